Source: an optimization exercise on an open RTL-to-GDS flow (aim: small area and a short achievable clock period). Production flows keep margins and buffers that such runs may drop. Only simulation tests tie the RTL to the original design; equivalence was not proved. The runs stand in the order in which they began. Some may have run side by side, so a run need not build on the results above it, and the first need not be the original design. Not every run is shown, and edits may drop behaviour that the tests do not exercise.

### flow/config.mk
export PLATFORM = sky130hd
export DESIGN_NAME = mult64_top
export DESIGN_NICKNAME = mult64_top
export VERILOG_FILES = /design/flow/design.v
export SDC_FILE = /design/flow/constraint.sdc
export NUM_CORES = 4
export LEC_CHECK = 0
export CAP_MARGIN = 20
export CORE_MARGIN = 2
export CORE_UTILIZATION = 40
export SLEW_MARGIN = 20
### flow/constraint.sdc
create_clock -name core_clock -period 16.0 [get_ports {clk}]
set_input_delay 3.2000 -clock core_clock [delete_from_list [all_inputs] [get_ports {clk}]]
set_output_delay 3.2000 -clock core_clock [all_outputs]
set_load 0.01 [all_outputs]
### flow/design.v
`timescale 1ns / 1ps
module multiplier64x64(input [63:0]a,b, output [127:0]sum);
	reg[63:0] p1;
	reg[64:0] p2;
	reg[65:0] p3;
	reg[66:0] p4;
	reg[67:0] p5;
	reg[68:0] p6;
	reg[69:0] p7;
	reg[70:0] p8;
	reg[71:0] p9;
	reg[72:0] p10;
	reg[73:0] p11;
	reg[74:0] p12;
	reg[75:0] p13;
	reg[76:0] p14;
	reg[77:0] p15;
	reg[78:0] p16;
	reg[79:0] p17;
	reg[80:0] p18;
	reg[81:0] p19;
	reg[82:0] p20;
	reg[83:0] p21;
	reg[84:0] p22;
	reg[85:0] p23;
	reg[86:0] p24;
	reg[87:0] p25;
	reg[88:0] p26;
	reg[89:0] p27;
	reg[90:0] p28;
	reg[91:0] p29;
	reg[92:0] p30;
	reg[93:0] p31;
	reg[94:0] p32;
	reg[95:0] p33;
	reg[96:0] p34;
	reg[97:0] p35;
	reg[98:0] p36;
	reg[99:0] p37;
	reg[100:0] p38;
	reg[101:0] p39;
	reg[102:0] p40;
	reg[103:0] p41;
	reg[104:0] p42;
	reg[105:0] p43;
	reg[106:0] p44;
	reg[107:0] p45;
	reg[108:0] p46;
	reg[109:0] p47;
	reg[110:0] p48;
	reg[111:0] p49;
	reg[112:0] p50;
	reg[113:0] p51;
	reg[114:0] p52;
	reg[115:0] p53;
	reg[116:0] p54;
	reg[117:0] p55;
	reg[118:0] p56;
	reg[119:0] p57;
	reg[120:0] p58;
	reg[121:0] p59;
	reg[122:0] p60;
	reg[123:0] p61;
	reg[124:0] p62;
	reg[125:0] p63;
	reg[126:0] p64;
always @(a or b) begin
	if(b[0]==1'b0)
		p1[63:0] <= 0;
	else 
		p1[63:0] <= a;
	if(b[1]==1'b0)
		p2[64:0] <= 0;
	else begin
		p2[0] <= 0;
		p2[64:1] <= a;
	end
	if(b[2]==1'b0)
		p3[65:0] <= 0;
	else begin
		p3[1:0] <= 0;
		p3[65:2] <= a;
	end	
	if(b[3]==1'b0)
		p4[66:0] <= 0;
	else begin
		p4[2:0] <= 0;
		p4[66:3] <= a;
	end	
	if(b[4]==1'b0)
		p5[67:0] <= 0;
	else begin
		p5[3:0] <= 0;
		p5[67:4] <= a;
	end
	if(b[5]==1'b0)
		p6[68:0] <= 0;
	else begin
		p6[4:0] <= 0;
		p6[68:5] <= a;
	end
	if(b[6]==1'b0)
		p7[69:0] <= 0;
	else begin
		p7[5:0] <= 0;
		p7[69:6] <= a;
	end
	if(b[7]==1'b0)
		p8[70:0] <= 0;
	else begin
		p8[6:0] <= 0;
		p8[70:7] <= a;
	end
	if(b[8]==1'b0)
		p9[71:0] <= 0;
	else begin
		p9[7:0] <= 0;
		p9[71:8] <= a;
	end
	if(b[9]==1'b0)
		p10[72:0] <= 0;
	else begin
		p10[8:0] <= 0;
		p10[72:9] <= a;
	end
	if(b[10]==1'b0)
		p11[73:0] <= 0;
	else begin
		p11[9:0] <= 0;
		p11[73:10] <= a;
	end
	if(b[11]==1'b0)
		p12[74:0] <= 0;
	else begin
		p12[10:0] <= 0;
		p12[74:11] <= a;
	end
	if(b[12]==1'b0)
		p13[75:0] <= 0;
	else begin
		p13[11:0] <= 0;
		p13[75:12] <= a;
	end
	if(b[13]==1'b0)
		p14[76:0] <= 0;
	else begin
		p14[12:0] <= 0;
		p14[76:13] <= a;
	end
	if(b[14]==1'b0)
		p15[77:0] <= 0;
	else begin
		p15[13:0] <= 0;
		p15[77:14] <= a;
	end
	if(b[15]==1'b0)
		p16[78:0] <= 0;
	else begin
		p16[14:0] <= 0;
		p16[78:15] <= a;
	end
	if(b[16]==1'b0)
		p17[79:0] <= 0;
	else begin
		p17[15:0] <= 0;
		p17[79:16] <= a;
	end
	if(b[17]==1'b0)
		p18[80:0] <= 0;
	else begin
		p18[16:0] <= 0;
		p18[80:17] <= a;
	end
	if(b[18]==1'b0)
		p19[81:0] <= 0;
	else begin
		p19[17:0] <= 0;
		p19[81:18] <= a;
	end
	if(b[19]==1'b0)
		p20[82:0] <= 0;
	else begin
		p20[18:0] <= 0;
		p20[82:19] <= a;
	end	
	if(b[20]==1'b0)
		p21[83:0] <= 0;
	else begin
		p21[19:0] <= 0;
		p21[83:20] <= a;
	end	
	if(b[21]==1'b0)
		p22[84:0] <= 0;
	else begin
		p22[20:0] <= 0;
		p22[84:21] <= a;
	end	
	if(b[22]==1'b0)
		p23[85:0] <= 0;
	else begin
		p23[21:0] <= 0;
		p23[85:22] <= a;
	end
	if(b[23]==1'b0)
		p24[86:0] <= 0;
	else begin
		p24[22:0] <= 0;
		p24[86:23] <= a;
	end	
	if(b[24]==1'b0)
		p25[87:0] <= 0;
	else begin
		p25[23:0] <= 0;
		p25[87:24] <= a;
	end	
	if(b[25]==1'b0)
		p26[88:0] <= 0;
	else begin
		p26[24:0] <= 0;
		p26[88:25] <= a;
	end
	if(b[26]==1'b0)
		p27[89:0] <= 0;
	else begin
		p27[25:0] <= 0;
		p27[89:26] <= a;
	end
	if(b[27]==1'b0)
		p28[90:0] <= 0;
	else begin
		p28[26:0] <= 0;
		p28[90:27] <= a;
	end	
	if(b[28]==1'b0)
		p29[91:0] <= 0;
	else begin
		p29[27:0] <= 0;
		p29[91:28] <= a;
	end	
	if(b[29]==1'b0)
		p30[92:0] <= 0;
	else begin
		p30[28:0] <= 0;
		p30[92:29] <= a;
	end	
	if(b[30]==1'b0)
		p31[93:0] <= 0;
	else begin
		p31[29:0] <= 0;
		p31[93:30] <= a;
	end		
	if(b[31]==1'b0)
		p32[94:0] <= 0;
	else begin
		p32[30:0] <= 0;
		p32[94:31] <= a;
	end		
	if(b[32]==1'b0)
		p33[95:0] <= 0;
	else begin
		p33[31:0] <= 0;
		p33[95:32] <= a;
	end		
	if(b[33]==1'b0)
		p34[96:0] <= 0;
	else begin
		p34[32:0] <= 0;
		p34[96:33] <= a;
	end		
	if(b[34]==1'b0)
		p35[97:0] <= 0;
	else begin
		p35[33:0] <= 0;
		p35[97:34] <= a;
	end		
	if(b[35]==1'b0)
		p36[98:0] <= 0;
	else begin
		p36[34:0] <= 0;
		p36[98:35] <= a;
	end		
	if(b[36]==1'b0)
		p37[99:0] <= 0;
	else begin
		p37[35:0] <= 0;
		p37[99:36] <= a;
	end		
	if(b[37]==1'b0)
		p38[100:0] <= 0;
	else begin
		p38[36:0] <= 0;
		p38[100:37] <= a;
	end		
	if(b[38]==1'b0)
		p39[101:0] <= 0;
	else begin
		p39[37:0] <= 0;
		p39[101:38] <= a;
	end		
	if(b[39]==1'b0)
		p40[102:0] <= 0;
	else begin
		p40[38:0] <= 0;
		p40[102:39] <= a;
	end		
	if(b[40]==1'b0)
		p41[103:0] <= 0;
	else begin
		p41[39:0] <= 0;
		p41[103:40] <= a;
	end		
	if(b[41]==1'b0)
		p42[104:0] <= 0;
	else begin
		p42[40:0] <= 0;
		p42[104:41] <= a;
	end		
	if(b[42]==1'b0)
		p43[105:0] <= 0;
	else begin
		p43[41:0] <= 0;
		p43[105:42] <= a;
	end		
	if(b[43]==1'b0)
		p44[106:0] <= 0;
	else begin
		p44[42:0] <= 0;
		p44[106:43] <= a;
	end		
	if(b[44]==1'b0)
		p45[107:0] <= 0;
	else begin
		p45[43:0] <= 0;
		p45[107:44] <= a;
	end		
	if(b[45]==1'b0)
		p46[108:0] <= 0;
	else begin
		p46[44:0] <= 0;
		p46[108:45] <= a;
	end		
	if(b[46]==1'b0)
		p47[109:0] <= 0;
	else begin
		p47[45:0] <= 0;
		p47[109:46] <= a;
	end		
	if(b[47]==1'b0)
		p48[110:0] <= 0;
	else begin
		p48[46:0] <= 0;
		p48[110:47] <= a;
	end		
	if(b[48]==1'b0)
		p49[111:0] <= 0;
	else begin
		p49[47:0] <= 0;
		p49[111:48] <= a;
	end		
	if(b[49]==1'b0)
		p50[112:0] <= 0;
	else begin
		p50[48:0] <= 0;
		p50[112:49] <= a;
	end		
	if(b[50]==1'b0)
		p51[113:0] <= 0;
	else begin
		p51[49:0] <= 0;
		p51[113:50] <= a;
	end		
	if(b[51]==1'b0)
		p52[114:0] <= 0;
	else begin
		p52[50:0] <= 0;
		p52[114:51] <= a;
	end		
	if(b[52]==1'b0)
		p53[115:0] <= 0;
	else begin
		p53[51:0] <= 0;
		p53[115:52] <= a;
	end			
	if(b[53]==1'b0)
		p54[116:0] <= 0;
	else begin
		p54[52:0] <= 0;
		p54[116:53] <= a;
	end			
	if(b[54]==1'b0)
		p55[117:0] <= 0;
	else begin
		p55[53:0] <= 0;
		p55[117:54] <= a;
	end			
	if(b[55]==1'b0)
		p56[118:0] <= 0;
	else begin
		p56[54:0] <= 0;
		p56[118:55] <= a;
	end			
	if(b[56]==1'b0)
		p57[119:0] <= 0;
	else begin
		p57[55:0] <= 0;
		p57[119:56] <= a;
	end			
	if(b[57]==1'b0)
		p58[120:0] <= 0;
	else begin
		p58[56:0] <= 0;
		p58[120:57] <= a;
	end			
	if(b[58]==1'b0)
		p59[121:0] <= 0;
	else begin
		p59[57:0] <= 0;
		p59[121:58] <= a;
	end			
	if(b[59]==1'b0)
		p60[122:0] <= 0;
	else begin
		p60[58:0] <= 0;
		p60[122:59] <= a;
	end			
	if(b[60]==1'b0)
		p61[123:0] <= 0;
	else begin
		p61[59:0] <= 0;
		p61[123:60] <= a;
	end			
	if(b[61]==1'b0)
		p62[124:0] <= 0;
	else begin
		p62[60:0] <= 0;
		p62[124:61] <= a;
	end		
	if(b[62]==1'b0)
		p63[125:0] <= 0;
	else begin
		p63[61:0] <= 0;
		p63[125:62] <= a;
	end
	if(b[63]==1'b0)
		p64[126:0] <= 0;
	else begin
		p64[62:0] <= 0;
		p64[126:63] <= a;
	end
end
	assign sum=p1+p2+p3+p4+p5+p6+p7+p8+p9+p10+p11+p12+p13+p14+p15+p16+p17+p18+p19+p20+p21+p22+p23+p24+p25+p26+p27+p28+p29+p30+p31+p32+p33+p34+p35+p36+p37+p38+p39+p40+p41+p42+p43+p44+p45+p46+p47+p48+p49+p50+p51+p52+p53+p54+p55+p56+p57+p58+p59+p60+p61+p62+p63+p64;
endmodule
`timescale 1ns / 1ps
module mult64_top(
    input              clk,
    input      [63:0]  a,
    input      [63:0]  b,
    output reg [127:0] prod
    );
    wire [127:0] sum;
    multiplier64x64 u_mult(.a(a), .b(b), .sum(sum));
    always @(posedge clk) begin
        prod <= sum;
    end
endmodule
### flow/run.sh
#!/bin/bash
# synth_recipe.tcl (not shown) runs the flow's synth.tcl, then flattens the netlist and writes it again
# the make line also repeats each setting of config.mk as NAME=value (left out here)
make -C /OpenROAD-flow-scripts/flow DESIGN_CONFIG=/design/flow/config.mk WORK_HOME=/design/flow/orfs CLKGATE_MAP_FILE= SYNTH_SCRIPT=/design/flow/synth_recipe.tcl finish
==> results of run 1 <==
-- cell usage after synthesis, drive strengths merged (16+ instances only) --
library cell,n,area [µm²]
nor2b,23,143.9
ha,602,7532
o21ai,133,665.6
clkbuf,945,3547
a31oi,21,137.6
and2,961,6012
nand2b,16,100.1
o21a,26,196.4
a21oi,244,1236
buf,29,157.7
nor2,120,450.4
nor3,27,150.2
dfxtp,128,2562
a211oi,18,147.6
a21o,96,720.7
inv,3455,12970
nand2,3310,12430
o21bai,48,364.1
nand3,35,175.2
xor2,77,674.4
and3,22,137.6
fa,3786,75790
nand4,53,331.6
xnor2,97,849.6
-- per-stage QoR --
stage / std cells / hold WS [ps] / cell area [µm²] / util, %
2_1_floorplan: 14423 / 3504 / 128800 / -
3_3_place_gp: 18271 / 3817 / 134700 / 41.98
3_5_place_dp: 18271 / 3784 / 134700 / 41.98
4_1_cts: 18303 / 3194 / 135400 / 42.20
5_1_grt: 18309 / 3220 / 135400 / 42.21
6_report: 18340 / 3238 / 135500 / 42.23
-- final timing paths --
kind,depth (start not counted),start,to,slack (ps)
setup / recovery,37,b[0],prod[125]$_DFF_P_,1500
hold / removal,3,b[1],prod[1]$_DFF_P_,3240
-- worst max-delay path: cells and delay by family --
kind | cells | cell delay (ps)
adders and majority gates | 11 | 5230
and+or+nand+nor | 4 | 860
xor gates and xnor gates | 1 | 100
AOI/OAI and AO/OA | 16 | 4670
buffers and inverters | 5 | 860
-- cell usage in the layout, fill, tap and decap left out, types with 16 or more instances in the layout --
master,count
fa_1,3786
inv_1,3455
nand2_1,3308
and2_1,961
ha_1,602
buf_4,244
a21oi_1,240
clkdlybuf4s50_1,128
dfxtp_1,128
buf_2,122
nor2_1,120
o21ai_0,102
xnor2_1,97
a21o_1,96
xor2_1,77
nand4_1,53
o21bai_1,47
diode_2,37
nand3_1,35
o21ai_1,31
o21a_1,25
clkbuf_16,25
nor3_1,24
nor2b_1,23
buf_12,23
and3_1,22
a31oi_1,20
a211oi_1,17
nand2b_1,16
-- cell type report --
class,instances,area [µm²],area share (%)
diodes,37,92.59,0.06832
flip-flops and latches,128,2562,1.891
clock buffers,28,656.9,0.4847
inverters,3455,12970,9.570
multi-input cells,9866,109600,80.89
clock inverters,4,45.04,0.03324
well taps,4305,5386,3.975
repair buffers,517,4184,3.087
-- metal layers --
layer	global-route usage (%)	share of wire, %	routed length [µm]	vias to the layer above
li1	-	-	-	39859
met1	34.47	35	166400	52183
met2	49.94	48	227800	4568
met3	6.719	8.6	40610	1416
met4	20.15	8.4	39640	30
met5	0	0.043	206	-
-- logic make-up after synthesis --
family | share of synthesized area (%)
AOI/OAI and AO/OA | 3.385
xor gates and xnor gates | 1.183
adders and majority gates | 64.67
buffers and inverters | 12.94
DFF | 1.989
muxes | 0.02428
and+or+nand+nor | 15.81
==> metrics.md, run 1 <==
| Metric | Value |
|---|---|
| Status | no timing/DRC/antenna violations |
| Slowest-stage cell, CP | o31ai_1 |
| Crit end category | flop |
| Gr usage total | between 20 and 30% |
| Sink Count | ~130 |
| Crit path top cell by count | fa_1 |
| First-pass DRT Iterations | 6 |
| Fin. Hold Viols | 0 |
| Std cell rows | 208 |
| Initial DRC Count | between 7,000 and 8,000 |
| Slew HR | 16.52% |
| DR vias | 98,056 |
| Setup TNS | 0 ps |
| Overflow after GRT | 0 |
| Ys async rst share | 0% |
| Via density | 5.347 |
| Initial antenna violation count | 56 |
| Post-DP HPWL | 391.3 mm |
| WL/cell | 25.88 µm |
| CTS tree | built |
| Mean post-synth cell area | 8.933 µm² |
| Synth Register Bits | 128 |
| Max Cap Viol | 0 |
| Clock tree buffer depth | 3 |
| Fin worst setup slack | ~1500 ps |
| Fraction of layout cells with a size suffix above 1 | 3.250% |
| Setup Fix Bufs, Post-CTS | 0 |
| WS Path Type | input pin to flop |
| Fmax | approximately 0.07 GHz |
| Ys flop type | dfxtp_1 |
| Filler instances | around 32,000 |
| Hold Crit Class | input pin to flop |
| Num CTS Buffers | 25 |
| EDFF count, synth | 0 |
| Yosys Warn Count | 2 |
| Startpoint Class | input pin |
| Die area | 0.3267 mm² |
| CP max stage delay | roughly 800 ps |
| Number of port buffers | 256 |
| Die Y | 571.6 µm |
| Worst-margin pin slew | 1252 ps |
| Arr. time, crit path | 14,990 ps |
| CTS Root Cell | clkbuf_16 |
| Mapped cell area | 0.1288 mm² |
| First-pass GRT wire length | 706.7 mm |
| Die W | 571.6 µm |
| Synth Instances | roughly 14,000 |
| Synthesis-to-layout area growth | 5.180% |
| Reg with most FFs | prod |
| Placeable Area | 0.3209 mm² |
| GPL Wtd Cong | 1.005 |
| Pre-CTS setup slack | 1120 ps |
| Count of cell types in the netlist | between 80 and 90 |
| Clk slew on worst S/H paths | 60 ps |
| Post-layout min period | 14,500 ps |
| Period utilisation layout | between 90% and 100% |
| # nets final | 18,510 |
| Resized Gates After CTS | 0 |
| H-tree Lvls | 4 |
| Hold buffer count at CTS | 0 |
| RSZ-0062 raised after global routing | false |
| Vias in the first global route | 106,388 |
| Residual DRC count | 0 |
| Required time of the worst setup path | 16,490 ps |
| Post-synthesis sequential area ratio | 1.989% |
| Top flop regs | prod: 128 flops |
| Slew Limit Fails | 0 |
| Routed WL | between 400 and 500 mm |
| Setup-failing EPs final | 0 |
| Critical path peak fanout | 54 |
| Initial Utilization | 40.15% |
| Largest net degree at the start of global routing | 65 |
| Remaining antenna violation count after routing | 0 |
| Max reg flops | 128 |
| Ports | 257 |
Power of run 1 is not shown: default switching activity piles up to over one toggle a cycle in this logic, so the estimate is an artifact.
## Run 2: large edit since run 1, in outline
flow/design.v: 465 -> 6703 lines; modules unchanged: 1
  multiplier64x64: edited, 451 -> 6682 lines, shown in part
  fa_cell: new, 4 lines
  ha_cell: new, 4 lines
  code outside the modules changed too, not shown
==> module multiplier64x64 as of run 2, first 85 of 6682 lines <==
module multiplier64x64(input [63:0] a, input [63:0] b, output [127:0] sum);
wire one0, two0, neg0;
wire [64:0] pp0;
wire one1, two1, neg1;
wire [64:0] pp1;
wire one2, two2, neg2;
wire [64:0] pp2;
wire one3, two3, neg3;
wire [64:0] pp3;
wire one4, two4, neg4;
wire [64:0] pp4;
wire one5, two5, neg5;
wire [64:0] pp5;
wire one6, two6, neg6;
wire [64:0] pp6;
wire one7, two7, neg7;
wire [64:0] pp7;
wire one8, two8, neg8;
wire [64:0] pp8;
wire one9, two9, neg9;
wire [64:0] pp9;
wire one10, two10, neg10;
wire [64:0] pp10;
wire one11, two11, neg11;
wire [64:0] pp11;
wire one12, two12, neg12;
wire [64:0] pp12;
wire one13, two13, neg13;
wire [64:0] pp13;
wire one14, two14, neg14;
wire [64:0] pp14;
wire one15, two15, neg15;
wire [64:0] pp15;
wire one16, two16, neg16;
wire [64:0] pp16;
wire one17, two17, neg17;
wire [64:0] pp17;
wire one18, two18, neg18;
wire [64:0] pp18;
wire one19, two19, neg19;
wire [64:0] pp19;
wire one20, two20, neg20;
wire [64:0] pp20;
wire one21, two21, neg21;
wire [64:0] pp21;
wire one22, two22, neg22;
wire [64:0] pp22;
wire one23, two23, neg23;
wire [64:0] pp23;
wire one24, two24, neg24;
wire [64:0] pp24;
wire one25, two25, neg25;
wire [64:0] pp25;
wire one26, two26, neg26;
wire [64:0] pp26;
wire one27, two27, neg27;
wire [64:0] pp27;
wire one28, two28, neg28;
wire [64:0] pp28;
wire one29, two29, neg29;
wire [64:0] pp29;
wire one30, two30, neg30;
wire [64:0] pp30;
wire one31, two31, neg31;
wire [64:0] pp31;
wire h0_s, h0_c;
wire h1_s, h1_c;
wire f0_s, f0_c;
wire h2_s, h2_c;
wire f1_s, f1_c;
wire h3_s, h3_c;
wire f2_s, f2_c;
wire f3_s, f3_c;
wire h4_s, h4_c;
wire f4_s, f4_c;
wire f5_s, f5_c;
wire h5_s, h5_c;
wire f6_s, f6_c;
wire f7_s, f7_c;
wire f8_s, f8_c;
wire h6_s, h6_c;
wire f9_s, f9_c;
wire f10_s, f10_c;
wire f11_s, f11_c;
wire h7_s, h7_c;
==> module fa_cell as of run 2 <==
module fa_cell(input x, input y, input z, output s, output c);
assign s = x ^ y ^ z;
assign c = (x & y) | (x & z) | (y & z);
endmodule
==> module ha_cell as of run 2 <==
module ha_cell(input x, input y, output s, output c);
assign s = x ^ y;
assign c = x & y;
endmodule
--- a/flow/config.mk
+++ b/flow/config.mk
@@ -5,7 +5,9 @@
 export SDC_FILE = /design/flow/constraint.sdc
 export NUM_CORES = 4
 export LEC_CHECK = 0
+export ABC_AREA = 1
 export CAP_MARGIN = 20
 export CORE_MARGIN = 2
 export CORE_UTILIZATION = 40
 export SLEW_MARGIN = 20
+export SYNTH_HIERARCHICAL = 1
==> run 2 against run 1 <==
Against the previous run: sequential share of layout area rose by 0.74 points; setup slack improved by 1800 ps; non-clock buffer count rose by 26; fmax rose by 14%; still clean on timing, DRC and antenna; global-route usage rose by 16 points; die area fell by 29%; utilization rose by 0.58 points.
==> metrics.md, run 2 <==
| Metric | Value |
|---|---|
| Setup TNS | 0 ps (unchanged) |
| First-pass GRT wire length | 754.4 mm (+6.7%) |
| H-tree Lvls | 4 (unchanged) |
| Placeable Area | 0.2275 mm² (-29%) |
| Std cell rows | 175 (-16%) |
| Required time of the worst setup path | 16,300 ps (-190 ps) |
| Period utilisation layout | 79.30% (-11 points) |
| Initial Utilization | 40.28% (+0.12 points) |
| Share of the synthesized area in the top cell type | 42.84% (-16 points) |
| Post-synthesis sequential area ratio | 2.796% (+0.81 points) |
| CTS tree | built |
| List of most frequent post-synthesis cells | 2,111 x xor2_1, 2,015 x o22ai_1, 1,961 x fa_1 |
| WL/cell | 43.35 µm (+67%) |
| Clock tree buffer depth | 2 (-1) |
| Fin. Hold Viols | 0 (unchanged) |
| Mean post-synth cell area | 9.019 µm² (+0.96%) |
| Most frequent cells in the layout | 2,109 x xor2_1, 2,015 x o22ai_1, 1,961 x fa_1 |
| Post-layout min period | 12,690 ps (-1811 ps) |
| Count of cell types in the netlist | 42 (-52%) |
| Largest net degree at the start of global routing | 65 (unchanged) |
| Final hold slack | 3291 ps (+53.27 ps) |
| Routed WL | 552.3 mm (+16%) |
| Max reg flops | 128 (unchanged) |
| Fmax | 0.07882 GHz (+14%) |
| CP max stage delay | 790 ps (about the same) |
| Initial DRC Count | 16,957 (+130%) |
| Filler instances | 22,313 (-30%) |
| Post-DP HPWL | 370.4 mm (-5.3%) |
| Reg with most FFs | prod |
| Hold buffer count at CTS | 0 (unchanged) |
| Die area | 0.2329 mm² (-29%) |
| Hold Crit Class | input pin to flop |
| Worst-margin pin slew | 1325 ps (+72.44 ps) |
| Yosys top cell by area | fa_1 |
| First-pass DRT Iterations | 11 (+5) |
| Critical path peak fanout | 33 (-39%) |
| Arr. time, crit path | 12,980 ps (-2010 ps) |
| WS Path Type | input pin to flop |
| DR vias | 94,915 (-3.2%) |
| GPL Wtd Cong | 1.104 (+9.9%) |
| Status | no timing/DRC/antenna violations |
| Ys async rst share | 0% (unchanged) |
| # nets final | 12,013 (-35%) |
| Slew HR | 11.39% (-5.1 points) |
| Initial antenna violation count | 40 (-29%) |
| Resized Gates After CTS | 0 (unchanged) |
| Synthesis-to-layout area growth | 6.282% |
| Clk slew on worst S/H paths | 70 ps (about the same) |
| Sink Count | 128 (unchanged) |
| Most common cell in the netlist | xor2_1 |
| Vias in the first global route | 96,826 (-9.0%) |
| RSZ-0062 raised after global routing | false |
| Slowest-stage cell, CP | buf_4 |
| Residual DRC count | 0 (unchanged) |
| Setup Fix Bufs, Post-CTS | 0 (unchanged) |
| Ys flop type | dfxtp_1 |
| Top flop regs | prod: 128 flops |
| Startpoint Class | input pin |
| Critical-path cell list | buf_4 -> buf_4 -> nor2_1 -> a21oi_4 -> buf_4 -> o22ai_1 -> xor2_1 -> fa_1 -> fa_1 -> fa_1 -> fa_1 -> fa_1 -> fa_1 -> fa_1 -> fa_1 -> ha_1 -> a21oi_1 -> o21ai_0 -> a21oi_1 -> o21ai_0 -> a21oi_1 -> nand3_1 -> xor2_1 |
| Synth top area cells | fa_1 43%, xor2_1 20%, o22ai_1 14% |
| Die Y | 482.6 µm (-16%) |
| Fraction of layout cells with a size suffix above 1 | 7.629% (+4.4 points) |
| Via density | 7.450 (+39%) |
| EDFF count, synth | 0 (unchanged) |
| Ports | 257 (unchanged) |
| Die W | 482.6 µm (-16%) |
| Setup-failing EPs final | 0 (unchanged) |
| Number of port buffers | 256 (unchanged) |
| Fin worst setup slack | 3312 ps (+1811 ps) |
| Gr usage total | 46.16% (+16 points) |
| Overflow after GRT | 0 (unchanged) |
| Pre-CTS setup slack | 3378 ps (+2258 ps) |
| Remaining antenna violation count after routing | 0 (unchanged) |
| Max Cap Viol | 0 (unchanged) |
| CTS Root Cell | clkbuf_16 |
| Most common cell after layout, fill and taps aside | xor2_1 |
| Mapped cell area | 0.09163 mm² (-29%) |
| Num CTS Buffers | 17 (-32%) |
| Crit path top cell by count | fa_1 |
| Slew Limit Fails | 0 (unchanged) |
| Synth Instances | 10,160 (-30%) |
| Crit end category | flop |
| Synth Register Bits | 128 (unchanged) |
| Yosys Warn Count | 7 (+5) |
==> run 2: changes by cell type in the layout (fill, tap and decap cells not counted), sizes merged, moves of 79 or more <==
cell / delta
a21o: -83
ha: -367
nand3: +79
inv: -2792
and2: -960
clkdlybuf4s50: +95
nor2: +383
o21ai: +79
fa: -1825
xor2: +2034
o22ai: +2013
xnor2: -93
nand2: -2537
==> run 2: cell families (layout without fill, tap and decap cells) <==
group	Yosys count	count (layout)	synth area share, %
other	0	31	0
adder cells (fa/ha/maj)	2196	2196	46.05
flip-flops	128	128	2.796
buffers and inverters	1693	1233	7.055
AND/OR/NAND/NOR	1464	1464	6.868
XOR/XNOR	2115	2115	20.22
AO/OA/AOI/OAI	2564	2564	17.01
==> run 2: final timing paths <==
path / depth (start not counted) / end / slack [ps] / start
max: 23 / prod[78]$_DFF_P_ / 3310 / b[3]
min: 2 / prod[0]$_DFF_P_ / 3290 / b[1]
==> run 2: critical path: cells and delay by family <==
kind                     cells  cell delay [ps]
AO/OA/AOI/OAI                7             2260
buffers and inverters        3             1820
AND/OR/NAND/NOR              2              640
adder cells (fa/ha/maj)      9             4590
XOR/XNOR                     2              420
==> run 2: area by class of cell <==
class	instances	area (µm²)	share of cell area, %
Antenna cell	31	77.57	0.07965
Clock buffer	17	425.4	0.4368
Sequential cell	128	2562	2.631
Multi-Input combinational cell	8339	82900	85.13
Clock inverter	14	131.4	0.1349
Timing Repair Buffer	543	5049	5.184
Inverter	659	2475	2.541
Tap cell	3009	3765	3.866
==> run 2: routing by layer <==
metal  vias to the layer above  wire length [µm]  GRT usage, %  share of wire, %
met5                         -              1040         3.002              0.19
met1                     46743            187900         54.26                34
met4                        33             57310         35.43                10
met2                     11266            211100         62.19                38
met3                      3727             95020         24.80                17
li1                      33146                 -             -                 -
==> run 2: metrics by stage <==
step           instance area (µm²)  utilization, %  cells
3_3_place_gp                 96730           42.52  12677
6_report                     97390           42.81  12740
5_1_grt                      97340           42.79  12719
3_5_place_dp                 96750           42.53  12677
2_1_floorplan                91630               -  10160
4_1_cts                      97300           42.77  12708
==> run 2: per-module statistics from Yosys, one instance, submodules excluded <==
module,cell area [µm²],copies in the design
fa_cell,20.02,1961
ha_cell,12.51,85
mult64_top,2562,1
multiplier64x64,48750,1
Power of run 2 is left out for the same reason.
==> inputs of run 3 (changes only) <==
--- a/flow/config.mk
+++ b/flow/config.mk
@@ -9,5 +9,6 @@
 export CAP_MARGIN = 20
 export CORE_MARGIN = 2
 export CORE_UTILIZATION = 40
+export SETUP_SLACK_MARGIN = 4.5
 export SLEW_MARGIN = 20
 export SYNTH_HIERARCHICAL = 1
==> run 3 against run 2 <==
Against the previous run: still clean; flip-flop and latch count unchanged; cell count is essentially flat; count of clock-buffer cells in the layout stayed put; global-route usage is essentially flat; via count is essentially flat; utilization rose by 0.26 points; die area stayed put; routed wire length fell by 0.14%; non-clock buffer count increased by 9.
==> metrics.md, run 3 <==
| Metric | Value |
|---|---|
| Status | no timing/DRC/antenna violations |
| Pre-CTS setup slack | 3378 ps (unchanged) |
| Num CTS Buffers | 17 (unchanged) |
| Slew Limit Fails | 0 (unchanged) |
| Clk slew on worst S/H paths | 70 ps (about the same) |
| Synthesis-to-layout area growth | 6.920% |
| RSZ-0062 raised after global routing | true |
| WL/cell | 43.27 µm (-0.19%) |
| Mapped cell area | 0.09163 mm² (unchanged) |
| Die W | 482.6 µm (unchanged) |
| Worst-margin pin slew | 1405 ps (+80.11 ps) |
| Clock tree buffer depth | 2 (unchanged) |
| Hold buffer count at CTS | 0 (unchanged) |
| Post-DP HPWL | 370.4 mm (unchanged) |
| Fin. Hold Viols | 0 (unchanged) |
| Ports | 257 (unchanged) |
| Hold Crit Class | input pin to flop |
| DR vias | 94,922 (+0.0074%) |
| Period utilisation layout | 72.98% (-6.3 points) |
| Gr usage total | 46.16% (about the same) |
| Synth top area cells | fa_1 43%, xor2_1 20%, o22ai_1 14% |
| Max reg flops | 128 (unchanged) |
| Most frequent cells in the layout | 2,108 x xor2_1, 2,014 x o22ai_1, 1,961 x fa_1 |
| Setup TNS | 0 ps (unchanged) |
| GPL Wtd Cong | 1.104 (unchanged) |
| Yosys Warn Count | 7 (unchanged) |
| Synth Register Bits | 128 (unchanged) |
| EDFF count, synth | 0 (unchanged) |
| First-pass DRT Iterations | 12 (+1) |
| Filler instances | 22,261 (-0.23%) |
| Crit end category | flop |
| Reg with most FFs | prod |
| Post-synthesis sequential area ratio | 2.796% (unchanged) |
| Critical path peak fanout | 52 (+58%) |
| Number of port buffers | 256 (unchanged) |
| Xor/xnor cell area share of the yosys netlist | 20.22% (unchanged) |
| Initial DRC Count | 17,262 (+1.8%) |
| Fin worst setup slack | 4324 ps (+1012 ps) |
| Fraction of layout cells with a size suffix above 1 | 8.023% (+0.39 points) |
| CTS Root Cell | clkbuf_16 |
| Min-Delay Path Depth | 2 (unchanged) |
| Required time of the worst setup path | 16,310 ps (about the same) |
| Max Cap Viol | 0 (unchanged) |
| Simple-Gate Fraction of Synth Area | 6.868% (unchanged) |
| Largest net degree at the start of global routing | 65 (unchanged) |
| Initial antenna violation count | 27 (-33%) |
| First-pass GRT wire length | 754.3 mm (about the same) |
| Main combinational cell family by area after synthesis | adder cells |
| Placeable Area | 0.2275 mm² (unchanged) |
| Share of the synthesized area in the top cell type | 42.84% (unchanged) |
| Std cell rows | 175 (unchanged) |
| Startpoint Class | input pin |
| WS Path Type | input pin to flop |
| Most common cell in the netlist | xor2_1 |
| Fmax | 0.08564 GHz (+8.7%) |
| Synth Area in Adders | 46.05% (unchanged) |
| Overflow after GRT | 0 (unchanged) |
| Most common cell after layout, fill and taps aside | xor2_1 |
| Residual DRC count | 0 (unchanged) |
| Synth Instances | 10,160 (unchanged) |
| Final hold slack | 3292 ps (+0.6000 ps) |
| Top flop regs | prod: 128 flops |
| Mean post-synth cell area | 9.019 µm² (unchanged) |
| Remaining antenna violation count after routing | 0 (unchanged) |
| Sink Count | 128 (unchanged) |
| List of most frequent post-synthesis cells | 2,111 x xor2_1, 2,015 x o22ai_1, 1,961 x fa_1 |
| Vias in the first global route | 96,864 (+0.039%) |
| # nets final | 12,022 (+0.075%) |
| Die area | 0.2329 mm² (unchanged) |
| Post-layout min period | 11,680 ps (-1012 ps) |
| Ys flop type | dfxtp_1 |
| H-tree Lvls | 4 (unchanged) |
| Multiplexer share of the synthesized area | 0% (unchanged) |
| Arr. time, crit path | 11,990 ps (-990 ps) |
| Dpl cells | 12,677 (unchanged) |
| Yosys top cell by area | fa_1 |
| Ys async rst share | 0% (unchanged) |
| Setup-failing EPs final | 0 (unchanged) |
| Initial Utilization | 40.28% (unchanged) |
| Compound-cell area share of the yosys netlist | 17.01% (unchanged) |
| CTS tree | built |
| Die Y | 482.6 µm (unchanged) |
| Post-Layout Cell Count | 12,746 (+0.047%) |
| Via density | 7.447 (about the same) |
| Slew HR | 6.029% (-5.4 points) |
| Count of cell types in the netlist | 42 (unchanged) |
| Routed WL | 551.5 mm (-0.14%) |
## run 3: cell types whose count changed in the layout (fill, tap and decap cells not counted), moves of 4 or more
| cell | change |
|---|---|
| buf_4 | -58 |
| buf_6 | +51 |
| inv_2 | -20 |
| inv_4 | +20 |
| ha_1 | -13 |
| ha_2 | +13 |
| a21oi_1 | -12 |
| a21oi_2 | +12 |
| buf_8 | +7 |
| buf_12 | +6 |
| nand2_2 | -4 |
## run 3: kinds of logic after synthesis
group                      Yosys count
adders and majority gates         2196
DFF                                128
AOI/OAI and AO/OA                 2564
buffers and inverters             1693
and+or+nand+nor                   1464
xor gates and xnor gates          2115
## run 3: final timing paths
path | from | end | slack [ps]
max | b[36] | prod[99]$_DFF_P_ | 4320
min | b[1] | prod[0]$_DFF_P_ | 3290
## run 3: what timing repair did
item,4_1_cts,5_1_grt
resized for setup,44,116
buffers inserted,4,5
gates cloned,0,0
endpoints found under the setup margin,58,67
pin swaps,0,1
## run 3: area by class of cell
cell class                 count  area (µm²)  share of cell area, %
tap                         3009        3765                  3.843
clock buffer                  17       425.4                 0.4342
clock inverter                14       131.4                 0.1341
antenna                       28       70.07                0.07152
multi-input combinational   8339       83040                  84.76
timing repair buffer         552        5454                  5.567
inverter                     659        2525                  2.577
sequential                   128        2562                  2.615
## run 3: layer usage
metal  part of all wire (%)  vias up  GRT usage [%]
li1                       -    33144              -
met1                     34    46622          54.17
met2                     38    11296          62.03
met3                     17     3824          25.18
met4                     10       36          35.37
met5                   0.20        -          3.084
## run 3: worst max-delay path, stage by stage
cell	delay [ps]
clkdlybuf4s50_1	600
nand2_1	140
nor2_1	250
a21oi_4	60
buf_12	180
buf_12	190
o22ai_1	320
xor2_1	140
fa_1	610
fa_1	530
fa_1	440
fa_1	590
fa_1	480
fa_1	440
fa_1	610
fa_1	490
ha_1	620
nand2_1	160
nor2_1	240
inv_2	70
nor2_1	130
inv_2	70
nor2_2	300
inv_1	240
nor3_2	200
nand3_1	130
nand4_1	110
nand2_1	180
## run 3: modules after synthesis (local to each module, per instance)
module           times used  flops+latches
multiplier64x64           1              0
mult64_top                1            128
fa_cell                1961              0
ha_cell                  85              0
## run 3: metrics by stage
| stage | util, % | instance area, µm² |
|---|---|---|
| 3_3_place_gp | 42.52 | 96730 |
| 6_report | 43.07 | 97970 |
| 2_1_floorplan | - | 91630 |
| 4_1_cts | 42.86 | 97520 |
| 3_5_place_dp | 42.53 | 96750 |
| 5_1_grt | 43.04 | 97910 |
Power of run 3 is left out for the same reason.
--- run 4: outline of the changes from run 3 ---
flow/design.v: 6703 -> 8313 lines; modules unchanged: 3
  multiplier64x64: edited, 6682 -> 8287 lines, shown in part
  booth_enc: new, 5 lines
==> module multiplier64x64, changes in run 4, first 74 of 6039 lines <==
@@ -1,67 +1,195 @@
 module multiplier64x64(input [63:0] a, input [63:0] b, output [127:0] sum);
-wire one0, two0, neg0;
+wire neg0;
+wire one0_0, two0_0;
+wire one0_0n, two0_0n, neg0_0n;
+wire one0_1, two0_1;
+wire one0_1n, two0_1n, neg0_1n;
 wire [64:0] pp0;
-wire one1, two1, neg1;
+wire neg1;
+wire one1_0, two1_0;
+wire one1_0n, two1_0n, neg1_0n;
+wire one1_1, two1_1;
+wire one1_1n, two1_1n, neg1_1n;
 wire [64:0] pp1;
-wire one2, two2, neg2;
+wire neg2;
+wire one2_0, two2_0;
+wire one2_0n, two2_0n, neg2_0n;
+wire one2_1, two2_1;
+wire one2_1n, two2_1n, neg2_1n;
 wire [64:0] pp2;
-wire one3, two3, neg3;
+wire neg3;
+wire one3_0, two3_0;
+wire one3_0n, two3_0n, neg3_0n;
+wire one3_1, two3_1;
+wire one3_1n, two3_1n, neg3_1n;
 wire [64:0] pp3;
-wire one4, two4, neg4;
+wire neg4;
+wire one4_0, two4_0;
+wire one4_0n, two4_0n, neg4_0n;
+wire one4_1, two4_1;
+wire one4_1n, two4_1n, neg4_1n;
 wire [64:0] pp4;
-wire one5, two5, neg5;
+wire neg5;
+wire one5_0, two5_0;
+wire one5_0n, two5_0n, neg5_0n;
+wire one5_1, two5_1;
+wire one5_1n, two5_1n, neg5_1n;
 wire [64:0] pp5;
-wire one6, two6, neg6;
+wire neg6;
+wire one6_0, two6_0;
+wire one6_0n, two6_0n, neg6_0n;
+wire one6_1, two6_1;
+wire one6_1n, two6_1n, neg6_1n;
 wire [64:0] pp6;
-wire one7, two7, neg7;
+wire neg7;
+wire one7_0, two7_0;
+wire one7_0n, two7_0n, neg7_0n;
+wire one7_1, two7_1;
+wire one7_1n, two7_1n, neg7_1n;
 wire [64:0] pp7;
-wire one8, two8, neg8;
+wire neg8;
+wire one8_0, two8_0;
+wire one8_0n, two8_0n, neg8_0n;
+wire one8_1, two8_1;
+wire one8_1n, two8_1n, neg8_1n;
 wire [64:0] pp8;
-wire one9, two9, neg9;
+wire neg9;
+wire one9_0, two9_0;
+wire one9_0n, two9_0n, neg9_0n;
+wire one9_1, two9_1;
+wire one9_1n, two9_1n, neg9_1n;
 wire [64:0] pp9;
-wire one10, two10, neg10;
+wire neg10;
==> module booth_enc as of run 4 <==
module booth_enc(input b2, input b1, input b0, output one_n, output two_n, output neg_n);
assign one_n = ~(b1 ^ b0);
assign two_n = ~((b2 & ~b1 & ~b0) | (~b2 & b1 & b0));
assign neg_n = ~b2;
endmodule
--- a/flow/config.mk
+++ b/flow/config.mk
@@ -9,6 +9,6 @@
 export CAP_MARGIN = 20
 export CORE_MARGIN = 2
 export CORE_UTILIZATION = 40
-export SETUP_SLACK_MARGIN = 4.5
+export SETUP_SLACK_MARGIN = 5
 export SLEW_MARGIN = 20
 export SYNTH_HIERARCHICAL = 1
==> run 4 against run 3 <==
Against the previous run: still clean; first-iteration DRC count fell by 15%; die area shrank 2.8%; design area decreased by 2.3%; critical endpoint is now prod[67]$_DFF_P_; largest cell class unchanged; highest routed layer unchanged.
==> metrics.md, run 4 <==
| Metric | Value |
|---|---|
| Fraction of layout cells with a size suffix above 1 | 6.959% (-1.1 points) |
| Crit path top cell by count | fa_1 |
| Clk slew on worst S/H paths | 70 ps (about the same) |
| Die W | 475.7 µm (-1.4%) |
| First-pass DRT Iterations | 9 (-3) |
| Initial antenna violation count | 22 (-19%) |
| Required time of the worst setup path | 16,350 ps (+40 ps) |
| Yosys Warn Count | 7 (unchanged) |
| Std cell rows | 173 (-1.1%) |
| Mapped cell area | 0.08900 mm² (-2.9%) |
| RSZ-0062 raised after global routing | true |
| Crit end category | flop |
| Most common cell after layout, fill and taps aside | xor2_1 |
| Yosys top cell by area | fa_1 |
| Synthesis-to-layout area growth | 7.577% |
| Startpoint Class | input pin |
| Synth top area cells | fa_1 44%, xor2_1 21%, o22ai_1 14% |
| Share of the synthesized area in the top cell type | 44.24% (+1.4 points) |
| Highest metal used | met5 |
| Via density | 6.968 (-6.4%) |
| Num CTS Buffers | 17 (unchanged) |
| Max Cap Viol | 0 (unchanged) |
| Clock tree buffer depth | 2 (unchanged) |
| Slowest-stage cell, CP | clkdlybuf4s50_1 |
| Setup-failing EPs final | 0 (unchanged) |
| Residual DRC count | 0 (unchanged) |
| Setup TNS | 0 ps (unchanged) |
| Metal3 WL | 75.08 mm (-21%) |
| WL/cell | 35.99 µm (-17%) |
| # nets final | 11,544 (-4.0%) |
| WS Path Type | input pin to flop |
| Largest net degree at the start of global routing | 65 (unchanged) |
| EDFF count, synth | 0 (unchanged) |
| Die Y | 475.7 µm (-1.4%) |
| Post-layout min period | 10,970 ps (-710.7 ps) |
| Sink Count | 128 (unchanged) |
| DR vias | 85,089 (-10%) |
| Initial DRC Count | 14,690 (-15%) |
| H-tree Lvls | 4 (unchanged) |
| Vias in the first global route | 88,113 (-9.0%) |
| Slew HR | 24.60% (+19 points) |
| Ports | 257 (unchanged) |
| First-pass GRT wire length | 624.7 mm (-17%) |
| Worst-margin pin slew | 1129 ps (-275.5 ps) |
| Final core utilization | 43.20% (+0.13 points) |
| Arr. time, crit path | 11,310 ps (-680 ps) |
| Ys async rst share | 0% (unchanged) |
| Mean post-synth cell area | 9.253 µm² (+2.6%) |
| Placeable Area | 0.2217 mm² (-2.6%) |
| Top flop regs | prod: 128 flops |
| Critical-path cell list | clkdlybuf4s50_1 -> xnor2_2 -> buf_4 -> o22ai_1 -> xor2_1 -> fa_1 -> fa_1 -> fa_1 -> fa_1 -> fa_1 -> fa_1 -> fa_1 -> ha_1 -> nand2_1 -> nor2_1 -> nand3_1 -> nor3_2 -> nand2_2 -> nand2_8 -> nand2_1 -> nand3_1 -> nand2_1 |
| Overflow after GRT | 0 (unchanged) |
| CTS Root Cell | clkbuf_16 |
| Post-synthesis sequential area ratio | 2.879% (+0.083 points) |
| Die area | 0.2263 mm² (-2.8%) |
| CTS tree | built |
| Post-DP HPWL | 291.2 mm (-21%) |
| Number of port buffers | 256 (unchanged) |
| Fmax | 0.09120 GHz (+6.5%) |
| Most common cell in the netlist | xor2_1 |
| Slew Limit Fails | 0 (unchanged) |
| Reg with most FFs | prod |
| Ys flop type | dfxtp_1 |
| Max reg flops | 128 (unchanged) |
| Most frequent cells in the layout | 2,115 x xor2_1, 2,016 x o22ai_1, 1,965 x fa_1 |
| CP max stage delay | 770 ps (+150 ps) |
| Fin. Hold Viols | 0 (unchanged) |
| Critical path peak fanout | 31 (-40%) |
| List of most frequent post-synthesis cells | 2,117 x xor2_1, 2,016 x o22ai_1, 1,967 x fa_1 |
| Initial Utilization | 40.15% (-0.12 points) |
| Remaining antenna violation count after routing | 0 (unchanged) |
| Routed WL | 439.5 mm (-20%) |
| Synth Register Bits | 128 (unchanged) |
| Count of cell types in the netlist | 42 (unchanged) |
| Met1 WL | 148.2 mm (-21%) |
| Wire length on met2 | 177.1 mm (-16%) |
| Synth Instances | 9,619 (-5.3%) |
| Status | no timing/DRC/antenna violations |
| Period utilisation layout | 68.53% (-4.4 points) |
| GPL Wtd Cong | 1.033 (-6.5%) |
| Gr usage total | 38.23% (-7.9 points) |
| Hold Crit Class | input pin to flop |
## run 4: path summary, 6_finish.rpt
check | slack [ps] | depth (start not counted) | endpoint | startpoint
worst max-delay path | 5030 | 22 | prod[67]$_DFF_P_ | b[18]
worst min-delay path | 3720 | 3 | prod[0]$_DFF_P_ | b[1]
## run 4: final cells by class
cell class                      count  area (µm²)
Tap cell                         2975        3722
Multi-Input combinational cell   7907       81230
Fill cell                       21494      125900
Clock inverter                     15       195.2
Timing Repair Buffer              584        5299
Clock buffer                       17       425.4
Sequential cell                   128        2562
Inverter                          575        2287
Antenna cell                       11       27.53
## run 4: worst max-delay path: cells and delay by family
kind,cells,cell delay [ps]
AND/OR/NAND/NOR,9,1800
AO/OA/AOI/OAI,1,220
adder cells (fa/ha/maj),8,3910
XOR/XNOR,2,660
buffers and inverters,2,1440
## run 4: repair_timing
action,in CTS,in global routing
buffers inserted,2,4
cloned,0,2
gates resized for setup,88,137
endpoints found under the setup margin,64,64
pin swaps,1,2
hold buffers,0,0
## run 4: modules after synthesis (local to each module, per instance)
module | cell area [µm²] | flip-flops and latches | copies in the design | cells
mult64_top | 2562 | 128 | 1 | 128
multiplier64x64 | 44280 | 0 | 1 | 7061
booth_enc | 28.78 | 0 | 64 | 6
ha_cell | 12.51 | 0 | 85 | 1
fa_cell | 20.02 | 0 | 1961 | 1
## run 4: per-stage QoR
| stage | hold slack (ps) | worst slack [ps] | cells | cell area, µm² |
|---|---|---|---|---|
| global route | 3711 | 4961 | 12207 | 95730 |
| detailed placement | 3937 | 3203 | 12160 | 94440 |
| finish | 3724 | 5034 | 12212 | 95750 |
| CTS | 3659 | 4990 | 12194 | 95300 |
| floorplan | 3330 | 6301 | 9624 | 89020 |
| global placement | 3936 | 3247 | 12159 | 94410 |
## run 4: logic make-up (layout without fill, tap and decap cells)
logic type      Yosys count  in the layout  synth area share (%)
compound gates         2263           2263                 15.67
fa+ha+maj              2202           2202                 47.55
xor+xnor               2188           2188                 21.53
buf+inv                1591           1191                 6.763
simple gates           1246           1248                 5.608
flops                   128            128                 2.879
other cells               1             17              0.004213
## run 4: layer usage
| metal | GRT usage, % | vias to the layer above |
|---|---|---|
| met3 | 19.58 | 2727 |
| li1 | - | 31405 |
| met1 | 45.31 | 41813 |
| met4 | 26.13 | 26 |
| met5 | 0.3198 | - |
| met2 | 53.46 | 9118 |
Power of run 4 is left out for the same reason.
==> inputs of run 5 (changes only) <==
==> flow/flow/run.sh (new file) <==
#!/bin/bash
set -euo pipefail
bash standard.sh SETUP_SLACK_MARGIN=6.2 finish > standard_flow.log 2>&1
==> flow/standard.sh (new file) <==
#!/bin/bash
# synth_recipe.tcl (not shown) runs the flow's synth.tcl, then flattens the netlist and writes it again
# the make line also repeats each setting of config.mk as NAME=value (left out here)
make -C /OpenROAD-flow-scripts/flow DESIGN_CONFIG=/design/flow/config.mk WORK_HOME=/design/flow/orfs CLKGATE_MAP_FILE= SYNTH_SCRIPT=/design/flow/synth_recipe.tcl "${@:-finish}"
--- a/flow/config.mk
+++ b/flow/config.mk
@@ -9,6 +9,6 @@
 export CAP_MARGIN = 20
 export CORE_MARGIN = 2
 export CORE_UTILIZATION = 40
-export SETUP_SLACK_MARGIN = 5
 export SLEW_MARGIN = 20
 export SYNTH_HIERARCHICAL = 1
+export TNS_END_PERCENT = 0
removed: flow/run.sh
==> run 5 against run 4 <==
Against the previous run: via count grew 1.7%; design area grew 5.4%; synthesized cell count is the same; count of clock-buffer cells in the layout is the same; non-clock buffer count grew 93; critical path type unchanged; critical endpoint is now prod[64]$_DFF_P_; highest routed layer unchanged.
==> metrics.md, run 5 <==
| Metric | Value |
|---|---|
| Status | no timing/DRC/antenna violations |
| Gr usage total | 39.10% (+0.87 points) |
| GPL Wtd Cong | 1.033 (unchanged) |
| Die Y | 475.7 µm (unchanged) |
| Remaining antenna violation count after routing | 0 (unchanged) |
| Arr. time, crit path | 10,570 ps (-740 ps) |
| Most common cell in the netlist | xor2_1 |
| Yosys Warn Count | 7 (unchanged) |
| Num CTS Buffers | 17 (unchanged) |
| Fraction of layout cells with a size suffix above 1 | 11.03% (+4.1 points) |
| Fin. Hold Viols | 0 (unchanged) |
| CTS tree | built |
| EDFF count, synth | 0 (unchanged) |
| Max reg flops | 128 (unchanged) |
| Yosys top cell by area | fa_1 |
| Ys async rst share | 0% (unchanged) |
| Fmax | 0.09878 GHz (+8.3%) |
| Required time of the worst setup path | 16,440 ps (+90 ps) |
| Post-DP HPWL | 291.2 mm (unchanged) |
| DR vias | 86,563 (+1.7%) |
| Sink Count | 128 (unchanged) |
| H-tree Lvls | 4 (unchanged) |
| Overflow after GRT | 0 (unchanged) |
| Die W | 475.7 µm (unchanged) |
| Std cell rows | 173 (unchanged) |
| Post-layout min period | 10,120 ps (-842.1 ps) |
| Startpoint Class | input pin |
| Clock tree buffer depth | 2 (unchanged) |
| # nets final | 11,651 (+0.93%) |
| Placeable Area | 0.2217 mm² (unchanged) |
| Ports | 257 (unchanged) |
| Vias in the first global route | 89,089 (+1.1%) |
| Synth Register Bits | 128 (unchanged) |
| Most common cell after layout, fill and taps aside | xor2_1 |
| WL/cell | 37.00 µm (+2.8%) |
| Count of cell types in the netlist | 42 (unchanged) |
| First-pass GRT wire length | 636.2 mm (+1.8%) |
| Max Cap Viol | 0 (unchanged) |
| Slew Limit Fails | 0 (unchanged) |
| Synth Instances | 9,619 (unchanged) |
| Hold buffer count at CTS | 0 (unchanged) |
| WS Path Type | input pin to flop |
| Largest net degree at the start of global routing | 65 (unchanged) |
| Most frequent cells in the layout | 2,089 x xor2_1, 1,971 x o22ai_1, 1,890 x fa_1 |
| Crit end category | flop |
| Filler instances | 20,986 (-2.4%) |
| Reg with most FFs | prod |
| Slew HR | 23.79% (-0.81 points) |
| Hold Crit Class | input pin to flop |
| Ys flop type | dfxtp_1 |
| Number of port buffers | 256 (unchanged) |
| RSZ-0062 raised after global routing | true |
| Initial DRC Count | 15,378 (+4.7%) |
| Setup TNS | 0 ps (unchanged) |
| Synth top area cells | fa_1 44%, xor2_1 21%, o22ai_1 14% |
| Worst-margin pin slew | 1141 ps (+12.16 ps) |
| Mapped cell area | 0.08900 mm² (unchanged) |
| Post-synthesis sequential area ratio | 2.879% (unchanged) |
| Setup-failing EPs final | 0 (unchanged) |
| Clk slew on worst S/H paths | 70 ps (about the same) |
| Die area | 0.2263 mm² (unchanged) |
| Synthesis-to-layout area growth | 13.39% |
| List of most frequent post-synthesis cells | 2,117 x xor2_1, 2,016 x o22ai_1, 1,967 x fa_1 |
| Critical path peak fanout | 18 (-42%) |
| Via density | 7.021 (+0.77%) |
| Routed WL | 456.2 mm (+3.8%) |
| Residual DRC count | 0 (unchanged) |
| Share of the synthesized area in the top cell type | 44.24% (unchanged) |
| Initial antenna violation count | 25 (+14%) |
| CTS Root Cell | clkbuf_16 |
| Mean post-synth cell area | 9.253 µm² (unchanged) |
| Period utilisation layout | 63.27% (-5.3 points) |
| Initial Utilization | 40.15% (unchanged) |
| First-pass DRT Iterations | 14 (+5) |
| Top flop regs | prod: 128 flops |
==> run 5: stage by stage <==
step / setup WS (ps) / cell area [µm²] / hold slack, ps / instances / utilization [%]
after CTS: 5920 / 97890 / 3596 / 12247 / 44.17
after global routing: 5805 / 100900 / 3259 / 12322 / 45.52
final: 5877 / 100900 / 3258 / 12329 / 45.53
after global placement: 3247 / 94410 / 3936 / 12159 / 42.60
after floorplan: 6301 / 89020 / 3330 / 9624 / -
after detailed placement: 3203 / 94440 / 3937 / 12160 / 42.61
==> run 5: worst paths after layout <==
| path | startpoint | to | slack, ps | depth (start not counted) |
|---|---|---|---|---|
| worst max-delay path | a[2] | prod[64]$_DFF_P_ | 5880 | 22 |
| worst min-delay path | b[1] | prod[0]$_DFF_P_ | 3260 | 4 |
==> run 5: cells by family (layout without fill, tap and decap cells) <==
logic type | Yosys count | count (layout) | share of synthesized area [%]
AO/OA/AOI/OAI | 2263 | 2263 | 15.67
adder cells (fa/ha/maj) | 2202 | 2202 | 47.55
XOR/XNOR | 2188 | 2188 | 21.53
buffers and inverters | 1591 | 1287 | 6.763
AND/OR/NAND/NOR | 1246 | 1259 | 5.608
flip-flops | 128 | 128 | 2.879
other | 1 | 27 | 0.004213
==> run 5: repair_timing <==
item | 4_1_cts | 5_1_grt
cloned | 17 | 21
setup buffers | 38 | 40
pin swaps | 27 | 121
endpoints found under the setup margin | 96 | 93
gates resized for setup | 624 | 581
hold endpoints to repair | 0 | 0
==> run 5: final cells by class <==
class	count	area, µm²	share of cell area [%]
tap	2975	3722	3.688
clock buffer	17	425.4	0.4215
timing repair buffer	677	8119	8.045
timing repair inverter	3	26.28	0.02603
inverter	575	2859	2.833
clock inverter	15	195.2	0.1934
multi-input combinational	7918	82960	82.20
antenna	21	52.55	0.05207
sequential	128	2562	2.539
==> run 5: critical path: stages <==
cell and delay (ps):
clkdlybuf4s50_1 680, bufinv_16 420, buf_6 280, o22ai_1 140
xor2_1 290, ha_1 320, fa_1 520, fa_1 550
fa_1 490, fa_1 460, fa_1 450, fa_1 540
ha_4 310, nand2_1 110, nor2_4 140, inv_2 80
nor2_4 240, nand3_4 140, nor3_4 230, nand2_4 180
nand2_8 170, fa_2 530
==> run 5: per-module statistics from Yosys, one instance, submodules excluded <==
| module | flops+latches | copies in the design | cells inside | cell area (µm²) |
|---|---|---|---|---|
| booth_enc | 0 | 64 | 6 | 28.78 |
| mult64_top | 128 | 1 | 128 | 2562 |
| fa_cell | 0 | 1961 | 1 | 20.02 |
| multiplier64x64 | 0 | 1 | 7061 | 44280 |
| ha_cell | 0 | 85 | 1 | 12.51 |
==> run 5: routing by layer <==
layer,track usage [%],part of all wire [%]
met3,20.62,17
met1,45.83,33
met5,1.151,0.23
met2,54.42,40
met4,27.41,9.6
Power of run 5 is left out for the same reason.
==> inputs of run 6 (changes only) <==
==> flow/flow/run.sh (replaced) <==
#!/bin/bash
set -euo pipefail
bash standard.sh SETUP_SLACK_MARGIN=6.0 "BUFFER_PORTS_ARGS=-buffer_cell sky130_fd_sc_hd__buf_2" finish > standard_flow.log 2>&1
==> run 6 against run 5 <==
Against the previous run: global-route usage decreased by 0.18 points; first-iteration DRC count is 0.95% higher; hold slack worse by 190 ps; via count fell by 0.66%; non-clock buffer count decreased by 83; design area fell by 4.5%; flip-flop and latch count stayed put; cell count decreased by 0.75%; critical path depth is 4 higher; critical path type unchanged; synthesized cell count unchanged; still clean on timing, DRC and antenna; die area stayed put; fmax is 0.73% higher.
==> metrics.md, run 6 <==
| Metric | Value |
|---|---|
| Synth Register Bits | 128 (unchanged) |
| Placed instance area | 0.09303 mm² (-1.5%) |
| Fraction of layout cells with a size suffix above 1 | 10.33% (-0.69 points) |
| Post-layout min period | 10,050 ps (-73.22 ps) |
| Fin. Hold Viols | 0 (unchanged) |
| Max reg flops | 128 (unchanged) |
| First-pass DRT Iterations | 13 (-1) |
| Compound-cell area share of the yosys netlist | 15.67% (unchanged) |
| CTS tree | built |
| Number of port buffers | 256 (unchanged) |
| First-pass GRT wire length | 633.2 mm (-0.48%) |
| Die W | 475.7 µm (unchanged) |
| Period utilisation layout | 62.81% (-0.46 points) |
| Yosys Warn Count | 7 (unchanged) |
| Most frequent cells in the layout | 2,109 x xor2_1, 2,010 x o22ai_1, 1,963 x fa_1 |
| Clock tree buffer depth | 2 (unchanged) |
| # nets final | 11,560 (-0.78%) |
| Gr usage total | 38.92% (-0.18 points) |
| WP buf/inv | 6 (+2) |
| WL/cell | 36.82 µm (-0.47%) |
| Required time of the worst setup path | 16,350 ps (-90 ps) |
| Placeable Area | 0.2217 mm² (unchanged) |
| Ports | 257 (unchanged) |
| Share of the synthesized area in the top cell type | 44.24% (unchanged) |
| Post-synthesis sequential area ratio | 2.879% (unchanged) |
| Synth Instances | 9,619 (unchanged) |
| Most common cell in the netlist | xor2_1 |
| Synth top area cells | fa_1 44%, xor2_1 21%, o22ai_1 14% |
| Multiplexer share of the synthesized area | 0% (unchanged) |
| Ys async rst share | 0% (unchanged) |
| Count of cell types in the netlist | 42 (unchanged) |
| Residual DRC count | 0 (unchanged) |
| Status | no timing/DRC/antenna violations |
| Sink Count | 128 (unchanged) |
| Vias in the first global route | 88,460 (-0.71%) |
| Via density | 7.027 (about the same) |
| Mean post-synth cell area | 9.253 µm² (unchanged) |
| Std cell rows | 173 (unchanged) |
| Pre-CTS setup slack | 3901 ps (+698.0 ps) |
| Initial DRC Count | 15,524 (+0.95%) |
| Hold buffer count at CTS | 0 (unchanged) |
| Hold Crit Class | input pin to flop |
| Slew Limit Fails | 0 (unchanged) |
| Post-DP HPWL | 293.0 mm (+0.64%) |
| Num CTS Buffers | 17 (unchanged) |
| Mapped cell area | 0.08900 mm² (unchanged) |
| WS Path Type | input pin to flop |
| Slew HR | 28.57% (+4.8 points) |
| Top flop regs | prod: 128 flops |
| Hold path start | b[1] |
| Routed WL | 450.6 mm (-1.2%) |
| Max Cap Viol | 0 (unchanged) |
| Largest net degree at the start of global routing | 65 (unchanged) |
| Initial Utilization | 40.15% (unchanged) |
| Synthesis-to-layout area growth | 8.255% |
| CTS Root Cell | clkbuf_16 |
| Arr. time, crit path | 10,400 ps (-170 ps) |
| Xor/xnor cell area share of the yosys netlist | 21.53% (unchanged) |
| Remaining antenna violation count after routing | 0 (unchanged) |
| List of most frequent post-synthesis cells | 2,117 x xor2_1, 2,016 x o22ai_1, 1,967 x fa_1 |
| DR vias | 85,993 (-0.66%) |
| H-tree Lvls | 4 (unchanged) |
| Hold EP | prod[0]$_DFF_P_ |
| Fmax | 0.09950 GHz (+0.73%) |
| Yosys top cell by area | fa_1 |
| Die area | 0.2263 mm² (unchanged) |
| Setup TNS | 0 ps (unchanged) |
| Main combinational cell family by area after synthesis | adder cells |
| Startpoint Class | input pin |
| Crit end category | flop |
| Simple-Gate Fraction of Synth Area | 5.608% (unchanged) |
| Worst-margin pin slew | 1068 ps (-73.79 ps) |
| Min-Delay Path Depth | 2 (-2) |
| Setup-failing EPs final | 0 (unchanged) |
| Final core utilization | 43.47% (-2.1 points) |
| Clk slew on worst S/H paths | 80 ps (about the same) |
| Most common cell after layout, fill and taps aside | xor2_1 |
| Reg with most FFs | prod |
| Fin worst setup slack | 5950 ps (+73.22 ps) |
| CP max stage delay | 620 ps (-60 ps) |
| Launch point of the worst path | a[6] |
| Overflow after GRT | 0 (unchanged) |
| Critical path peak fanout | 34 (+16) |
| Post-route cell area | 0.09635 mm² (-4.5%) |
| Top Family by Delay on Critical Path | adder cells |
| Synth Area in Adders | 47.55% (unchanged) |
| EDFF count, synth | 0 (unchanged) |
| RSZ-0062 raised after global routing | true |
| Slowest-stage cell, CP | buf_4 |
| Initial antenna violation count | 37 (+48%) |
| Ys flop type | dfxtp_1 |
| GPL Wtd Cong | 1.042 (+0.84%) |
| Die Y | 475.7 µm (unchanged) |
-- run 6: metal layers --
layer	wire length [µm]	up-vias	global-route usage, %
li1	-	31466	-
met1	150800	41962	46.05
met2	180400	9523	54.35
met3	76910	3000	20.00
met4	41760	42	26.62
met5	710	-	1.237
-- run 6: modules after synthesis, one instance, submodules excluded --
| module | cell area, µm² | cells inside |
|---|---|---|
| mult64_top | 2562 | 128 |
| ha_cell | 12.51 | 1 |
| fa_cell | 20.02 | 1 |
| multiplier64x64 | 44280 | 7061 |
| booth_enc | 28.78 | 6 |
-- run 6: how the worst max path moves through the flow --
| stage | cells after the start | slack (ps) | endpoint |
|---|---|---|---|
| after floorplan | 23 | 6300 | prod[65]$_DFF_P_ |
| after global routing | 28 | 5860 | prod[119]$_DFF_P_ |
| after detailed placement | 27 | 3900 | prod[122]$_DFF_P_ |
| final | 26 | 5950 | prod[67]$_DFF_P_ |
| after global placement | 28 | 4000 | prod[115]$_DFF_P_ |
| after CTS | 26 | 5950 | prod[112]$_DFF_P_ |
-- run 6: per-stage QoR --
stage	cells	hold WS (ps)
5_1_grt	12227	3060
6_report	12237	3071
3_5_place_dp	12147	3592
4_1_cts	12197	3070
2_1_floorplan	9624	3330
3_3_place_gp	12147	3597
-- run 6: area by class of cell --
type                            count  area [µm²]
Tap cell                         2975        3722
Clock inverter                     15       219.0
Clock buffer                       17       425.4
Antenna cell                       20       50.05
Fill cell                       21305      125300
Timing Repair Buffer              594        5255
Inverter                          575        2336
Sequential cell                   128        2562
Multi-Input combinational cell   7913       81780
-- run 6: repair_timing --
item | in CTS | in global routing
gates cloned | 3 | 9
endpoints found under the setup margin | 91 | 74
pin swaps | 5 | 16
endpoints found under the hold margin | 0 | 0
buffers inserted | 15 | 11
gates resized for setup | 265 | 301
-- run 6: cell families after synthesis --
group / count (synthesis)
AND/OR/NAND/NOR: 1246
adder cells (fa/ha/maj): 2202
AO/OA/AOI/OAI: 2263
flip-flops: 128
buffers and inverters: 1591
XOR/XNOR: 2188
other: 1
Power of run 6 is left out for the same reason.
==> inputs of run 7 (changes only) <==
--- a/flow/config.mk
+++ b/flow/config.mk
@@ -8,7 +8,9 @@
 export ABC_AREA = 1
 export CAP_MARGIN = 20
 export CORE_MARGIN = 2
-export CORE_UTILIZATION = 40
+export CORE_UTILIZATION = 50
+export CTS_CLUSTER_DIAMETER = 40
+export CTS_CLUSTER_SIZE = 10
 export SLEW_MARGIN = 20
 export SYNTH_HIERARCHICAL = 1
 export TNS_END_PERCENT = 0
==> run 7 against run 6 <==
Against the previous run: still clean; setup slack worse by 8.3 ps; synthesized area unchanged; cell count down 5.1%; non-clock buffer count up 3.
==> metrics.md, run 7 <==
| Metric | Value |
|---|---|
| Hold EP | prod[0]$_DFF_P_ |
| Setup-failing EPs final | 0 (unchanged) |
| Crit path top cell by count | fa_1 |
| Min-Delay Path Depth | 2 (unchanged) |
| Final hold slack | 3023 ps (-48.35 ps) |
| Area taken by multi-input logic gates | 0.08171 mm² (about the same) |
| Critical path peak fanout | 12 (-65%) |
| Yosys top cell by area | fa_1 |
| Mean post-synth cell area | 9.253 µm² (unchanged) |
| Main combinational cell family by area after synthesis | adder cells |
| Hold path start | b[1] |
| Residual DRC count | 0 (unchanged) |
| Fraction of layout cells with a size suffix above 1 | 10.30% (-0.034 points) |
| Num CTS Buffers | 17 (unchanged) |
| Slew HR | 26.78% (-1.8 points) |
| Crit end category | flop |
| Post-synthesis sequential area ratio | 2.879% (unchanged) |
| Yosys Warn Count | 7 (unchanged) |
| Most common cell in the netlist | xor2_1 |
| Slowest-stage cell, CP | fa_2 |
| Synth top area cells | fa_1 44%, xor2_1 21%, o22ai_1 14% |
| Sink Count | 128 (unchanged) |
| Startpoint Class | input pin |
| Worst-margin pin slew | 1098 ps (+30.57 ps) |
| Synth Instances | 9,619 (unchanged) |
| Multiplexer share of the synthesized area | 0% (unchanged) |
| GPL Wtd Cong | 1.056 (+1.4%) |
| Setup TNS | 0 ps (unchanged) |
| Initial Utilization | 50.43% (+10 points) |
| Status | no timing/DRC/antenna violations |
| Synth Area in Adders | 47.55% (unchanged) |
| Required time of the worst setup path | 16,480 ps (+130 ps) |
| First-pass GRT wire length | 611.7 mm (-3.4%) |
| Post-DP HPWL | 276.3 mm (-5.7%) |
| Clk slew on worst S/H paths | 70 ps (about the same) |
| Top Family by Delay on Critical Path | adder cells |
| Via density | 7.359 (+4.7%) |
| CTS tree | built |
| Largest net degree at the start of global routing | 65 (unchanged) |
| WL/cell | 36.95 µm (+0.35%) |
| Mapped cell area | 0.08900 mm² (unchanged) |
| Share of the synthesized area in the top cell type | 44.24% (unchanged) |
| Number of port buffers | 256 (unchanged) |
| List of most frequent post-synthesis cells | 2,117 x xor2_1, 2,016 x o22ai_1, 1,967 x fa_1 |
| Hold Crit Class | input pin to flop |
| # nets final | 11,561 (+0.0087%) |
| Std cell rows | 154 (-11%) |
| Synth Register Bits | 128 (unchanged) |
| WP buf/inv | 3 (-3) |
| Most frequent cells in the layout | 2,110 x xor2_1, 2,006 x o22ai_1, 1,957 x fa_1 |
| Max Cap Viol | 0 (unchanged) |
| Clock tree buffer depth | 2 (unchanged) |
| Overflow after GRT | 0 (unchanged) |
| Die W | 425.9 µm (-10%) |
| DR vias | 85,443 (-0.64%) |
| Reg with most FFs | prod |
| Placed instance area | 0.09212 mm² (-0.97%) |
| H-tree Lvls | 4 (unchanged) |
| Storage cell area | 0.002562 mm² (unchanged) |
| Period utilisation layout | 62.87% (about the same) |
| Post-route cell area | 0.09569 mm² (-0.68%) |
| Max reg flops | 128 (unchanged) |
| Fin. Hold Viols | 0 (unchanged) |
| Hold buffer count at CTS | 0 (unchanged) |
| Arr. time, crit path | 10,540 ps (+140 ps) |
| Remaining antenna violation count after routing | 0 (unchanged) |
| Filler instances | 15,902 (-25%) |
| Post-layout min period | 10,060 ps (+8.310 ps) |
| Initial DRC Count | 15,197 (-2.1%) |
| Count of cell types in the netlist | 42 (unchanged) |
| Placeable Area | 0.1765 mm² (-20%) |
| Die area | 0.1814 mm² (-20%) |
| Ports | 257 (unchanged) |
| Compound-cell area share of the yosys netlist | 15.67% (unchanged) |
| Critical-path cell list | buf_4 -> clkinvlp_4 -> nand2_4 -> nand2_8 -> buf_4 -> o22ai_1 -> xor2_2 -> fa_1 -> fa_1 -> fa_1 -> fa_1 -> fa_1 -> fa_1 -> fa_1 -> ha_1 -> a21oi_1 -> nand2_1 -> a21oi_1 -> nand2_1 -> a21oi_4 -> nand2_8 -> fa_2 |
| CTS Root Cell | clkbuf_16 |
| Simple-Gate Fraction of Synth Area | 5.608% (unchanged) |
| Most common cell after layout, fill and taps aside | xor2_1 |
| RSZ-0062 raised after global routing | true |
| Critical Path Stages | 22 (-15%) |
| First-pass DRT Iterations | 12 (-1) |
| Ys async rst share | 0% (unchanged) |
| Die Y | 425.9 µm (-10%) |
| Fmax | 0.09942 GHz (about the same) |
| Top flop regs | prod: 128 flops |
| Vias in the first global route | 87,215 (-1.4%) |
| CP max stage delay | 730 ps (+110 ps) |
| EDFF count, synth | 0 (unchanged) |
| Initial antenna violation count | 22 (-41%) |
| Xor/xnor cell area share of the yosys netlist | 21.53% (unchanged) |
| Gr usage total | 46.70% (+7.8 points) |
| Routed WL | 429.0 mm (-4.8%) |
| Synthesis-to-layout area growth | 7.518% |
| Ys flop type | dfxtp_1 |
| WS Path Type | input pin to flop |
| Slew Limit Fails | 0 (unchanged) |
## run 7: changes by cell type in the layout (fill, tap and decap cells not counted), moves of 6 or more
cell / previous run / this run
buf_6: 124 / 116
fa_1: 1963 / 1957
diode_2: 20 / 27
buf_12: 39 / 48
nand2_4: 13 / 20
buf_4: 151 / 135
buf_8: 28 / 40
a21oi_1: 112 / 134
fa_2: 4 / 10
a21oi_2: 24 / 5
inv_6: 30 / 24
## run 7: final cells by class
type / instances / area share, %
Sequential cell: 128 / 2.678
Multi-Input combinational cell: 7911 / 85.39
Timing Repair Buffer: 597 / 5.744
Clock buffer: 17 / 0.4445
Inverter: 575 / 2.429
Tap cell: 2340 / 3.060
Clock inverter: 15 / 0.1830
Antenna cell: 27 / 0.07060
## run 7: per-stage QoR
| stage | util [%] | worst slack [ps] | std cells |
|---|---|---|---|
| 2_1_floorplan | - | 6301 | 9624 |
| 3_3_place_gp | 52.19 | 3978 | 11499 |
| 3_5_place_dp | 52.20 | 3754 | 11499 |
| 4_1_cts | 53.08 | 5951 | 11545 |
| 5_1_grt | 54.20 | 5831 | 11597 |
| 6_report | 54.22 | 5941 | 11610 |
## run 7: worst max-delay path by stage
| stage | start | endpoint | slack, ps |
|---|---|---|---|
| after floorplan | b[21] | prod[65]$_DFF_P_ | 6300 |
| after global placement | b[41] | prod[125]$_DFF_P_ | 3980 |
| after detailed placement | b[35] | prod[127]$_DFF_P_ | 3750 |
| after CTS | b[21] | prod[114]$_DFF_P_ | 5950 |
| after global routing | b[9] | prod[73]$_DFF_P_ | 5830 |
| final | b[9] | prod[64]$_DFF_P_ | 5940 |
## run 7: timing repair
item	in CTS	in global routing
gates cloned	2	9
endpoints found under the setup margin	80	80
setup buffers	12	29
pin swaps	8	16
resized for setup	207	457
## run 7: modules after synthesis (local to each module, per instance)
| module | flops+latches | area, µm² |
|---|---|---|
| mult64_top | 128 | 2562 |
| booth_enc | 0 | 28.78 |
| fa_cell | 0 | 20.02 |
| multiplier64x64 | 0 | 44280 |
| ha_cell | 0 | 12.51 |
## run 7: cell families after synthesis
| family | after synthesis |
|---|---|
| adders and majority gates | 2202 |
| and+or+nand+nor | 1246 |
| DFF | 128 |
| other | 1 |
| xor gates and xnor gates | 2188 |
| AOI/OAI and AO/OA | 2263 |
| buffers and inverters | 1591 |
## run 7: per-layer routing
metal	share of wire, %	GRT usage [%]	vias up
met3	17	23.65	3031
met1	33	55.16	41761
met5	0.19	3.175	-
met2	40	65.37	9154
li1	-	-	31461
met4	9.5	32.50	36
Power of run 7 is left out for the same reason.
==> inputs of run 8 (changes only) <==
==> flow/flow/run.sh (replaced) <==
#!/bin/bash
set -euo pipefail
bash standard.sh SETUP_SLACK_MARGIN=6.2 "BUFFER_PORTS_ARGS=-buffer_cell sky130_fd_sc_hd__buf_2" finish > standard_flow.log 2>&1
==> run 8 against run 7 <==
Against the previous run: still clean; sequential share of layout area decreased by 0.055 points; non-clock buffer count rose by 28; fmax grew 2.3%; design area up 2.1%; first-iteration DRC count grew 4.1%; synthesized area is the same; utilization grew 1.1 points; critical path depth rose by 5.
==> metrics.md, run 8 <==
| Metric | Value |
|---|---|
| Status | no timing/DRC/antenna violations |
| Mapped cell area | 0.08900 mm² (unchanged) |
| Max reg flops | 128 (unchanged) |
| Yosys top cell by area | fa_1 |
| Die W | 425.9 µm (unchanged) |
| WS Path Type | input pin to flop |
| Overflow after GRT | 0 (unchanged) |
| Remaining antenna violation count after routing | 0 (unchanged) |
| Main combinational cell family by area after synthesis | adder cells |
| Die area | 0.1814 mm² (unchanged) |
| CTS tree | built |
| Ys async rst share | 0% (unchanged) |
| Synth Area in Adders | 47.55% (unchanged) |
| Number of port buffers | 256 (unchanged) |
| Slew Limit Fails | 0 (unchanged) |
| # nets final | 11,588 (+0.23%) |
| Most frequent cells in the layout | 2,100 x xor2_1, 1,980 x o22ai_1, 1,931 x fa_1 |
| Top flop regs | prod: 128 flops |
| Placed instance area | 0.09212 mm² (unchanged) |
| GPL Wtd Cong | 1.056 (unchanged) |
| Routed WL | 437.1 mm (+1.9%) |
| Most common cell in the netlist | xor2_1 |
| Post-Layout Cell Count | 11,638 (+0.24%) |
| Residual DRC count | 0 (unchanged) |
| Period utilisation layout | 61.47% (-1.4 points) |
| Initial DRC Count | 15,819 (+4.1%) |
| Ports | 257 (unchanged) |
| Launch point of the worst path | b[40] |
| Simple-Gate Fraction of Synth Area | 5.608% (unchanged) |
| EDFF count, synth | 0 (unchanged) |
| Setup-failing EPs final | 0 (unchanged) |
| Ys flop type | dfxtp_1 |
| Vias in the first global route | 87,433 (+0.25%) |
| List of most frequent post-synthesis cells | 2,117 x xor2_1, 2,016 x o22ai_1, 1,967 x fa_1 |
| Slew HR | 45.28% (+19 points) |
| Arr. time, crit path | 10,330 ps (-210 ps) |
| Die Y | 425.9 µm (unchanged) |
| Critical path peak fanout | 17 (+5) |
| Std cell rows | 154 (unchanged) |
| Mean post-synth cell area | 9.253 µm² (unchanged) |
| Initial Utilization | 50.43% (unchanged) |
| Hold Crit Class | input pin to flop |
| Fin. Hold Viols | 0 (unchanged) |
| CTS Root Cell | clkbuf_16 |
| Post-DP HPWL | 276.3 mm (unchanged) |
| Share of the synthesized area in the top cell type | 44.24% (unchanged) |
| Multiplexer share of the synthesized area | 0% (unchanged) |
| Gr usage total | 46.83% (+0.13 points) |
| Num CTS Buffers | 17 (unchanged) |
| Synth top area cells | fa_1 44%, xor2_1 21%, o22ai_1 14% |
| Crit end category | flop |
| Xor/xnor cell area share of the yosys netlist | 21.53% (unchanged) |
| Via density | 7.432 (+0.99%) |
| Synthesis-to-layout area growth | 9.775% |
| Synth Instances | 9,619 (unchanged) |
| Reg with most FFs | prod |
| Worst-margin pin slew | 820.7 ps (-277.5 ps) |
| RSZ-0062 raised after global routing | true |
| Max Cap Viol | 0 (unchanged) |
| Synth Register Bits | 128 (unchanged) |
| Count of cell types in the netlist | 42 (unchanged) |
| Hold buffer count at CTS | 0 (unchanged) |
| Startpoint Class | input pin |
| Sink Count | 128 (unchanged) |
| DR vias | 86,496 (+1.2%) |
| Placeable Area | 0.1765 mm² (unchanged) |
| Largest net degree at the start of global routing | 65 (unchanged) |
| First-pass GRT wire length | 612.8 mm (+0.19%) |
| Post-synthesis sequential area ratio | 2.879% (unchanged) |
| First-pass DRT Iterations | 16 (+4) |
| Min-Delay Path Depth | 2 (unchanged) |
| Fraction of layout cells with a size suffix above 1 | 11.69% (+1.4 points) |
| Dpl cells | 11,499 (unchanged) |
| Required time of the worst setup path | 16,500 ps (+20 ps) |
| Clock tree buffer depth | 2 (unchanged) |
| WL/cell | 37.56 µm (+1.6%) |
| Post-layout min period | 9835 ps (-223.0 ps) |
| Initial antenna violation count | 26 (+18%) |
| Most common cell after layout, fill and taps aside | xor2_1 |
| H-tree Lvls | 4 (unchanged) |
| Fmax | 0.1017 GHz (+2.3%) |
| Hold EP | prod[0]$_DFF_P_ |
| Yosys Warn Count | 7 (unchanged) |
| Post-route cell area | 0.09770 mm² (+2.1%) |
| Setup TNS | 0 ps (unchanged) |
| Hold path start | b[1] |
| Final hold slack | 2988 ps (-34.64 ps) |
| Clk slew on worst S/H paths | 80 ps (about the same) |
| Compound-cell area share of the yosys netlist | 15.67% (unchanged) |
[run 8: per-stage QoR]
step | setup slack, ps | utilization, %
4_1_cts | 6168 | 53.36
3_5_place_dp | 3754 | 52.20
2_1_floorplan | 6301 | -
3_3_place_gp | 3978 | 52.19
5_1_grt | 6073 | 55.32
6_report | 6165 | 55.36
[run 8: cell type report]
cell class	count	area, µm²
inverter	575	2359
sequential	128	2562
tap	2340	2928
fill	15659	78800
timing repair buffer	625	6805
clock inverter	15	175.2
multi-input combinational	7910	82380
antenna	28	70.07
clock buffer	17	425.4
[run 8: routing by layer]
layer / vias to the layer above / routed length [µm] / GRT usage, %
li1: 31542 / - / -
met1: 42326 / 143400 / 55.55
met2: 9561 / 174900 / 65.76
met3: 3037 / 75520 / 23.46
met4: 30 / 42350 / 32.15
met5: - / 917 / 2.460
[run 8: how the worst max path moves through the flow]
stage / endpoint / slack, ps / cells after the start
CTS: prod[125]$_DFF_P_ / 6170 / 26
detailed placement: prod[127]$_DFF_P_ / 3750 / 26
global placement: prod[125]$_DFF_P_ / 3980 / 24
floorplan: prod[65]$_DFF_P_ / 6300 / 23
finish: prod[109]$_DFF_P_ / 6160 / 27
global route: prod[85]$_DFF_P_ / 6070 / 31
[run 8: critical path, cell delays in order]
cell and delay, ps:
clkbuf_4 230, xnor2_4 310, buf_12 230, o22ai_1 120, xor2_1 200, fa_1 510, fa_1 500, fa_1 440
fa_1 590, fa_1 460, fa_1 440, fa_2 620, fa_1 470, ha_1 310, nand2_1 170, inv_1 90
a21oi_2 200, nand2_4 170, nand2_4 130, nand2_8 120, nand2_8 150, nand2_4 60, buf_12 160, a21oi_1 180
nand2_1 70, nand2_1 60, nand2_1 50
[run 8: what timing repair did]
item / 4_1_cts / 5_1_grt
pin swaps: 12 / 69
setup buffers: 20 / 27
endpoints found under the hold margin: 0 / 0
gates resized for setup: 315 / 651
gates cloned: 2 / 30
setup endpoints to repair: 80 / 85
[run 8: per-module statistics from Yosys (local to each module, per instance)]
module / flops+latches / times used / cell area (µm²)
multiplier64x64: 0 / 1 / 44280
mult64_top: 128 / 1 / 2562
booth_enc: 0 / 64 / 28.78
fa_cell: 0 / 1961 / 20.02
ha_cell: 0 / 85 / 12.51
[run 8: kinds of logic (layout without fill, tap and decap cells)]
kind of cell	after synthesis	count (layout)
adder cells (fa/ha/maj)	2202	2202
AND/OR/NAND/NOR	1246	1251
AO/OA/AOI/OAI	2263	2263
buffers and inverters	1591	1232
flip-flops	128	128
other	1	34
XOR/XNOR	2188	2188
Power of run 8 is left out for the same reason.

## afterwards: timing with drivers on the ports
How much do the figures lean on ideal ports? The routed layouts below were timed once more, with nothing changed but the port constraints. Step 1: set_driving_cell puts a clkbuf_16 on clk and a buf_2 on each other input, an assumption about the parent block. Step 2 times the ports against the registers' clock, not the clock port: input delays grow and output delays shrink by t, the midpoint of the rising clock arrivals with the driver on. a / b / c = ideal / step 1 / step 2; a / b = the first two.
| run | t, ns | setup slack, ns | worst data-port slew with drivers (ns) |
|---|---|---|---|
| run 1 | 0.695 | 1.501 / 1.528 / 0.833 | 0.28 |
| run 2 | 0.525 | 3.312 / 3.278 / 2.753 | 0.18 |
| run 3 | 0.528 | 4.324 / 4.341 / 3.813 | 0.19 |
| run 4 | 0.683 | 5.034 / 5.028 / 4.344 | 0.27 |
| run 5 | 0.712 | 5.877 / 5.801 / 5.088 | 0.27 |
| run 6 | 0.701 | 5.950 / 5.870 / 5.170 | 0.33 |
| run 7 | 0.690 | 5.941 / 5.952 / 5.262 | 0.34 |
| run 8 | 0.690 | 6.165 / 6.034 / 5.344 | 0.33 |
After both steps setup and hold are still met in every run listed. The setup slack of run 8, which loses most, moves by -0.131 ns with the drivers and by -0.821 ns with both steps.
